This design comes from an exercise in tuning for a short achievable clock period and few clock cycles on the open sky130 flow, not from production work.
Where RTL was checked, it was by simulation tests only, not by an equivalence proof against the original.
The runs stand in the order in which they began. Some may have run side by side, so a run need not build on the results above it, and the first need not be the original design.
Some runs may be left out. An edit can pass the tests and still lose a function that they never use.
For run 5, only the layout was checked, not whether the RTL still works.
In run 2 the design's own scripts or RTL, not TritonCTS, make the clock network.
No driver is modelled on the clock port, so clock power and skew are understated where the tree is cut down; a real chip needs a root buffer or a tree.

==> flow/design.v <==
module TinyMIPS(
    input  wire        clk,
    input  wire        rst,
    input  wire [15:0] data_fromRAM,
    output wire        wrEn,
    output wire [7:0]  addr_toRAM,
    output wire [15:0] data_toRAM
);
    reg  [7:0]  pA;         
    reg  [7:0]  pAi;        
    reg         pWEi;
    reg         pWE;
    reg  [15:0] pDO;
    reg         pF;         
    reg         pH;         
    reg  [15:0] pSD;
    reg  [7:0]  pPC;        
    reg  [7:0]  pNX;        
    reg         pBP;        
    assign addr_toRAM = pA;
    assign wrEn       = pWE;
    assign data_toRAM = pDO;
    reg         rV, rBP;    
    reg         rF;         
    reg  [7:0]  rPC, rPC1, rNX;
    reg         LAbb;
    reg         dropP;      
    reg  [7:0]  LApc, LApc1;
    reg  [5:0]  LAimm;
    reg  [7:0]  fpc;        
    reg         hF;         
    reg         halted;
    reg         bv;         
    reg  [7:0]  bpc, btg;
    reg  [7:0]  cv;
    reg  [4:0]  ctag [0:7];
    reg  [15:0] cdat [0:7];
    localparam QW = 52;
    reg  [QW-1:0] Q [0:3];
    reg  [3:0]  qh, qt, qn;
    wire        q_ne  = qn[0];
    wire        q_ge2 = qn[1];
    wire        q_ge3 = qn[2];
    wire        q_full = qn[3];
    reg  [15:0] RF [0:7];
    reg         ev;
    reg         e_wr;       
    reg         e_long;     
    reg  [7:0]  e_av, e_lv;          
    reg         e_srl, e_ld, e_st, e_br, e_beq, e_halt;
    reg  [15:0] eX, eY;
    reg         fxa, fya;   
    reg         fxc, fyc;   
    reg         fxm, fym;   
    reg         fxu, fyu;   
    reg  [5:0]  e_imm;
    reg  [7:0]  e_pc, e_pc1, e_pc2;
    reg         e_ptk, e_rb;     
    reg  [7:0]  e_pn;            
    reg         e_bk;            
    reg  [7:0]  e_alt;           
    reg  [7:0]  e_aoh, e_a1oh;   
    reg         bV, b_tk, b_ptk, b_sane, b_bk;
    reg  [7:0]  b_alt;           
    reg  [7:0]  b_pc, b_tgt, b_pc1, b_tgt1, b_pc2;
    reg         b_h0, b_h1;      
    reg  [15:0] b_w0, b_w1;
    reg  [15:0] Rres;       
    reg  [15:0] LR;         
    reg  [7:0]  s1_av, s1_lv;        
    reg         s1_ld;
    reg  [7:0]  s2_lv;               
    reg         s2_ld;
    reg  [7:0]  s3_lv;               
    reg  [7:0]  rselv, dselv, lselv, bxv;
    reg  [15:0] MR0, MR1, MR2, MR3, MR4, MR5;    
    reg  [15:0] SR;                              
    reg  [15:0] M0, M1;                          
    wire [15:0] Xa = fxa ? Rres : eX;
    wire [15:0] Ya = fya ? Rres : eY;
    wire [15:0] Xc = fxc ? Rres : eX;
    wire [15:0] Yc = fyc ? Rres : eY;
    wire [15:0] Xm = fxm ? Rres : eX;
    wire [15:0] Ym = fym ? Rres : eY;
    wire [15:0] Xu = fxu ? Rres : eX;
    wire [15:0] Yu = fyu ? Rres : eY;
    wire [15:0] sum;
    add16m u_sum (.a(Xa), .b(Ya), .s(sum));
    wire        c_eq, c_lt;
    cmp16m u_cmp (.a(Xc), .b(Yc), .eq(c_eq), .lt(c_lt));
    wire        taken = e_beq ? c_eq : c_lt;
    wire        misB  = bV & (~b_sane | (b_tk != b_ptk));
    wire [7:0]  redir  = b_tk ? b_tgt  : b_pc1;
    wire [7:0]  redir1 = b_tk ? b_tgt1 : b_pc2;
    wire        e_ok     = ev & ~misB;
    wire        e_halt_v = e_ok & e_halt;
    wire        e_mem    = e_ok & (e_ld | e_st);
    wire        sq       = misB | e_halt_v;
    wire [7:0]  maddr    = Xm[7:0] + {2'b00, e_imm};
    wire [7:0]  e_tgt, e_tgt1;
    add8m u_et0 (.a(e_pc),  .b({{2{e_imm[5]}}, e_imm}), .s(e_tgt));
    add8m u_et1 (.a(e_pc1), .b({{2{e_imm[5]}}, e_imm}), .s(e_tgt1));
    wire [7:0]  e_alt1 = e_alt + 8'd1;
    reg  [15:0] ew0, ew1;
    reg         eh0r, eh1r;
    integer j;
    always @* begin
        ew0 = 16'd0; ew1 = 16'd0; eh0r = 1'b0; eh1r = 1'b0;
        for (j = 0; j < 8; j = j + 1) begin
            ew0  = ew0  | (cdat[j] & {16{e_aoh[j]}});
            ew1  = ew1  | (cdat[j] & {16{e_a1oh[j]}});
            eh0r = eh0r | (e_aoh[j]  & cv[j] & (ctag[j] == e_alt[7:3]));
            eh1r = eh1r | (e_a1oh[j] & cv[j] & (ctag[j] == e_alt1[7:3]));
        end
    end
    wire        eh0 = eh0r & ~(pWEi & (pAi == e_alt));
    wire        eh1 = eh1r & ~(pWEi & (pAi == e_alt1));
    wire [15:0] r0, r1, r2, r3, r4, r5, shres, m0n, m1n;
    mul_e  u_mul_e  (.x(Xu), .y(Yu), .srl(e_srl), .r0(r0), .r1(r1), .r2(r2), .r3(r3),
                     .r4(r4), .r5(r5), .sh(shres));
    mul_e2 u_mul_e2 (.r0(MR0), .r1(MR1), .r2(MR2), .r3(MR3), .r4(MR4), .r5(MR5), .sh(SR),
                     .s(m0n), .c(m1n));
    wire [15:0] mres;
    add16m u_mres (.a(M0), .b(M1), .s(mres));
    wire [15:0] lres = s2_ld ? data_fromRAM : mres;
    wire [15:0] ri = data_fromRAM;
    wire        r_ok = rV & ~LAbb;
    wire        r_bb = r_ok & (ri[15:12] >= 4'd8) & (ri[15:12] <= 4'd10) & ri[5] & ~rBP;
    wire        p_ok = pF & pH & ~LAbb;
    wire        p_bb = p_ok & (pSD[15:12] >= 4'd8) & (pSD[15:12] <= 4'd10) & pSD[5] & ~pBP;
    wire        wr_p = p_ok & ~r_bb;                     
    wire [17:0] r_pd, p_pd;
    predec u_pr (.w(ri),  .pd(r_pd));
    predec u_pp (.w(pSD), .pd(p_pd));
    wire [QW-1:0] a_r = {ri,  rPC, rNX, r_pd, r_bb, rBP};
    wire [QW-1:0] a_p = {pSD, pPC, pNX, p_pd, p_bb, pBP};
    wire [QW-1:0] q0;
    wire [15:0] rx, ry;
    wire        issue, x0, y0;
    wire [7:0]  e_wv = e_av | e_lv;
    dstage #(.QW(QW)) u_d (
        .q0e(Q[0]), .q1e(Q[1]), .q2e(Q[2]), .q3e(Q[3]), .qh(qh), .q_ne(q_ne), .halted(halted),
        .rf({RF[7], RF[6], RF[5], RF[4], RF[3], RF[2], RF[1], RF[0]}),
        .rres(Rres), .lr(LR), .din(data_fromRAM),
        .rselv(rselv), .dselv(dselv), .lselv(lselv), .bxv(bxv),
        .ev(ev), .e_lv(e_lv), .e_wv(e_wv),
        .q0(q0), .rx(rx), .ry(ry), .issue(issue), .x0(x0), .y0(y0));
    wire [15:0] di   = q0[51:36];
    wire [7:0]  d_pc = q0[35:28];
    wire [7:0]  d_pn = q0[27:20];
    wire        d_rb = q0[1];
    wire        d_bp = q0[0];
    wire [3:0]  dop = di[15:12];
    wire [2:0]  da = di[11:9];
    wire        d_add  = (dop == 4'd0);
    wire        d_addi = (dop == 4'd1);
    wire        d_mul  = (dop == 4'd2);
    wire        d_srl  = (dop == 4'd3);
    wire        d_ld   = (dop == 4'd4);
    wire        d_st   = (dop == 4'd5);
    wire        d_cp   = (dop == 4'd6);
    wire        d_cpi  = (dop == 4'd7);
    wire        d_br   = (dop == 4'd8) | (dop == 4'd9) | (dop == 4'd10);
    wire        d_halt = (dop >= 4'd11);
    wire        needx = q0[3];
    wire        needy = q0[2];
    wire        d_wr  = d_add | d_addi | d_cp | d_cpi;
    wire        d_long = d_ld | d_mul | d_srl;
    wire        d_ptk = d_br & (d_rb | d_bp);
    wire [7:0]  d_pc1 = d_pc + 8'd1;
    wire [7:0]  d_pc2 = d_pc + 8'd2;
    wire [7:0]  d_tgt;
    add8m u_dt0 (.a(d_pc),  .b({{2{di[5]}}, di[5:0]}), .s(d_tgt));
    wire [2:0]  d_t0 = d_pc[2:0]  + di[2:0];
    wire [2:0]  d_t1 = d_pc1[2:0] + di[2:0];
    wire [7:0]  n_w1 = e_ok ? e_wv : 8'd0;                   
    wire [7:0]  n_l1 = e_ok ? e_lv : 8'd0;                   
    wire [7:0]  n_l2 = s1_lv & ~(e_ok ? e_av : 8'd0);        
    wire        room  = ~(q_full | (q_ge3 & (rV | pF)) | (q_ge2 & rV & pF));
    wire [2:0]  fi    = fpc[2:0];
    wire        hitF  = hF & ~(pWEi & (pAi[2:0] == fi));
    wire        bhit  = bv & (bpc == fpc);
    wire [7:0]  fpc1  = fpc + 8'd1;
    wire [7:0]  fpred = bhit ? btg : fpc1;
    wire        hC = cv[fi] & (ctag[fi] == fpc[7:3]) & ~(rF & (rPC[2:0] == fi));
    wire        hA = cv[fpc1[2:0]] & (ctag[fpc1[2:0]] == fpc1[7:3]) & ~(rF & (rPC[2:0] == fpc1[2:0]));
    wire        hB = cv[btg[2:0]] & (ctag[btg[2:0]] == btg[7:3]) & ~(rF & (rPC[2:0] == btg[2:0]));
    wire [7:0]  LAtgt, la_tgt1;
    add8m u_lat  (.a(LApc),  .b({{2{LAimm[5]}}, LAimm}), .s(LAtgt));
    add8m u_lat1 (.a(LApc1), .b({{2{LAimm[5]}}, LAimm}), .s(la_tgt1));
    wire        bf2 = b_sane & b_h0 & b_h1;
    wire        bf1 = b_sane & b_h0 & ~b_h1;
    wire [7:0]  b_alt1 = b_alt + 8'd1;
    wire [7:0]  b_alt2 = b_alt + 8'd2;
    wire [7:0]  b_alt3 = b_alt + 8'd3;
    wire [7:0]  b_s  = bf2 ? b_alt2 : bf1 ? b_alt1 : redir;
    wire [7:0]  b_s1 = bf2 ? b_alt3 : bf1 ? b_alt2 : redir1;
    reg  [7:0]  nA, nNX, nfpc, nPC;
    reg         nF, nH, nBP, nhF;
    always @* begin
        nA = pAi; nNX = pNX; nfpc = fpc; nPC = pPC;
        nF = 1'b0; nH = 1'b0; nBP = 1'b0; nhF = hC & ~pWEi;
        if (misB) begin
            nA = b_s; nF = 1'b1; nPC = b_s; nNX = b_s1; nfpc = b_s1; nhF = 1'b0;
        end else if (e_halt_v | halted) begin
            nF = 1'b0;
        end else begin
            if (e_mem) nA = maddr;
            if (LAbb) begin
                nhF = 1'b0;
                if (room & ~e_mem) begin
                    nA = LAtgt; nF = 1'b1; nPC = LAtgt; nNX = la_tgt1; nfpc = la_tgt1;
                end else
                    nfpc = LAtgt;
            end else if (room & hitF) begin
                nF = 1'b1; nH = 1'b1; nPC = fpc; nNX = fpred; nfpc = fpred; nBP = bhit;
                nhF = (bhit ? hB : hA) & ~pWEi;
            end else if (room & ~e_mem) begin
                nA = fpc; nF = 1'b1; nPC = fpc; nNX = fpred; nfpc = fpred; nBP = bhit;
                nhF = (bhit ? hB : hA) & ~pWEi;
            end
        end
    end
    wire [17:0] b0_pd, b1_pd;
    predec u_pb0 (.w(b_w0), .pd(b0_pd));
    predec u_pb1 (.w(b_w1), .pd(b1_pd));
    wire [QW-1:0] a_b0 = {b_w0, b_alt,  b_alt1, b0_pd, 2'b00};
    wire [QW-1:0] a_b1 = {b_w1, b_alt1, b_alt2, b1_pd, 2'b00};
    wire        rsel = r_ok & ~misB;
    wire [QW-1:0] A0 = rsel ? a_r : (misB ? a_b0 : a_p);
    wire [QW-1:0] A1 = misB ? a_b1 : a_p;
    wire [1:0]  am  = misB ? {bf2, bf1} : e_halt_v ? 2'd0 :
                      {r_ok & p_ok, r_ok ^ p_ok};
    wire        drop = dropP & ~sq;                      
    wire [3:0]  nqh, nqt, nqn;
    qptr u_q (.qh(qh), .qt(qt), .qn(qn), .sq(sq), .issue(issue), .drop(drop), .am(am),
              .nqh(nqh), .nqt(nqt), .nqn(nqn));
    wire [3:0]  qt1 = {qt[2:0], qt[3]};
    always @(posedge clk) begin
        if (rst) begin
            pA  <= 8'd0;
            pWE <= 1'b0;
        end else begin
            pA  <= nA;
            pWE <= e_mem & e_st;
        end
        pDO <= Ym;
    end
    always @(posedge clk or posedge rst) begin
        if (rst) begin
            pAi  <= 8'd0;
            pWEi <= 1'b0;
        end else begin
            pAi  <= nA;
            pWEi <= e_mem & e_st;
        end
    end
    integer i, r;
    always @(posedge clk) begin
        if (rst) begin
            pF <= 1'b1; pH <= 1'b0; pPC <= 8'd0; pNX <= 8'd1; pBP <= 1'b0;
            rV <= 1'b0; rF <= 1'b0; LAbb <= 1'b0; dropP <= 1'b0;
            fpc <= 8'd1; hF <= 1'b0; halted <= 1'b0; bv <= 1'b0;
            cv <= 8'd0;
            qh <= 4'd1; qt <= 4'd1; qn <= 4'd0;
            ev <= 1'b0; bV <= 1'b0;
            s1_av <= 8'd0; s1_lv <= 8'd0; s2_lv <= 8'd0; s3_lv <= 8'd0;
            rselv <= 8'd0; dselv <= 8'd0; lselv <= 8'd0; bxv <= 8'd0;
        end else begin
            pF <= nF; pH <= nH; pPC <= nPC; pNX <= nNX; pBP <= nBP;
            fpc <= nfpc; hF <= nhF;
            qh <= nqh; qt <= nqt; qn <= nqn;
            rV <= pF & ~pH & ~sq & ~LAbb;
            rF <= pF & ~pH;
            LAbb <= (r_bb | (wr_p & p_bb)) & ~sq;
            dropP <= r_bb & p_ok & ~sq;
            if (rF) cv[rPC[2:0]] <= 1'b1;
            if (pWEi) cv[pAi[2:0]] <= 1'b0;
            ev <= issue & ~sq;
            bV <= e_ok & ~e_halt;
            if (e_halt_v) halted <= 1'b1;
            if (bV & b_tk & b_bk) bv <= 1'b1;
            s1_av <= e_ok ? e_av : 8'd0;
            s1_lv <= e_ok ? e_lv : 8'd0;
            s2_lv <= s1_lv & ~(e_ok ? e_av : 8'd0);
            s3_lv <= s2_lv;
            rselv <= n_w1;
            dselv <= ~n_w1 & (s1_ld ? n_l2 : 8'd0);
            lselv <= ~n_w1 & ~n_l2 & s2_lv;
            bxv   <= n_l1 | (~n_w1 & (s1_ld ? 8'd0 : n_l2));
        end
    end
    always @(posedge clk) begin
        pSD <= cdat[fi];
        rPC <= pPC;
        rPC1 <= pPC + 8'd1;
        rNX <= pNX;
        rBP <= pBP;
        if (rF) begin
            cdat[rPC[2:0]] <= data_fromRAM;
            ctag[rPC[2:0]] <= rPC[7:3];
        end
        if (r_bb) begin
            LApc <= rPC; LApc1 <= rPC1; LAimm <= ri[5:0];
        end else begin
            LApc <= pPC; LApc1 <= pPC + 8'd1; LAimm <= pSD[5:0];
        end
        if (bV & b_tk & b_bk) begin
            bpc <= b_pc; btg <= b_tgt;
        end
        for (i = 0; i < 4; i = i + 1) begin
            if ((misB | ~q_full) & qt[i])
                Q[i] <= A0;
            else if ((misB | ~q_ge3) & qt1[i])
                Q[i] <= A1;
        end
        e_wr   <= d_wr;
        e_long <= d_long;
        e_av   <= d_wr   ? (8'd1 << da) : 8'd0;
        e_lv   <= d_long ? (8'd1 << da) : 8'd0;
        e_srl  <= d_srl;
        e_ld   <= d_ld;
        e_st   <= d_st;
        e_br   <= d_br;
        e_beq  <= (dop == 4'd8);
        e_halt <= d_halt;
        eX     <= d_cpi ? {7'd0, di[8:0]} : rx;
        eY     <= d_addi ? {{10{di[5]}}, di[5:0]} : (d_cp | d_cpi) ? 16'd0 : ry;
        fxa    <= needx & x0 & d_wr;
        fya    <= needy & y0 & d_wr;
        fxc    <= needx & x0 & d_br;
        fyc    <= needy & y0 & d_br;
        fxm    <= needx & x0 & (d_ld | d_st);
        fym    <= needy & y0 & d_st;
        fxu    <= needx & x0 & (d_mul | d_srl);
        fyu    <= needy & y0 & (d_mul | d_srl);
        e_imm  <= di[5:0];
        e_bk   <= di[5];
        e_pc   <= d_pc;
        e_pc1  <= d_pc1;
        e_pc2  <= d_pc2;
        e_ptk  <= d_ptk;
        e_rb   <= d_rb;
        e_pn   <= d_pn;
        e_alt  <= d_ptk ? d_pc1 : d_tgt;
        e_aoh  <= 8'd1 << (d_ptk ? d_pc1[2:0] : d_t0);
        e_a1oh <= 8'd1 << (d_ptk ? d_pc2[2:0] : d_t1);
        b_tk   <= e_br & taken;
        b_ptk  <= e_ptk;
        b_alt  <= e_alt;
        b_sane <= e_rb | (e_ptk ? (e_pn == e_tgt) : (e_pn == e_pc1));
        b_bk   <= e_br & e_bk;
        b_pc   <= e_pc;
        b_tgt  <= e_tgt;
        b_pc1  <= e_pc1;
        b_tgt1 <= e_tgt1;
        b_pc2  <= e_pc2;
        b_h0   <= eh0;
        b_h1   <= eh1;
        b_w0   <= ew0;
        b_w1   <= ew1;
        Rres <= sum;
        s1_ld <= e_ld;
        s2_ld <= s1_ld;
        MR0 <= r0; MR1 <= r1; MR2 <= r2; MR3 <= r3; MR4 <= r4; MR5 <= r5;
        SR  <= shres;
        M0  <= m0n; M1 <= m1n;
        LR <= lres;
        for (r = 0; r < 8; r = r + 1) begin
            if (s3_lv[r]) RF[r] <= LR;
            if (s1_av[r]) RF[r] <= Rres;
        end
    end
endmodule
module add16m(input wire [15:0] a, input wire [15:0] b, output wire [15:0] s);
    reg [15:0] g, p;
    integer i, k;
    always @* begin
        g = a & b;
        p = a ^ b;
        for (k = 1; k < 16; k = k * 2)
            for (i = 15; i >= k; i = i - 1) begin
                g[i] = g[i] | (p[i] & g[i-k]);
                p[i] = p[i] & p[i-k];
            end
    end
    assign s = (a ^ b) ^ {g[14:0], 1'b0};
endmodule
module cmp16m(input wire [15:0] a, input wire [15:0] b, output wire eq, output wire lt);
    reg [15:0] g, p;
    integer i, k;
    always @* begin
        g = ~a & b;
        p = ~(a ^ b);
        for (k = 1; k < 16; k = k * 2)
            for (i = 15; i >= k; i = i - 1) begin
                g[i] = g[i] | (p[i] & g[i-k]);
                p[i] = p[i] & p[i-k];
            end
    end
    assign lt = g[15];
    assign eq = (a == b);
endmodule
module mul_e(input wire [15:0] x, input wire [15:0] y, input wire srl,
             output wire [15:0] r0, output wire [15:0] r1, output wire [15:0] r2,
             output wire [15:0] r3, output wire [15:0] r4, output wire [15:0] r5,
             output wire [15:0] sh);
    wire [16:0] yb = {y, 1'b0};
    wire [15:0] pp [0:7];
    wire [15:0] pk;
    genvar g;
    generate
        for (g = 0; g < 8; g = g + 1) begin : booth
            wire one = ~srl & (yb[2*g+1] ^ yb[2*g]);
            wire two = ~srl & ((yb[2*g+2] & ~yb[2*g+1] & ~yb[2*g]) | (~yb[2*g+2] & yb[2*g+1] & yb[2*g]));
            wire neg = ~srl & yb[2*g+2];
            wire [15:0] m  = two ? {x[14:0], 1'b0} : one ? x : 16'd0;
            wire [15:0] mm = neg ? ~m : m;
            assign pp[g] = mm << (2*g);
            assign pk[2*g]   = neg;
            assign pk[2*g+1] = 1'b0;
        end
    endgenerate
    assign r0 = pp[0] ^ pp[1] ^ pp[2];
    assign r1 = ((pp[0] & pp[1]) | (pp[0] & pp[2]) | (pp[1] & pp[2])) << 1;
    assign r2 = pp[3] ^ pp[4] ^ pp[5];
    assign r3 = ((pp[3] & pp[4]) | (pp[3] & pp[5]) | (pp[4] & pp[5])) << 1;
    assign r4 = pp[6] ^ pp[7] ^ pk;
    assign r5 = ((pp[6] & pp[7]) | (pp[6] & pk) | (pp[7] & pk)) << 1;
    wire        zero = (|y[15:6]) | y[4];
    wire [15:0] shr = x >> y[3:0];
    wire [15:0] shl = x << y[3:0];
    assign sh = (srl & ~zero) ? (y[5] ? shl : shr) : 16'd0;
endmodule
module mul_e2(input wire [15:0] r0, input wire [15:0] r1, input wire [15:0] r2,
              input wire [15:0] r3, input wire [15:0] r4, input wire [15:0] r5,
              input wire [15:0] sh, output wire [15:0] s, output wire [15:0] c);
    wire [15:0] a0 = r0 ^ r1 ^ r2;
    wire [15:0] b0 = ((r0 & r1) | (r0 & r2) | (r1 & r2)) << 1;
    wire [15:0] a1 = r3 ^ r4 ^ r5;
    wire [15:0] b1 = ((r3 & r4) | (r3 & r5) | (r4 & r5)) << 1;
    wire [15:0] a2 = a0 ^ b0 ^ a1;
    wire [15:0] b2 = ((a0 & b0) | (a0 & a1) | (b0 & a1)) << 1;
    assign s = (a2 ^ b2 ^ b1) | sh;
    assign c = ((a2 & b2) | (a2 & b1) | (b2 & b1)) << 1;
endmodule
module add8m(input wire [7:0] a, input wire [7:0] b, output wire [7:0] s);
    reg [7:0] g, p;
    integer i, k;
    always @* begin
        g = a & b;
        p = a ^ b;
        for (k = 1; k < 8; k = k * 2)
            for (i = 7; i >= k; i = i - 1) begin
                g[i] = g[i] | (p[i] & g[i-k]);
                p[i] = p[i] & p[i-k];
            end
    end
    assign s = (a ^ b) ^ {g[6:0], 1'b0};
endmodule
module predec(input wire [15:0] w, output wire [17:0] pd);
    wire [3:0] op = w[15:12];
    wire [7:0] fa = 8'd1 << w[11:9];
    wire [7:0] fb = 8'd1 << w[8:6];
    wire [7:0] fc = 8'd1 << w[5:3];
    wire       ab = (op == 4'd8) | (op == 4'd9);
    wire       ya = (op == 4'd5) | (op == 4'd10);
    wire       br = ab | (op == 4'd10);
    wire [7:0] xoh = ab ? fa : fb;
    wire [7:0] yoh = ya ? fa : ab ? fb : fc;
    wire       nx = (op != 4'd7) & (op <= 4'd10);
    wire       ny = (op == 4'd0) | (op == 4'd2) | (op == 4'd3) | (op == 4'd5) | br;
    assign pd = {xoh, yoh, nx, ny};
endmodule
module dstage #(parameter QW = 52) (
    input  wire [QW-1:0] q0e, q1e, q2e, q3e,
    input  wire [3:0]    qh,
    input  wire          q_ne, halted,
    input  wire [127:0]  rf,
    input  wire [15:0]   rres, lr, din,
    input  wire [7:0]    rselv, dselv, lselv, bxv,
    input  wire          ev,
    input  wire [7:0]    e_lv, e_wv,
    output wire [QW-1:0] q0,
    output wire [15:0]   rx, ry,
    output wire          issue, x0, y0);
    assign q0 = ({QW{qh[0]}} & q0e) | ({QW{qh[1]}} & q1e) |
                ({QW{qh[2]}} & q2e) | ({QW{qh[3]}} & q3e);
    wire [7:0]  xs = q0[19:12];      
    wire [7:0]  ys = q0[11:4];
    wire        needx = q0[3];
    wire        needy = q0[2];
    wire [7:0]  w0   = ev ? e_wv : 8'd0;
    wire [7:0]  busy = ev ? (e_lv | (~e_wv & bxv)) : bxv;
    wire        xstall = needx & |(busy & xs);
    wire        ystall = needy & |(busy & ys);
    assign issue = q_ne & ~xstall & ~ystall & ~halted;
    assign x0 = |(xs & w0);
    assign y0 = |(ys & w0);
    reg  [15:0] rfx, rfy;
    integer r;
    always @* begin
        rfx = 16'd0; rfy = 16'd0;
        for (r = 0; r < 8; r = r + 1) begin
            rfx = rfx | (rf[16*r +: 16] & {16{xs[r]}});
            rfy = rfy | (rf[16*r +: 16] & {16{ys[r]}});
        end
    end
    wire        xr = |(xs & rselv);
    wire        yr = |(ys & rselv);
    wire        xd = |(xs & dselv);
    wire        yd = |(ys & dselv);
    wire        xl = |(xs & lselv);
    wire        yl = |(ys & lselv);
    wire [15:0] rx1 = xr ? rres : xl ? lr : rfx;
    wire [15:0] ry1 = yr ? rres : yl ? lr : rfy;
    assign rx = xd ? din : rx1;
    assign ry = yd ? din : ry1;
endmodule
module qptr(input wire [3:0] qh, qt, qn, input wire sq, issue, drop, input wire [1:0] am,
            output wire [3:0] nqh, nqt, nqn);
    assign nqt = drop ? {qt[0], qt[3:1]} :
                 am[1] ? {qt[1:0], qt[3:2]} : am[0] ? {qt[2:0], qt[3]} : qt;
    function [3:0] cnt;
        input [3:0] c;
        cnt = drop ? {1'b0, c[3:1]} :
              am[1] ? {c[1:0], 2'b11} : am[0] ? {c[2:0], 1'b1} : c;
    endfunction
    wire [3:0] n0 = cnt(sq ? 4'd0 : qn);
    wire [3:0] n1 = cnt(sq ? 4'd0 : {1'b0, qn[3:1]});
    assign nqn = issue ? n1 : n0;
    assign nqh = sq ? qt : issue ? {qh[2:0], qh[3]} : qh;
endmodule
==> flow/flow/run.sh <==
#!/bin/bash
# Standard layout, with the timing repair aiming at a larger setup margin.
bash standard.sh SETUP_SLACK_MARGIN=5.25 > standard_flow.log 2>&1
==> flow/standard.sh <==
#!/bin/bash
# synth_recipe.tcl (not shown) runs the flow's synth.tcl, then flattens the netlist and writes it again
# the make line also repeats each setting of config.mk as NAME=value (left out here)
make -C /OpenROAD-flow-scripts/flow DESIGN_CONFIG=/design/flow/config.mk WORK_HOME=/design/flow/orfs CLKGATE_MAP_FILE= SYNTH_SCRIPT=/design/flow/synth_recipe.tcl "${@:-finish}"
==> flow/config.mk <==
export PLATFORM = sky130hd
export DESIGN_NAME = TinyMIPS
export DESIGN_NICKNAME = TinyMIPS
export VERILOG_FILES = /design/flow/design.v
export SDC_FILE = /design/flow/constraint.sdc
export NUM_CORES = 8
export LEC_CHECK = 0
export CAP_MARGIN = 20
export CORE_MARGIN = 2
export CORE_UTILIZATION = 50
export PLACE_DENSITY = 0.65
export SETUP_SLACK_MARGIN = 5
export SLEW_MARGIN = 20
export SYNTH_HIERARCHICAL = 1
==> flow/constraint.sdc <==
create_clock -name core_clock -period 8.0 [get_ports {clk}]
set_input_delay 1.6000 -clock core_clock [delete_from_list [all_inputs] [get_ports {clk}]]
set_output_delay 1.6000 -clock core_clock [all_outputs]
set_load 0.01 [all_outputs]
==> results_dict.tcl, run 1 <==
set metrics [dict create \
    run_status "complete, no violations" \
    synthSimpleGateAreaFrac 0.126 \
    cp-start-kind "flop" \
    synth_area_leader_cell "edfxtp_1" \
    path_clk_slew_ns 0.06 \
    wl_microns 227000 \
    setup_viol 0 \
    cp_data_arrival_time_ns 1.28 \
    place_hpwl_microns 137000 \
    synth_edf_count 520 \
    overflow 0 \
    fin_skew_ns 0.0458 \
    finalHoldViolations 0 \
    seq_area_frac_synth 0.444 \
    postRouteAntennaNets 0 \
    max_freq_mhz 347 \
    async_flop_share 0.00796 \
    drtIter0Drc 7704 \
    antenna_found_initial 12 \
    post-route-cell-area_sq_um 73100 \
    yosys_warnings 17 \
    synth_top_family_by_area "compound AO/OA/AOI/OAI gates" \
    cts_sinks 1131 \
    cts_made_buffers 119 \
    gp_congestion 0.952 \
    avgSynthCellArea_sq_um 10.4 \
    core-area_sq_um 125000 \
    grt_pass1_wl_microns 322000 \
    holdBufCountCts 0 \
    die_h_microns 359 \
    relSlewSlack 0.171 \
    slew_violations 0 \
    cpMaxStageDelayCell "dfxtp_4" \
    vias 51500 \
    critPathTopFamily "flip-flops" \
    cts_tree "done" \
    grt_setup_unrepaired "true" \
    rr_worst_depth 7 \
    num_rows 130 \
    r2r-end "MR0[4]$_DFF_P_" \
    max_stage_delay_ns 0.41 \
    muxShareOfSynthArea 0.137 \
    maxCapViolCount 0 \
    rrSetupSlack_ns 5.24 \
    htreeDepth 3 \
    end_kind "primary output" \
    synthAdderAreaFrac 0.0512 \
    start_util 0.502 \
    clock_latency_ns 0.78 \
    grtUsageTotal 0.337 \
    fp.dieW_microns 359 \
    hold_path_depth 0 \
    fin_crit_sh 0.361 \
    hp-class "flop to flop" \
    drive_above_1_share 0.232 \
    synth_top_cell_area_share 0.248 \
    vias_per_cell 6.58 \
    synthXorXnorAreaFrac 0.0399 \
    grt_pass1_vias 47400 \
    first_pass_iters 7 \
    drc 0 \
    r2r-start "fxu$_DFF_P_" \
    syn_to_final_growth_pct 16.2 \
    cts-root-buf "clkbuf_16" \
    critical_path_class "flop to primary output" \
    period_minus_slack_ns 2.88 \
    synth_area_leaders "edfxtp_1 25%, dfxtp_1 19%, mux2_2 6.2%, a22oi_1 4.9%, mux2i_1 4.2%" \
    worstMarginPinSlew_ns 1.24 \
    holdCritStartpoint "e_pc2[5]$_DFF_P_" \
    path_buf_inv 1 \
    routedWlPerCell_microns 29.0 \
    io_buffers 42 \
    dpl_cell_area_sq_um 63800 \
    final_common_cell "dfxtp_1" \
    final_cell_mix "543 x dfxtp_1, 520 x edfxtp_1, 512 x nand2_1" \
    final_nets 6280 \
    die_area_sq_um 129000 \
    synthesis.area_sq_um 62900 \
    synthFlopType "dfxtp_1" \
    worstPathRequired_ns 6.40 \
    grt_max_degree 77 \
    tns_ns 0 \
    yosys_register_bits 1131 \
    synth_compound_area_frac 0.154 \
    synth_cell_types 129 \
    clockBufferDepth 3 \
    syn_inst 6043 \
    io_pins 43 \
    crit_chain "buf_6" \
    crit_fanout 1 \
    hold_path_end "b_pc2[5]$_DFF_P_" \
]
per-stage QoR:
step | util | cells | hold WS (ns) | setup WS (ns)
floorplan | - | 6081 | 0.310 | 4.74
global placement | 0.509 | 7331 | 0.310 | 3.49
detailed placement | 0.509 | 7332 | 0.312 | 3.40
CTS | 0.569 | 7701 | 0.327 | 5.09
global route | 0.583 | 7822 | 0.337 | 5.11
finish | 0.584 | 7825 | 0.327 | 5.12
cells in the mapped netlist, drive strengths merged (15+ instances only):
cell type / n
a211oi: 50
a21o: 18
a21oi: 303
a221oi: 16
a22oi: 418
a31oi: 73
and2: 22
and3: 38
buf: 247
clkbuf: 276
dfxtp: 602
edfxtp: 520
fa: 84
ha: 111
inv: 118
maj3: 15
mux2: 354
mux2i: 266
mux4: 86
nand2: 554
nand2b: 38
nand3: 115
nand3b: 43
nand4: 98
nor2: 478
nor2b: 54
nor3: 62
nor3b: 49
nor4: 17
o211ai: 56
o21a: 27
o21ai: 267
o21bai: 24
o22ai: 21
or2: 34
xnor2: 165
xor2: 111
Yosys stat by module (local to each module, per instance), a selection:
| module | cells inside | flops+latches | times used | area [sq um] |
|---|---|---|---|---|
| TinyMIPS | 3720 | 1131 | 1 | 45800 |
| add16m | 91 | 0 | 2 | 694 |
| add8m | 42 | 0 | 5 | 324 |
| cmp16m | 57 | 0 | 1 | 392 |
| mul_e | 834 | 0 | 1 | 5480 |
| mul_e2 | 94 | 0 | 1 | 1410 |
| predec | 73 | 0 | 4 | 556 |
| qptr | 61 | 0 | 1 | 459 |
area by class of cell:
| type | count | area (sq um) |
|---|---|---|
| Antenna cell | 3 | 7.51 |
| Clock buffer | 177 | 3720 |
| Clock inverter | 49 | 562 |
| Fill cell | 10200 | 52200 |
| Inverter | 123 | 492 |
| Multi-Input combinational cell | 4315 | 33700 |
| Sequential cell | 1131 | 28000 |
| Tap cell | 1650 | 2060 |
| Timing Repair Buffer | 376 | 4510 |
| Timing Repair inverter | 1 | 7.51 |
kinds of logic after synthesis:
kind of cell | after synthesis
simple gates | 1651
compound gates | 1419
flops | 1131
mux | 706
buf+inv | 646
xor+xnor | 278
fa+ha+maj | 210
other cells | 2
how the worst max path moves through the flow:
stage	from	end	slack, ns	cells past startpoint
after floorplan	data_fromRAM[14]	Q[1][7]$_DFFE_PP_	4.74	9
after global placement	data_fromRAM[13]	Q[2][10]$_DFFE_PP_	3.49	8
after detailed placement	data_fromRAM[13]	Q[2][10]$_DFFE_PP_	3.40	8
after CTS	pDO[12]$_DFF_P_	data_toRAM[12]	5.09	1
after global routing	pDO[12]$_DFF_P_	data_toRAM[12]	5.11	1
final	pDO[12]$_DFF_P_	data_toRAM[12]	5.12	1
routing by layer:
| layer | GRT usage | up-vias | part of all wire |
|---|---|---|---|
| li1 | - | 22300 | - |
| met1 | 0.486 | 25200 | 0.41 |
| met2 | 0.487 | 3391 | 0.42 |
| met3 | 0.0809 | 626 | 0.13 |
| met4 | 0.132 | 6 | 0.048 |
| met5 | 0 | - | 0.00018 |
sequential cells by signal (all words and copies together), names as in the netlist, 40 cells and up, named ones only:
name and count:
ctag 40, Q 208, cdat 128, RF 128
timing repair:
item	CTS	global route
buffers inserted	111	106
gates cloned	32	15
resized for setup	509	199
pin swaps	46	75
endpoints found under the setup margin	743	439
Testbench counts, summed over its fixed seeds: cycles 116,542.
Power of run 1 is not shown: the default activity estimate is doubtful for this run.
==> run 2, diff against run 1 <==
==> flow/flow/run.sh (replaced) <==
#!/bin/bash
# Standard layout with two changes: the timing repair aims at a larger setup
# margin, and the clock tree is built by flow/cts_tree.tcl (hooked in before
# ORFS's clock_tree_synthesis call) instead of TritonCTS.
HERE=$(pwd)
bash standard.sh SETUP_SLACK_MARGIN=5.25 PRE_CTS_TCL=$HERE/flow/cts_tree.tcl > standard_flow.log 2>&1
==> flow/flow/cts_tree.tcl (new file) <==
# Clock tree built here instead of TritonCTS: the clock port drives one
# buffer per quadrant, each of which drives one buffer per grid cell of
# flip-flops in its quadrant (two buffer levels).  The grid is chosen for
# about 20 flip-flops per leaf buffer.
proc build_clock_tree {midbuf leafbuf} {
  set db [ord::get_db]
  set block [ord::get_db_block]
  set clk [$block findNet clk]
  set core [$block getCoreArea]
  set x0 [$core xMin]; set y0 [$core yMin]; set x1 [$core xMax]; set y1 [$core yMax]
  set sinks [$clk getITerms]
  set g [expr {int(ceil(sqrt([llength $sinks] / 16.0)))}]
  if {$g < 2} {set g 2}
  set w [expr {double($x1 - $x0) / $g}]
  set h [expr {double($y1 - $y0) / $g}]
  array set cell {}
  foreach it $sinks {
    set loc [[$it getInst] getLocation]
    set cx [expr {int(([lindex $loc 0] - $x0) / $w)}]
    set cy [expr {int(([lindex $loc 1] - $y0) / $h)}]
    if {$cx >= $g} {set cx [expr {$g - 1}]}; if {$cx < 0} {set cx 0}
    if {$cy >= $g} {set cy [expr {$g - 1}]}; if {$cy < 0} {set cy 0}
    lappend cell($cx,$cy) $it
  }
  # split crowded cells (sorted along x) so no leaf drives more than maxn
  set maxn 22
  array set group {}
  foreach key [lsort [array names cell]] {
    set its $cell($key)
    set n [llength $its]
    if {$n <= $maxn} { set group($key,0) $its; continue }
    set keyed {}
    foreach it $its { lappend keyed [list [lindex [[$it getInst] getLocation] 0] $it] }
    set sorted {}
    foreach e [lsort -integer -index 0 $keyed] { lappend sorted [lindex $e 1] }
    set parts [expr {int(ceil(double($n) / $maxn))}]
    set per [expr {int(ceil(double($n) / $parts))}]
    for {set p 0} {$p < $parts} {incr p} {
      set group($key,$p) [lrange $sorted [expr {$p * $per}] [expr {($p + 1) * $per - 1}]]
    }
  }
  set mm [$db findMaster $midbuf]
  array set qleaves {}
  set k 0
  foreach gkey [lsort [array names group]] {
    set its $group($gkey)
    if {[llength $its] == 0} continue
    set key [join [lrange [split $gkey ,] 0 1] ,]
    set lm [$db findMaster [expr {[llength $its] > 12 ? $leafbuf : "sky130_fd_sc_hd__clkbuf_8"}]]
    set sx 0; set sy 0
    foreach it $its {
      set l [[$it getInst] getLocation]
      set sx [expr {$sx + [lindex $l 0]}]; set sy [expr {$sy + [lindex $l 1]}]
    }
    set n [llength $its]
    set lx [expr {int($sx / $n)}]; set ly [expr {int($sy / $n)}]
    set leaf [odb::dbInst_create $block $lm "clkleaf_$k"]
    $leaf setLocation $lx $ly
    $leaf setPlacementStatus PLACED
    set lnet [odb::dbNet_create $block "clkleafnet_$k"]
    $lnet setSigType CLOCK
    [$leaf findITerm X] connect $lnet
    foreach it $its { $it disconnect; $it connect $lnet }
    lassign [split $key ,] cx cy
    set q "[expr {$cx * 2 / $g}],[expr {$cy * 2 / $g}]"
    lappend qleaves($q) [list $leaf $lx $ly]
    incr k
  }
  set m 0
  foreach q [lsort [array names qleaves]] {
    set sx 0; set sy 0; set tot 0
    foreach e $qleaves($q) {
      lassign $e leaf lx ly
      set sx [expr {$sx + $lx}]; set sy [expr {$sy + $ly}]; incr tot
    }
    set mid [odb::dbInst_create $block $mm "clkmid_$m"]
    $mid setLocation [expr {int($sx / $tot)}] [expr {int($sy / $tot)}]
    $mid setPlacementStatus PLACED
    set mnet [odb::dbNet_create $block "clkmidnet_$m"]
    $mnet setSigType CLOCK
    [$mid findITerm X] connect $mnet
    [$mid findITerm A] connect $clk
    foreach e $qleaves($q) { [[lindex $e 0] findITerm A] connect $mnet }
    incr m
  }
  puts "clock tree: $g x $g grid, $k leaf buffers, $m quadrant buffers"
}

# cts.tcl calls clock_tree_synthesis right after this hook
rename clock_tree_synthesis tritoncts_clock_tree_synthesis
proc clock_tree_synthesis {args} {
  build_clock_tree sky130_fd_sc_hd__clkbuf_16 sky130_fd_sc_hd__clkbuf_16
  set_propagated_clock [all_clocks]
}
==> results_dict.tcl, run 2 <==
set metrics [dict create \
    antenna_found_initial 10 \
    fin_ws_ns 5.02 \
    final_common_cell "dfxtp_1" \
    grtUsageTotal 0.335 \
    path_clk_slew_ns 0.07 \
    synthesis.area_sq_um 62900 \
    synthFlopType "dfxtp_1" \
    max_freq_mhz 336 \
    relSlewSlack 0.166 \
    largest_reg_flops 208 \
    first_pass_iters 9 \
    worstPathRequired_ns 8.21 \
    grt_pass1_vias 47300 \
    synth_top_cell_area_share 0.248 \
    drc 0 \
    syn_inst 6043 \
    synth_cell_types 129 \
    cp_data_arrival_time_ns 3.19 \
    synth.most_common_cell "dfxtp_1" \
    final_nets 6269 \
    grt_setup_unrepaired "true" \
    crit_fanout 5 \
    synthTopCellsByCount "602 x dfxtp_1, 552 x nand2_1, 520 x edfxtp_1, 477 x nor2_1, 408 x a22oi_1" \
    routedWlPerCell_microns 29.4 \
    fin_util 0.567 \
    fin_crit_sh 0.372 \
    cp_common_cell "buf_12" \
    crit_chain "buf_12 > buf_12 > or3b_4 > buf_4 > mux2i_1 > mux2_4 > nand2_2 > a31oi_4 > nor2_1 > a21oi_1" \
    drtIter0Drc 7909 \
    drive_above_1_share 0.218 \
    start_util 0.502 \
    run_status "complete, no violations" \
    period_minus_slack_ns 2.98 \
    critical_path_class "primary input to flop" \
    avgSynthCellArea_sq_um 10.4 \
    fillers 10400 \
    io_buffers 42 \
    cpMaxStageDelayCell "or3b_4" \
    max_stage_delay_ns 0.45 \
    syn_to_final_growth_pct 12.9 \
    worstMarginPinSlew_ns 1.25 \
    synth_area_leader_cell "edfxtp_1" \
    setup_viol 0 \
    slew_violations 0 \
    num_rows 130 \
    yosys_register_bits 1131 \
    grt_max_degree 77 \
    io_pins 43 \
    postRouteAntennaNets 0 \
    vias_per_cell 6.65 \
    fp.dieW_microns 359 \
    hp-class "flop to flop" \
    overflow 0 \
    synth_edf_count 520 \
    final_cell_mix "550 x dfxtp_1, 520 x edfxtp_1, 508 x nand2_1" \
    end_kind "flop" \
    place_hpwl_microns 137000 \
    gp_congestion 0.952 \
    grt_pass1_wl_microns 322000 \
    clock_latency_ns 0.60 \
    tns_ns 0 \
    finalHoldViolations 0 \
    cp-start-kind "primary input" \
    wl_microns 226000 \
    place_ws_ns 3.40 \
    maxCapViolCount 0 \
    seq_area_frac_synth 0.444 \
    synth_area_leaders "edfxtp_1 25%, dfxtp_1 19%, mux2_2 6.2%, a22oi_1 4.9%, mux2i_1 4.2%" \
    vias 51300 \
    async_flop_share 0.00796 \
    yosys_warnings 17 \
    hold_ws_ns 0.330 \
    die_h_microns 359 \
    core-area_sq_um 125000 \
    die_area_sq_um 129000 \
    fin_skew_ns 0.121 \
]
[run 2: routing by layer]
layer | vias up | wire length, microns | track usage
li1 | 22100 | - | -
met1 | 25200 | 93400 | 0.488
met2 | 3373 | 95100 | 0.490
met3 | 574 | 27000 | 0.0705
met4 | 4 | 10600 | 0.123
met5 | - | 43 | 0
[run 2: through the flow]
| step | instance area [sq um] | std cells |
|---|---|---|
| final | 71000 | 7706 |
| after global routing | 71000 | 7705 |
| after CTS | 69100 | 7586 |
| after detailed placement | 63800 | 7332 |
| after global placement | 63800 | 7331 |
| after floorplan | 63200 | 6081 |
[run 2: path summary, 6_finish.rpt]
check                                 start            endpoint  slack, ns  depth (start not counted)
max                        data_fromRAM[14]  Q[0][10]$_DFFE_PP_       5.02                         10
min                        e_pc2[5]$_DFF_P_    b_pc2[5]$_DFF_P_       0.33                          0
max reg2reg                 pSD[14]$_DFF_P_  Q[0][10]$_DFFE_PP_       5.15                          5
min reg2reg                e_pc2[5]$_DFF_P_    b_pc2[5]$_DFF_P_       0.33                          0
max in group asynchronous               rst    pAi[2]$_DFF_PP0_       6.27                          3
min in group asynchronous               rst    pAi[5]$_DFF_PP0_       1.41                          3
[run 2: cell type report]
cell class / count / area, sq um / area share
multi-input cells: 4317 / 33800 / 0.476
inverters: 123 / 494 / 0.00696
plain buffers: 90 / 1820 / 0.0257
repair inverters: 1 / 5.00 / 0.0000705
repair buffers: 392 / 4770 / 0.0672
well taps: 1650 / 2060 / 0.0291
flip-flops and latches: 1131 / 28000 / 0.395
diodes: 2 / 5.00 / 0.0000705
[run 2: kinds of logic after synthesis]
kind of cell,share of synthesized area
DFF,0.444
xor gates and xnor gates,0.0399
and+or+nand+nor,0.126
AOI/OAI and AO/OA,0.154
buffers and inverters,0.0488
other,0.000119
adders and majority gates,0.0512
muxes,0.137
[run 2: modules after synthesis (local to each module, per instance), excerpt]
module / copies in the design / area [sq um] / flops+latches
mul_e: 1 / 5480 / 0
predec: 4 / 556 / 0
add8m: 5 / 324 / 0
add16m: 2 / 694 / 0
qptr: 1 / 459 / 0
TinyMIPS: 1 / 45800 / 1131
mul_e2: 1 / 1410 / 0
cmp16m: 1 / 392 / 0
[run 2: repair_timing]
action	4_1_cts	5_1_grt
pin swaps	54	78
cloned	42	12
setup buffers	122	106
setup endpoints to repair	749	323
hold buffers	0	0
gates resized for setup	481	203
[run 2: worst max-delay path: cells and delay by family]
| kind | cells | cell delay (ns) |
|---|---|---|
| simple gates | 3 | 0.64 |
| buf+inv | 3 | 0.40 |
| mux | 2 | 0.38 |
| compound gates | 2 | 0.16 |
Power of run 2 is not shown: the default activity estimate is doubtful for this run.
==> run 3, diff against run 2 <==
--- a/flow/design.v
+++ b/flow/design.v
@@ -141,7 +141,7 @@
     dstage #(.QW(QW)) u_d (
         .q0e(Q[0]), .q1e(Q[1]), .q2e(Q[2]), .q3e(Q[3]), .qh(qh), .q_ne(q_ne), .halted(halted),
         .rf({RF[7], RF[6], RF[5], RF[4], RF[3], RF[2], RF[1], RF[0]}),
-        .rres(Rres), .lr(LR), .din(data_fromRAM),
+        .rres(Rres), .lr(LR), .din(lres),
         .rselv(rselv), .dselv(dselv), .lselv(lselv), .bxv(bxv),
         .ev(ev), .e_lv(e_lv), .e_wv(e_wv),
         .q0(q0), .rx(rx), .ry(ry), .issue(issue), .x0(x0), .y0(y0));
@@ -285,9 +285,9 @@
             s2_lv <= s1_lv & ~(e_ok ? e_av : 8'd0);
             s3_lv <= s2_lv;
             rselv <= n_w1;
-            dselv <= ~n_w1 & (s1_ld ? n_l2 : 8'd0);
+            dselv <= ~n_w1 & n_l2;
             lselv <= ~n_w1 & ~n_l2 & s2_lv;
-            bxv   <= n_l1 | (~n_w1 & (s1_ld ? 8'd0 : n_l2));
+            bxv   <= n_l1;
         end
     end
     always @(posedge clk) begin
==> flow/flow/run.sh (replaced) <==
#!/bin/bash
# Standard layout, with the timing repair aiming at a larger setup margin.
bash standard.sh SETUP_SLACK_MARGIN=5.2 > standard_flow.log 2>&1
--- a/flow/config.mk
+++ b/flow/config.mk
@@ -7,8 +7,8 @@
 export LEC_CHECK = 0
 export CAP_MARGIN = 20
 export CORE_MARGIN = 2
-export CORE_UTILIZATION = 50
-export PLACE_DENSITY = 0.65
+export CORE_UTILIZATION = 58
+export PLACE_DENSITY = 0.72
 export SETUP_SLACK_MARGIN = 5
 export SLEW_MARGIN = 20
 export SYNTH_HIERARCHICAL = 1
removed: flow/flow/cts_tree.tcl
==> results_dict.tcl, run 3 <==
set metrics [dict create \
    die_h_microns 333 \
    routedWlPerCell_microns 28.5 \
    synth_area_leader_cell "edfxtp_1" \
    run_status "complete, no violations" \
    cpMaxStageDelayCell "mux2_2" \
    clockBufferDepth 3 \
    antenna_found_initial 6 \
    crit_start "fxm$_DFF_P_" \
    vias 51500 \
    synthFlopType "dfxtp_1" \
    final_common_cell "dfxtp_1" \
    gp_congestion 0.958 \
    seq_area_frac_synth 0.441 \
    fillers 8076 \
    period_minus_slack_ns 2.87 \
    r2r-end "pA[6]$_SDFF_PP0_" \
    hp-class "flop to flop" \
    first_pass_iters 9 \
    postRouteAntennaNets 0 \
    synth_edf_count 520 \
    finalHoldViolations 0 \
    cp_data_arrival_time_ns 3.48 \
    syn_to_final_growth_pct 12.2 \
    synth_compound_area_frac 0.153 \
    synth_area_leaders "edfxtp_1 25%, dfxtp_1 19%, mux2_2 6.2%, a22oi_1 4.9%, mux2i_1 4.5%" \
    synthSimpleGateAreaFrac 0.127 \
    synthesis.area_sq_um 63000 \
    finalNonFillerCells 7480 \
    rr_worst_depth 9 \
    final_cell_mix "554 x dfxtp_1, 520 x edfxtp_1, 490 x nand2_1" \
    cts-root-buf "clkbuf_16" \
    synthTopCellsByCount "594 x dfxtp_1, 522 x nand2_1, 520 x edfxtp_1, 499 x nor2_1, 409 x a22oi_1" \
    final_nets 6186 \
    muxShareOfSynthArea 0.138 \
    yosys_warnings 17 \
    grt_pass1_wl_microns 303000 \
    cp-start-kind "flop" \
    holdBufCountCts 0 \
    synth.most_common_cell "dfxtp_1" \
    drive_above_1_share 0.201 \
    end_kind "flop" \
    max_freq_mhz 348 \
    setup_viol 0 \
    path_clk_slew_ns 0.07 \
    avgSynthCellArea_sq_um 10.4 \
    maxCapViolCount 0 \
    tns_ns 0 \
    placed_cells 7090 \
    io_buffers 42 \
    crit_fanout 5 \
    drc 0 \
    grt_max_degree 100 \
    r2r-start "fxm$_DFF_P_" \
    fin_ws_ns 5.13 \
    start_util 0.586 \
    drtIter0Drc 8088 \
    grt_pass1_vias 47700 \
    synth_top_cell_area_share 0.248 \
    worstPathRequired_ns 8.61 \
    core-area_sq_um 107000 \
    htreeDepth 3 \
    place_hpwl_microns 131000 \
    slew_violations 0 \
    num_rows 120 \
    worstMarginPinSlew_ns 1.23 \
    synth_cell_types 117 \
    overflow 0 \
    rrSetupSlack_ns 5.13 \
    synth_top_family_by_area "compound AO/OA/AOI/OAI gates" \
    fin_crit_sh 0.359 \
    relSlewSlack 0.178 \
    fin_util 0.658 \
    vias_per_cell 6.89 \
    critical_path_class "flop to flop" \
    cts_tree "done" \
    cts_made_buffers 114 \
    wl_microns 213000 \
    clock_latency_ns 0.73 \
    synthAdderAreaFrac 0.0512 \
    fp.dieW_microns 333 \
    max_stage_delay_ns 0.42 \
    fin_skew_ns 0.0256 \
    die_area_sq_um 111000 \
    grtUsageTotal 0.358 \
    grt_setup_unrepaired "true" \
    io_pins 43 \
    largest_reg_flops 208 \
    crit_path_end "pA[6]$_SDFF_PP0_" \
    place_ws_ns 3.46 \
    crit_chain "buf_4 > mux2_2 > ha_1 > o21a_1 > o211a_1 > nor3_1 > nand3b_1 > a211o_1 > a32o_1" \
    syn_inst 6078 \
    async_flop_share 0.00801 \
    cts_sinks 1123 \
    yosys_register_bits 1123 \
    synthXorXnorAreaFrac 0.0409 \
]
-- run 3: cells by family (layout without fill, tap and decap cells) --
logic type               count (synthesis)  in the layout
XOR/XNOR                               285            285
AND/OR/NAND/NOR                       1668           1672
AO/OA/AOI/OAI                         1418           1420
flip-flops                            1123           1123
adder cells (fa/ha/maj)                210            210
other                                    2             42
multiplexers                           716            724
buffers and inverters                  656            601
-- run 3: Yosys stat by module, one instance, submodules excluded, excerpt --
module	cells inside	flops+latches	times used	area, sq um
TinyMIPS	3755	1123	1	45900
add16m	91	0	2	694
cmp16m	57	0	1	392
mul_e	834	0	1	5480
predec	73	0	4	556
qptr	61	0	1	459
add8m	42	0	5	324
mul_e2	94	0	1	1410
-- run 3: stage by stage --
step	cell area [sq um]	hold slack (ns)
6_report	70700	0.326
5_1_grt	70700	0.335
4_1_cts	68700	0.317
3_5_place_dp	63300	0.312
3_3_place_gp	63300	0.311
2_1_floorplan	63200	0.310
-- run 3: worst min path at each step --
stage                       endpoint  slack, ns  depth (start not counted)              from
floorplan           b_pc2[1]$_DFF_P_       0.31                          0  e_pc2[1]$_DFF_P_
global placement    b_pc2[5]$_DFF_P_       0.31                          0  e_pc2[5]$_DFF_P_
finish              b_pc2[2]$_DFF_P_       0.33                          0  e_pc2[2]$_DFF_P_
detailed placement  b_pc2[5]$_DFF_P_       0.31                          0  e_pc2[5]$_DFF_P_
global route        b_pc2[2]$_DFF_P_       0.33                          0  e_pc2[2]$_DFF_P_
CTS                 b_pc2[4]$_DFF_P_       0.32                          0  e_pc2[4]$_DFF_P_
-- run 3: final cells by class --
type | count | area (sq um) | share of cell area
sequential | 1123 | 27800 | 0.394
timing repair buffer | 272 | 3130 | 0.0443
clock inverter | 70 | 724 | 0.0103
inverter | 110 | 442 | 0.00625
timing repair inverter | 1 | 7.51 | 0.000106
multi-input combinational | 4351 | 33500 | 0.474
tap | 1403 | 1760 | 0.0248
clock buffer | 148 | 3260 | 0.0462
antenna | 2 | 5.00 | 0.0000708
-- run 3: layer usage --
layer  wire length, microns  share of wire  up-vias  global-route usage
met5                     13       0.000061        -                   0
met4                   9870          0.046        2               0.156
met3                  30500           0.14      676              0.0828
met2                  90100           0.42     3873               0.523
met1                  82500           0.39    24800               0.510
li1                       -              -    22100                   -
-- run 3: repair_timing --
item / in CTS / in global routing
gates resized for setup: 352 / 205
endpoints found under the setup margin: 687 / 355
buffers inserted: 55 / 79
endpoints found under the hold margin: 0 / 0
pin swaps: 23 / 39
gates cloned: 13 / 23
-- run 3: critical path, delay by kind of cell, from the launching register on --
kind / cells / cell delay (ns)
AOI/OAI and AO/OA: 4 / 1.00
DFF: 1 / 0.39
buffers and inverters: 1 / 0.16
muxes: 1 / 0.42
adders and majority gates: 1 / 0.40
and+or+nand+nor: 2 / 0.37
Testbench counts for the RTL of run 3, summed over its fixed seeds: cycles 114,982.
Power of run 3 is not shown: the default activity estimate is doubtful for this run.
==> run 4, diff against run 3 <==
==> flow/flow/run.sh (replaced) <==
#!/bin/bash
# Standard layout, with the timing repair aiming at a larger setup margin.
bash standard.sh SETUP_SLACK_MARGIN=5.25 > standard_flow.log 2>&1
--- a/flow/config.mk
+++ b/flow/config.mk
@@ -7,8 +7,8 @@
 export LEC_CHECK = 0
 export CAP_MARGIN = 20
 export CORE_MARGIN = 2
-export CORE_UTILIZATION = 58
-export PLACE_DENSITY = 0.72
+export CORE_UTILIZATION = 50
+export PLACE_DENSITY = 0.65
 export SETUP_SLACK_MARGIN = 5
 export SLEW_MARGIN = 20
 export SYNTH_HIERARCHICAL = 1
==> results_dict.tcl, run 4 <==
set metrics [dict create \
    run_status "complete, no violations" \
    fp.dieW_microns 359 \
    path_buf_inv 0 \
    tns_ns 0 \
    maxCapViolCount 0 \
    cp-start-kind "flop" \
    hp-class "flop to flop" \
    critical_path_class "flop to flop" \
    r2r-end "pA[6]$_SDFF_PP0_" \
    crit_fanout 4 \
    first_pass_iters 7 \
    grt_max_degree 89 \
    end_kind "flop" \
    setup_viol 0 \
    synth_area_leader_cell "edfxtp_1" \
    rrSetupSlack_ns 5.20 \
    crit_chain "mux2_4 > ha_1 > nor2b_1 > o21a_1 > o211a_1 > o21ai_1 > nand3b_1 > a211o_1 > a32o_2" \
    relSlewSlack 0.157 \
    holdCritStartpoint "e_pc2[2]$_DFF_P_" \
    clockBufferDepth 3 \
    r2r-start "fxm$_DFF_P_" \
    synth.most_common_cell "dfxtp_1" \
    synth_edf_count 520 \
    io_pins 43 \
    final_nets 6190 \
    clock_latency_ns 0.77 \
    worstMarginPinSlew_ns 1.26 \
    rr_worst_depth 9 \
    finalHoldViolations 0 \
    die_h_microns 359 \
    largest_reg_flops 208 \
    seq_area_frac_synth 0.441 \
    synth_cell_types 117 \
    yosys_register_bits 1123 \
    synthesis.area_sq_um 63000 \
    yosys_warnings 17 \
    critPathTopFamily "compound AO/OA/AOI/OAI gates" \
    fin_skew_ns 0.0429 \
    vias 50700 \
    cts-root-buf "clkbuf_16" \
    hold_path_end "b_pc2[2]$_DFF_P_" \
    hold_path_depth 0 \
    antenna_found_initial 4 \
    htreeDepth 3 \
    cts_sinks 1123 \
    drtIter0Drc 7166 \
    synth_area_leaders "edfxtp_1 25%, dfxtp_1 19%, mux2_2 6.2%, a22oi_1 4.9%, mux2i_1 4.5%" \
    place_hpwl_microns 136000 \
    io_buffers 42 \
    max_stage_delay_ns 0.40 \
    worstPathRequired_ns 8.64 \
    grt_pass1_vias 47600 \
    num_rows 130 \
    drive_above_1_share 0.214 \
    postRouteAntennaNets 0 \
    synthFlopType "dfxtp_1" \
    syn_inst 6078 \
    cpMaxStageDelayCell "dfxtp_4" \
    grt_setup_unrepaired "true" \
    max_freq_mhz 357 \
    drc 0 \
    synthTopCellsByCount "594 x dfxtp_1, 522 x nand2_1, 520 x edfxtp_1, 499 x nor2_1, 409 x a22oi_1" \
    die_area_sq_um 129000 \
    core-area_sq_um 125000 \
    holdBufCountCts 0 \
    syn_to_final_growth_pct 13.5 \
    gp_congestion 0.942 \
    slew_violations 0 \
    avgSynthCellArea_sq_um 10.4 \
    wl_microns 217000 \
    vias_per_cell 6.56 \
    grt_pass1_wl_microns 311000 \
    cts_tree "done" \
    async_flop_share 0.00801 \
    grtUsageTotal 0.317 \
    final_common_cell "dfxtp_1" \
    start_util 0.503 \
    overflow 0 \
    final_cell_mix "534 x dfxtp_1, 520 x edfxtp_1, 491 x nand2_1" \
    cp_data_arrival_time_ns 3.44 \
    period_minus_slack_ns 2.80 \
    routedWlPerCell_microns 28.0 \
    synth_top_cell_area_share 0.248 \
    fin_crit_sh 0.350 \
    path_clk_slew_ns 0.06 \
    cts_made_buffers 120 \
]
-- run 4: cell counts after synthesis --
No cell type changed its count.
-- run 4: per-layer routing --
layer,global-route usage,part of all wire
met4,0.130,0.046
met1,0.439,0.40
met5,0,0.00012
met2,0.484,0.44
met3,0.0678,0.12
-- run 4: how the worst max path moves through the flow --
| stage | from | end | slack, ns | cells after the start |
|---|---|---|---|---|
| final | fxm$_DFF_P_ | pA[6]$_SDFF_PP0_ | 5.20 | 9 |
| after global routing | pA[6]$_SDFF_PP0_ | addr_toRAM[6] | 5.18 | 1 |
| after CTS | pDO[11]$_DFF_P_ | data_toRAM[11] | 5.16 | 1 |
| after detailed placement | data_fromRAM[13] | Q[1][7]$_DFFE_PP_ | 3.69 | 8 |
| after global placement | data_fromRAM[14] | Q[0][10]$_DFFE_PP_ | 3.75 | 8 |
| after floorplan | data_fromRAM[14] | Q[3][7]$_DFFE_PP_ | 4.74 | 9 |
-- run 4: area by class of cell --
type,instances,area [sq um]
fillers,10500,53800
inverters,110,442
multi-input cells,4349,34000
clock buffers,170,3490
flip-flops and latches,1123,27900
repair inverters,1,7.51
clock inverters,57,708
well taps,1650,2060
diodes,2,5.00
repair buffers,272,2940
-- run 4: cells by family (layout without fill, tap and decap cells) --
group | Yosys count | after routing | synth area share
xor gates and xnor gates | 285 | 285 | 0.0409
other | 2 | 42 | 0.000119
AOI/OAI and AO/OA | 1418 | 1418 | 0.153
and+or+nand+nor | 1668 | 1673 | 0.127
buffers and inverters | 656 | 610 | 0.0498
DFF | 1123 | 1123 | 0.441
muxes | 716 | 723 | 0.138
adders and majority gates | 210 | 210 | 0.0512
-- run 4: Yosys stat by module (local to each module, per instance), excerpt --
module	flip-flops and latches	cells	area (sq um)
TinyMIPS	1123	3755	45900
predec	0	73	556
mul_e	0	834	5480
mul_e2	0	94	1410
add16m	0	91	694
qptr	0	61	459
add8m	0	42	324
cmp16m	0	57	392
-- run 4: metrics by stage --
stage          area, sq um  instances  setup WS, ns  utilization  hold slack [ns]
2_1_floorplan        63200       6116          4.74            -            0.310
3_3_place_gp         63700       7342          3.75        0.509            0.310
3_5_place_dp         63700       7342          3.69        0.509            0.314
4_1_cts              69800       7648          5.16        0.557            0.328
5_1_grt              71500       7732          5.18        0.571            0.332
6_report             71500       7734          5.20        0.571            0.327
-- run 4: what timing repair did --
action | CTS | global route
endpoints found under the setup margin | 660 | 460
cloned | 9 | 13
pin swaps | 25 | 52
buffers inserted | 70 | 71
resized for setup | 445 | 221
Power of run 4 is not shown: the default activity estimate is doubtful for this run.
==> run 5, diff against run 4 <==
--- a/flow/design.v
+++ b/flow/design.v
@@ -32,9 +32,9 @@
     reg         halted;
     reg         bv;         
     reg  [7:0]  bpc, btg;
-    reg  [7:0]  cv;
-    reg  [4:0]  ctag [0:7];
-    reg  [15:0] cdat [0:7];
+    reg  [15:0] cv;
+    reg  [3:0]  ctag [0:15];
+    reg  [15:0] cdat [0:15];
     localparam QW = 52;
     reg  [QW-1:0] Q [0:3];
     reg  [3:0]  qh, qt, qn;
@@ -59,7 +59,7 @@
     reg  [7:0]  e_pn;            
     reg         e_bk;            
     reg  [7:0]  e_alt;           
-    reg  [7:0]  e_aoh, e_a1oh;   
+    reg  [15:0] e_aoh, e_a1oh;   
     reg         bV, b_tk, b_ptk, b_sane, b_bk;
     reg  [7:0]  b_alt;           
     reg  [7:0]  b_pc, b_tgt, b_pc1, b_tgt1, b_pc2;
@@ -106,11 +106,11 @@
     integer j;
     always @* begin
         ew0 = 16'd0; ew1 = 16'd0; eh0r = 1'b0; eh1r = 1'b0;
-        for (j = 0; j < 8; j = j + 1) begin
+        for (j = 0; j < 16; j = j + 1) begin
             ew0  = ew0  | (cdat[j] & {16{e_aoh[j]}});
             ew1  = ew1  | (cdat[j] & {16{e_a1oh[j]}});
-            eh0r = eh0r | (e_aoh[j]  & cv[j] & (ctag[j] == e_alt[7:3]));
-            eh1r = eh1r | (e_a1oh[j] & cv[j] & (ctag[j] == e_alt1[7:3]));
+            eh0r = eh0r | (e_aoh[j]  & cv[j] & (ctag[j] == e_alt[7:4]));
+            eh1r = eh1r | (e_a1oh[j] & cv[j] & (ctag[j] == e_alt1[7:4]));
         end
     end
     wire        eh0 = eh0r & ~(pWEi & (pAi == e_alt));
@@ -171,20 +171,20 @@
     wire [7:0]  d_pc2 = d_pc + 8'd2;
     wire [7:0]  d_tgt;
     add8m u_dt0 (.a(d_pc),  .b({{2{di[5]}}, di[5:0]}), .s(d_tgt));
-    wire [2:0]  d_t0 = d_pc[2:0]  + di[2:0];
-    wire [2:0]  d_t1 = d_pc1[2:0] + di[2:0];
+    wire [3:0]  d_t0 = d_pc[3:0]  + di[3:0];
+    wire [3:0]  d_t1 = d_pc1[3:0] + di[3:0];
     wire [7:0]  n_w1 = e_ok ? e_wv : 8'd0;                   
     wire [7:0]  n_l1 = e_ok ? e_lv : 8'd0;                   
     wire [7:0]  n_l2 = s1_lv & ~(e_ok ? e_av : 8'd0);        
     wire        room  = ~(q_full | (q_ge3 & (rV | pF)) | (q_ge2 & rV & pF));
-    wire [2:0]  fi    = fpc[2:0];
-    wire        hitF  = hF & ~(pWEi & (pAi[2:0] == fi));
+    wire [3:0]  fi    = fpc[3:0];
+    wire        hitF  = hF & ~(pWEi & (pAi[3:0] == fi));
     wire        bhit  = bv & (bpc == fpc);
     wire [7:0]  fpc1  = fpc + 8'd1;
     wire [7:0]  fpred = bhit ? btg : fpc1;
-    wire        hC = cv[fi] & (ctag[fi] == fpc[7:3]) & ~(rF & (rPC[2:0] == fi));
-    wire        hA = cv[fpc1[2:0]] & (ctag[fpc1[2:0]] == fpc1[7:3]) & ~(rF & (rPC[2:0] == fpc1[2:0]));
-    wire        hB = cv[btg[2:0]] & (ctag[btg[2:0]] == btg[7:3]) & ~(rF & (rPC[2:0] == btg[2:0]));
+    wire        hC = cv[fi] & (ctag[fi] == fpc[7:4]) & ~(rF & (rPC[3:0] == fi));
+    wire        hA = cv[fpc1[3:0]] & (ctag[fpc1[3:0]] == fpc1[7:4]) & ~(rF & (rPC[3:0] == fpc1[3:0]));
+    wire        hB = cv[btg[3:0]] & (ctag[btg[3:0]] == btg[7:4]) & ~(rF & (rPC[3:0] == btg[3:0]));
     wire [7:0]  LAtgt, la_tgt1;
     add8m u_lat  (.a(LApc),  .b({{2{LAimm[5]}}, LAimm}), .s(LAtgt));
     add8m u_lat1 (.a(LApc1), .b({{2{LAimm[5]}}, LAimm}), .s(la_tgt1));
@@ -261,7 +261,7 @@
             pF <= 1'b1; pH <= 1'b0; pPC <= 8'd0; pNX <= 8'd1; pBP <= 1'b0;
             rV <= 1'b0; rF <= 1'b0; LAbb <= 1'b0; dropP <= 1'b0;
             fpc <= 8'd1; hF <= 1'b0; halted <= 1'b0; bv <= 1'b0;
-            cv <= 8'd0;
+            cv <= 16'd0;
             qh <= 4'd1; qt <= 4'd1; qn <= 4'd0;
             ev <= 1'b0; bV <= 1'b0;
             s1_av <= 8'd0; s1_lv <= 8'd0; s2_lv <= 8'd0; s3_lv <= 8'd0;
@@ -274,8 +274,8 @@
             rF <= pF & ~pH;
             LAbb <= (r_bb | (wr_p & p_bb)) & ~sq;
             dropP <= r_bb & p_ok & ~sq;
-            if (rF) cv[rPC[2:0]] <= 1'b1;
-            if (pWEi) cv[pAi[2:0]] <= 1'b0;
+            if (rF) cv[rPC[3:0]] <= 1'b1;
+            if (pWEi) cv[pAi[3:0]] <= 1'b0;
             ev <= issue & ~sq;
             bV <= e_ok & ~e_halt;
             if (e_halt_v) halted <= 1'b1;
@@ -297,8 +297,8 @@
         rNX <= pNX;
         rBP <= pBP;
         if (rF) begin
-            cdat[rPC[2:0]] <= data_fromRAM;
-            ctag[rPC[2:0]] <= rPC[7:3];
+            cdat[rPC[3:0]] <= data_fromRAM;
+            ctag[rPC[3:0]] <= rPC[7:4];
         end
         if (r_bb) begin
             LApc <= rPC; LApc1 <= rPC1; LAimm <= ri[5:0];
@@ -343,8 +343,8 @@
         e_rb   <= d_rb;
         e_pn   <= d_pn;
         e_alt  <= d_ptk ? d_pc1 : d_tgt;
-        e_aoh  <= 8'd1 << (d_ptk ? d_pc1[2:0] : d_t0);
-        e_a1oh <= 8'd1 << (d_ptk ? d_pc2[2:0] : d_t1);
+        e_aoh  <= 16'd1 << (d_ptk ? d_pc1[3:0] : d_t0);
+        e_a1oh <= 16'd1 << (d_ptk ? d_pc2[3:0] : d_t1);
         b_tk   <= e_br & taken;
         b_ptk  <= e_ptk;
         b_alt  <= e_alt;
==> results_dict.tcl, run 5 <==
set metrics [dict create \
    place_ws_ns 3.31 \
    synthTopCellsByCount "672 x edfxtp_1, 620 x dfxtp_1, 547 x nand2_1, 515 x nor2_1, 334 x clkbuf_1" \
    cts-root-buf "clkbuf_16" \
    grt_pass1_wl_microns 371000 \
    crit_start "e_alt[1]$_DFF_P_" \
    crit_path_end "b_h1$_DFF_P_" \
    die_area_sq_um 147000 \
    clock_latency_ns 0.80 \
    yosys_register_bits 1301 \
    vias_per_cell 6.78 \
    place_hpwl_microns 159000 \
    worstPathRequired_ns 8.66 \
    hold_ws_ns 0.327 \
    first_pass_iters 9 \
    fin_ws_ns 4.92 \
    path_buf_inv 3 \
    cts_sinks 1301 \
    critical_path_class "flop to flop" \
    io_buffers 42 \
    htreeDepth 4 \
    largest_reg_flops 256 \
    wl_microns 265000 \
    r2r-start "e_alt[1]$_DFF_P_" \
    cts_made_buffers 142 \
    grt_pass1_vias 54500 \
    setup_viol 0 \
    syn_inst 6610 \
    synthFlopType "edfxtp_1" \
    fp.dieW_microns 383 \
    synth.most_common_cell "edfxtp_1" \
    fillers 11700 \
    drive_above_1_share 0.239 \
    synthesis.area_sq_um 72000 \
    overflow 0 \
    synth_area_leaders "edfxtp_1 28%, dfxtp_1 17%, mux4_2 5.3%, mux2_2 5.0%, mux2i_1 3.7%" \
    io_pins 43 \
    drtIter0Drc 9321 \
    placed_cells 8117 \
    grt_setup_unrepaired "true" \
    crit_fanout 5 \
    drc 0 \
    synth_area_leader_cell "edfxtp_1" \
    clockBufferDepth 3 \
    critPathTopFamily "compound AO/OA/AOI/OAI gates" \
    maxCapViolCount 0 \
    final_common_cell "edfxtp_1" \
    die_h_microns 383 \
    cpMaxStageDelayCell "dfxtp_4" \
    yosys_warnings 17 \
    slew_violations 0 \
    worstMarginPinSlew_ns 1.17 \
    postRouteAntennaNets 0 \
    final_nets 6873 \
    async_flop_share 0.00692 \
    rrSetupSlack_ns 4.92 \
    max_stage_delay_ns 0.40 \
    synth_cell_types 114 \
    vias 58800 \
    fin_skew_ns 0.0227 \
    rr_worst_depth 13 \
    gp_congestion 0.974 \
    synth_top_cell_area_share 0.280 \
    path_clk_slew_ns 0.06 \
    r2r-end "b_h1$_DFF_P_" \
    start_util 0.502 \
    cp_num_cells 13 \
    avgSynthCellArea_sq_um 10.9 \
    crit_chain "ha_4 > and3_4 > and3_4 > xnor2_4 > buf_12 > buf_4 > buf_4 > xor2_1 > and3_1 > a2111o_1 > a2111oi_4 > o22ai_4 > o31a_1" \
    core-area_sq_um 143000 \
    run_status "complete, no violations" \
    end_kind "flop" \
    synth_edf_count 672 \
    cts_tree "done" \
    finalHoldViolations 0 \
    finalNonFillerCells 8677 \
    grtUsageTotal 0.340 \
    hp-class "flop to flop" \
    cp-start-kind "flop" \
    num_rows 139 \
    fin_crit_sh 0.385 \
    grt_max_degree 78 \
    final_cell_mix "672 x edfxtp_1, 551 x dfxtp_1, 500 x nor2_1" \
    routedWlPerCell_microns 30.5 \
    relSlewSlack 0.217 \
    seq_area_frac_synth 0.456 \
    max_freq_mhz 324 \
    cp_data_arrival_time_ns 3.74 \
    syn_to_final_growth_pct 16.1 \
    tns_ns 0 \
    antenna_found_initial 12 \
    period_minus_slack_ns 3.08 \
]
-- run 5: worst min-delay path by stage --
stage                startpoint               end  cells past startpoint
2_1_floorplan  e_pc2[1]$_DFF_P_  b_pc2[1]$_DFF_P_                      0
3_3_place_gp   e_pc2[5]$_DFF_P_  b_pc2[5]$_DFF_P_                      0
3_5_place_dp   e_pc2[3]$_DFF_P_  b_pc2[3]$_DFF_P_                      0
4_1_cts        e_pc2[3]$_DFF_P_  b_pc2[3]$_DFF_P_                      0
5_1_grt        e_pc2[3]$_DFF_P_  b_pc2[3]$_DFF_P_                      0
6_report       e_pc2[3]$_DFF_P_  b_pc2[3]$_DFF_P_                      0
-- run 5: through the flow --
stage / utilization / cell area [sq um]
after CTS: 0.564 / 80800
after detailed placement: 0.510 / 73100
final: 0.583 / 83500
after global placement: 0.510 / 73100
after floorplan: - / 72300
after global routing: 0.583 / 83500
-- run 5: area by class of cell --
cell class	count	area, sq um	share of cell area
Timing Repair inverter	3	20.0	0.000240
Timing Repair Buffer	434	5120	0.0613
Clock buffer	202	4140	0.0495
Multi-Input combinational cell	4651	37900	0.454
Inverter	120	498	0.00596
Clock inverter	59	485	0.00581
Antenna cell	4	10.0	0.000120
Sequential cell	1301	33000	0.395
Tap cell	1903	2380	0.0285
-- run 5: metal layers --
metal / vias up / track usage / wire length [microns]
li1: 24800 / - / -
met5: - / 0 / 38
met3: 921 / 0.0813 / 35000
met2: 4320 / 0.498 / 113000
met4: 6 / 0.160 / 15000
met1: 28800 / 0.475 / 102000
-- run 5: kinds of logic after synthesis --
group	after synthesis	synth area share
multiplexers	761	0.142
adder cells (fa/ha/maj)	217	0.0460
XOR/XNOR	324	0.0431
other	2	0.000104
AO/OA/AOI/OAI	1561	0.152
buffers and inverters	708	0.0460
AND/OR/NAND/NOR	1736	0.116
flip-flops	1301	0.456
-- run 5: what timing repair did --
action                     CTS  global route
hold buffers                 0             0
gates resized for setup    514           273
cloned                      26            30
setup endpoints to repair  746           479
pin swaps                   46            92
buffers inserted           126           113
-- run 5: worst reg2reg max path, stage by stage, from the launching register on --
cell       delay (ns)
dfxtp_4          0.40
ha_4             0.14
and3_4           0.21
and3_4           0.25
xnor2_4          0.09
buf_12           0.17
buf_4            0.14
buf_4            0.13
xor2_1           0.15
and3_1           0.20
a2111o_1         0.33
a2111oi_4        0.33
o22ai_4          0.17
o31a_1           0.23
-- run 5: modules after synthesis (local to each module, per instance), excerpt --
module	area (sq um)	flip-flops and latches	copies in the design	cells inside
qptr	459	0	1	61
mul_e2	1410	0	1	94
TinyMIPS	54900	1301	1	4287
add16m	694	0	2	91
add8m	324	0	5	42
cmp16m	392	0	1	57
mul_e	5480	0	1	834
predec	556	0	4	73
Power of run 5 is not shown: the default activity estimate is doubtful for this run.

static timing again, ports no longer ideal:
How much do the figures lean on ideal ports? The routed layouts below were timed once more, with nothing changed but the port constraints.
Step 1 sets driving cells, clkbuf_16 on the clock port and buf_2 on the other inputs (assumed; they add their load-dependent delay and slew).
Step 2 times the ports against the registers' clock, not the clock port: input delays grow and output delays shrink by t, the midpoint of the rising clock arrivals with the driver on.
a / b / c = no drivers / after step 1 / after step 2; a / b = the first two.
run | t (ns) | slack for setup (ns) | clock arrival spread, ns | pins driven straight from the clock port
run 1 | 0.834 | 5.115 / 5.036 / 4.421 | 0.052 / 0.052 | 1
run 2 | 0.687 | 5.021 / 5.111 / 4.448 | 0.153 / 0.154 | 4
run 3 | 0.790 | 5.129 / 5.129 / 4.524 | 0.030 / 0.030 | 1
run 4 | 0.832 | 5.198 / 5.120 / 4.490 | 0.044 / 0.044 | 1
run 5 | 0.879 | 4.917 / 4.917 / 4.405 | 0.031 / 0.031 | 1
After both steps every run listed still meets setup and hold. For run 4, which loses most, drivers alone change the setup slack by -0.078 ns; drivers and shift together by -0.708 ns.
